This is an optimization exercise on Yosys and OpenROAD, whose aim is small area and a short achievable clock period, not a production implementation.
In this exercise RTL edits were held to simulation tests only and were not proved equivalent to the original.
Order is by start time. A run may have started before the one above it ended, and the first run may already hold edits.
Not every run is shown, and edits may drop behaviour that the tests do not exercise.
Power is estimated from default activity; no workload was simulated.

### run.sh
#!/bin/bash
# synth_recipe.tcl (not shown) runs the flow's synth.tcl, then flattens the netlist and writes it again
# the make line also repeats each setting of config.mk as NAME=value (left out here)
make -C /OpenROAD-flow-scripts/flow DESIGN_CONFIG=/design/flow/config.mk WORK_HOME=/design/flow/orfs CLKGATE_MAP_FILE= SYNTH_SCRIPT=/design/flow/synth_recipe.tcl finish
### config.mk
export PLATFORM = sky130hd
export DESIGN_NAME = alu_top
export DESIGN_NICKNAME = alu_top
export VERILOG_FILES = /design/flow/design.v
export SDC_FILE = /design/flow/constraint.sdc
export NUM_CORES = 4
export LEC_CHECK = 0
export CAP_MARGIN = 20
export CORE_MARGIN = 2
export CORE_UTILIZATION = 40
export SLEW_MARGIN = 20
### constraint.sdc
create_clock -name core_clock -period 10.5 [get_ports {clk}]
set_input_delay 2.1000 -clock core_clock [delete_from_list [all_inputs] [get_ports {clk}]]
set_output_delay 2.1000 -clock core_clock [all_outputs]
set_load 0.01 [all_outputs]
### design.v
`timescale 1ns / 1ps
module ALU(a,b,s,out);
input [7:0] a,b;
input [3:0] s;
output [7:0] out;
reg [7:0] out;
always@(*)
begin
	case(s)
	3'b000:
		out=a+b;
	3'b001:
		out=a-b;	
	3'b010:
		out=a*b;
	3'b011:
		out=(b==8'd0) ? 8'hff : a/b;
	3'b100:
		out=a&b;
	3'b101:
		out=a|b;
	3'b110:
		out=a^b;
	3'b111:
		out=~(a^b);
	default:
		out=8'd0;
	endcase 
end
endmodule
`timescale 1ns / 1ps
module alu_top(clk,a,b,s,out);
input clk;
input [7:0] a,b;
input [3:0] s;
output [7:0] out;
reg [7:0] a_q,b_q;
reg [3:0] s_q;
reg [7:0] out_q;
wire [7:0] alu_out;
ALU u_alu(.a(a_q),.b(b_q),.s(s_q),.out(alu_out));
always@(posedge clk)begin
	a_q<=a;
	b_q<=b;
	s_q<=s;
	out_q<=alu_out;
end
assign out=out_q;
endmodule
==> results of run 1 <==
## state kept, by name (all words and copies together), names as in the netlist
name / flops
a_q: 8
out_q: 8
s_q: 4
b_q: 8
## kinds of logic (layout without fill, tap and decap cells)
group / after synthesis / after routing / share of synthesized area (%)
simple gates: 138 / 138 / 15.6
compound gates: 116 / 116 / 18.3
fa+ha+maj: 92 / 92 / 30.5
buf+inv: 64 / 105 / 6.32
xor+xnor: 45 / 45 / 9.62
flops: 28 / 28 / 13.7
mux: 22 / 22 / 5.98
## metrics by stage
stage          std cells  instance area [um^2]  power, W  hold slack (ns)  utilization, %
6_report             679                  4800  0.000510            0.678            48.7
5_1_grt              679                  4800  0.000546            0.730            48.7
4_1_cts              673                  4710  0.000500            0.690            47.7
3_5_place_dp         669                  4630  0.000407            0.645            46.9
3_3_place_gp         669                  4620  0.000403            0.627            46.8
2_1_floorplan        505                  4100  0.000329            0.575               -
## final timing paths
kind	cells after the start	slack [ns]	to
max	45	0.59	out_q[0]
min	1	0.68	out_q[7]
max reg2reg	45	0.59	out_q[0]
min reg2reg	1	0.68	out_q[7]
## worst max-delay path, delay by kind of cell (launching register included)
kind                       cells  cell delay (ns)
AOI/OAI and AO/OA             26             4.76
adders and majority gates      7             2.23
muxes                          4             1.39
and+or+nand+nor                7             1.03
DFF                            1             0.35
buffers and inverters          1             0.06
## layout make-up
cell class / count / area, um^2 / area share (%)
Multi-Input combinational cell: 413 / 3340 / 69.6
Clock buffer: 3 / 41.3 / 0.860
Timing Repair Buffer: 56 / 490 / 10.2
Tap cell: 133 / 166 / 3.46
Inverter: 45 / 169 / 3.52
Clock inverter: 1 / 30.0 / 0.625
Sequential cell: 28 / 562 / 11.7
## power by group through the flow
stage	Combinational [W]	Sequential [W]	Clock, W
final	0.000299	0.000123	0.0000886
after global routing	0.000330	0.000124	0.0000930
after detailed placement	0.000283	0.000125	0
after CTS	0.000287	0.000122	0.0000901
after floorplan	0.000204	0.000125	0
after global placement	0.000279	0.000125	0
## cells in the final DEF (no fill, tap or decap), drive strengths merged, types with 2 or more instances in the layout
cell type / count
a211oi: 3
a21boi: 3
a21o: 3
a21oi: 26
a221oi: 3
a31oi: 4
and3: 3
buf: 28
clkbuf: 3
clkdlybuf4s50: 28
dfxtp: 28
fa: 13
ha: 79
inv: 44
mux2: 10
mux2i: 12
nand2: 36
nand2b: 4
nand4: 4
nor2: 57
nor2b: 6
nor3: 13
nor4: 3
o211ai: 8
o21a: 12
o21ai: 36
o221ai: 5
o31ai: 2
or2: 3
or3: 4
xnor2: 33
xor2: 12
## what timing repair did
action                                  in CTS  in global routing
gates resized for setup                      2                 18
buffers inserted                             0                  6
pin swaps                                    1                  6
endpoints found under the setup margin       1                  2
## per-layer routing
metal,vias to the layer above,routed length [um],GRT usage (%)
met3,11,528,2.47
met1,1754,5650,29.1
met2,107,5630,35.7
met4,0,151,4.76
li1,1849,-,-
met5,-,0,0
==> results.yml, run 1 <==
clocking:
  clock_sinks: 28
  cts_made_buffers: 3
  cts_hold_buf: 0
  root_buffer: "clkbuf_8"
  cts_max_path_buffers: 2
  clk_latency_ns: 0.28
  clk_pin_slew_ns: 0.11
  cts_tree: "built"
  htree_levels: 1
power:
  clkPwrFrac_pct: 17.4
  p_sw_w: 0.000205
  swShare_pct: 40.2
  comb_power_share_pct: 58.6
  p_leak_nw: 2.17
  vdd_ir_drop_max_v: 0.0000661
  p_int_w: 0.000305
  pwr-share-seq_pct: 24.1
  power_density_nw_per_um2: 106
timing:
  clock.fmax_mhz: 101
  hold_viol_final: 0
  final.setup_skew_ns: 0.00398
  setup_tns_ns: 0
  min_period_over_period_pct: 94.4
  period_needed_ns: 9.91
  slew_violations: 0
  worstMarginPinSlew_ns: 0.748
  rsz0062_at_grt: "no"
  setup_viol: 0
  worst_slack_ns: 0.587
  relSlewSlack_pct: 49.4
hold_path:
  min_from: "s_q[3]"
  hold_class: "flop to flop"
global_route:
  grt_pass1_vias: 3679
  grt_pass1_wl_mm: 18.6
  grt_max_degree: 27
  grtUsageTotal_pct: 21.2
  overflow: 0
  antenna_found_initial: 0
logic_synthesis:
  ys_seq_area_share_pct: 13.7
  yosys_warnings: 2
  synth.area.top_cells: "ha_1 24%, dfxtp_1 14%, xnor2_1 7.1%"
  synth_fp_nets: 618
  avgSynthCellArea_um2: 8.12
  synth_edf_count: 0
  async_flop_share_pct: 0
  synth_cell_types: 54
  yosys.area.top_type: "ha_1"
  yosysMostFrequentCell: "ha_1"
  synthCells: 505
  ys_top_cells_by_count: "79 x ha_1, 57 x nor2_1, 44 x inv_1"
  synth_area_um2: 4100
  synth_top_area_share_pct: 24.1
  synth_flop_cell: "dfxtp_1"
  synth_seq_cells: 28
detailed_routing:
  drt_iter0_drc: 222
  ant_nets: 0
  routed_wl_mm: 12.0
  vias: 3721
  viasPerCell: 5.48
  drc_errors: 0
  firstDrtPassIters: 5
  wl_per_cell_um: 17.6
floorplan:
  start_util_pct: 41.6
  fp.dieArea_um2: 11100
  fp.dieW_um: 105
  coreArea_um2: 9860
  ios: 29
  rows: 36
  die_h_um: 105
setup_path:
  cp_data_required_time_ns: 10.68
  arrival_ns: 10.09
  r2r_start: "b_q[6]"
  endpoint_kind: "flop"
  slowest_stage: "ha_2"
  crit_top_cell: "ha_1"
  crit_type: "flop to flop"
  crit_start: "b_q[6]"
  cp_slowest_stage_delay_ns: 0.39
  cp-start-kind: "flop"
  critPathMaxFanout: 9
placement:
  io_buffers: 28
  gp_congestion: 0.882
  place_ws_ns: -0.247
  hpwl_mm: 9.15
job:
  cap_violations: 0
layout:
  syn_to_final_growth_pct: 17.2
  antenna_cells: 0
  drive_above_1_share_pct: 11.7
  nets: 660
  fillers: 980
run_status:
  status: "timing/DRC/antenna clean"
==> run 2: changes to the inputs <==
==> design.v (replaced) <==
`timescale 1ns / 1ps
module ALU_DIVSTEP #(parameter J = 0) (r, b, q, ro);
input  [7:0] r, b;
output       q;
output [7:0] ro;
localparam W = 8 - J;
wire [W-1:0] x = r[7:J];
wire [W-1:0] y = b[W-1:0];
wire bz;
generate
	if (J == 0) begin : nz
		assign bz = 1'b1;
	end else begin : hz
		assign bz = ~|b[7:W];
	end
endgenerate
wire [W-1:0] G [0:3];
wire [W-1:0] L [0:3];
assign G[0] = x & ~y;
assign L[0] = ~x & y;
genvar k, i;
generate
	for (k = 0; k < 3; k = k + 1) begin : lvl
		for (i = 0; i < W; i = i + 1) begin : bt
			if (((i >> k) & 1) == 1) begin : cmb
				localparam integer P = ((i >> k) << k) - 1;
				assign G[k+1][i] = G[k][i] | (~L[k][i] & G[k][P]);
				assign L[k+1][i] = L[k][i] | (~G[k][i] & L[k][P]);
			end else begin : pas
				assign G[k+1][i] = G[k][i];
				assign L[k+1][i] = L[k][i];
			end
		end
	end
endgenerate
assign q = bz & ~L[3][W-1];
generate
	if (W == 1) begin : w1
		assign ro[7:J] = x ^ (q & y);
	end else begin : wn
		assign ro[7:J] = x ^ ({W{q}} & (y ^ {L[3][W-2:0], 1'b0}));
	end
	if (J > 0) begin : lo
		assign ro[J-1:0] = r[J-1:0];
	end
endgenerate
endmodule
module ALU(a,b,s,out);
input [7:0] a,b;
input [3:0] s;
output [7:0] out;
reg [7:0] out;
always@(*)
begin
	case(s)
	4'd0: out=a+b;
	4'd1: out=a-b;
	4'd2: out=a*b;
	4'd4: out=a&b;
	4'd5: out=a|b;
	4'd6: out=a^b;
	4'd7: out=~(a^b);
	default: out=8'd0;
	endcase
end
endmodule
`timescale 1ns / 1ps
module alu_top(clk,a,b,s,out);
input clk;
input [7:0] a,b;
input [3:0] s;
output [7:0] out;
wire [7:0] r7;
wire q7;
ALU_DIVSTEP #(7) d7(.r(a), .b(b), .q(q7), .ro(r7));
wire [7:0] r6;
wire q6;
ALU_DIVSTEP #(6) d6(.r(r7), .b(b), .q(q6), .ro(r6));
wire [7:0] r5;
wire q5;
ALU_DIVSTEP #(5) d5(.r(r6), .b(b), .q(q5), .ro(r5));
reg [7:0] a_q, b_q;
reg [3:0] s_q;
reg [7:5] rh_q;
reg [2:0] qh_q;
always@(posedge clk)begin
	a_q<=a;
	b_q<=b;
	s_q<=s;
	rh_q<=r5[7:5];
	qh_q<={q7,q6,q5};
end
wire [7:0] r1_in = {rh_q, a_q[4:0]};
wire [7:0] r4;
wire q4;
ALU_DIVSTEP #(4) d4(.r(r1_in), .b(b_q), .q(q4), .ro(r4));
wire [7:0] r3;
wire q3;
ALU_DIVSTEP #(3) d3(.r(r4), .b(b_q), .q(q3), .ro(r3));
wire [7:0] r2;
wire q2;
ALU_DIVSTEP #(2) d2(.r(r3), .b(b_q), .q(q2), .ro(r2));
wire [7:0] r1;
wire q1;
ALU_DIVSTEP #(1) d1(.r(r2), .b(b_q), .q(q1), .ro(r1));
wire [7:0] other;
ALU u_alu(.a(a_q),.b(b_q),.s(s_q),.out(other));
wire isdiv = (s_q == 4'd3);
wire [7:0] qsofar = {qh_q,q4,q3,q2,q1,1'b0};
reg [7:0] res_q;
reg [7:0] rem_q, bl_q;
reg dv_q;
always@(posedge clk)begin
	res_q<=isdiv ? qsofar : other;
	rem_q<=r1;
	bl_q<=b_q;
	dv_q<=isdiv;
end
wire [7:0] x0;
wire lq0;
ALU_DIVSTEP #(0) e0(.r(rem_q), .b(bl_q), .q(lq0), .ro(x0));
assign out = {res_q[7:1], res_q[0:0] | ({1{dv_q}} & {lq0})};
endmodule
==> flow/run.sh (new file) <==
#!/bin/bash
# The standard layout (standard.sh), with one change to synthesis: ABC maps
# with a delay-driven script (flow/abc_speed.script) in place of ORFS's, and
# full adders are not extracted before ABC, so ABC can restructure them.
# The scripts folder is a copy of ORFS's with only abc_speed.script replaced.
set -euo pipefail
W=$(pwd)
S=$W/scripts_own
rm -rf "$S"
cp -r "$FLOW_HOME/scripts" "$S"
cp "$W/flow/abc_speed.script" "$S/abc_speed.script"
bash "$W/standard.sh" "SCRIPTS_DIR=$S" "ADDER_MAP_FILE=" finish > "$W/flow_make.log" 2>&1
==> flow/abc_speed.script (new file) <==
strash
dch
map -D 2500
topo
buffer -p
upsize -D 2500
dnsize -D 2500
==> standard.sh (new file) <==
#!/bin/bash
# synth_recipe.tcl (not shown) runs the flow's synth.tcl, then flattens the netlist and writes it again
# the make line also repeats each setting of config.mk as NAME=value (left out here)
make -C /OpenROAD-flow-scripts/flow DESIGN_CONFIG=/design/flow/config.mk WORK_HOME=/design/flow/orfs CLKGATE_MAP_FILE= SYNTH_SCRIPT=/design/flow/synth_recipe.tcl "${@:-finish}"
--- a/config.mk
+++ b/config.mk
@@ -6,6 +6,7 @@
 export NUM_CORES = 4
 export LEC_CHECK = 0
-export CAP_MARGIN = 20
+export CAP_MARGIN = 80
 export CORE_MARGIN = 2
 export CORE_UTILIZATION = 40
-export SLEW_MARGIN = 20
+export SETUP_SLACK_MARGIN = 5
+export SLEW_MARGIN = 80
removed: run.sh
==> results.yml, run 2 <==
hold_path:
  hold-path-endpoint: "bl_q[7]"
  min_from: "b_q[7]"
  worstHoldPathCells: 0
  hold_class: "flop to flop"
global_route:
  antenna_found_initial: 0
  grt_max_degree: 20
  overflow: 0
  grt_pass1_wl_mm: 21.2
  grt_pass1_vias: 4271
  grtUsageTotal_pct: 23.3
setup_path:
  cp-start-kind: "flop"
  cp_data_required_time_ns: 10.76
  endpoint_kind: "flop"
  reg2reg_depth: 29
  rr_endpoint: "rem_q[2]"
  ff2ff_setup_slack_ns: 5.65
  arrival_ns: 5.11
  crit_top_cell: "nand2_1"
  r2r_start: "b_q[4]"
  critPathMaxFanout: 13
  cp_slowest_stage_delay_ns: 0.31
  slowest_stage: "dfxtp_1"
  crit_type: "flop to flop"
power:
  vdd_ir_drop_max_v: 0.0000626
  p_leak_nw: 2.23
  power_density_nw_per_um2: 114
placement:
  io_buffers: 28
  gp_congestion: 0.916
  hpwl_mm: 10.1
  place_area_um2: 4760
timing:
  period_needed_ns: 4.85
  final.setup_skew_ns: 0.0113
  holdWs_ns: 0.455
  relSlewSlack_pct: 80.0
  worstMarginPinSlew_ns: 0.298
  slew_violations: 0
  setup_tns_ns: 0
  clock.fmax_mhz: 206
  rsz0062_at_grt: "no"
  hold_viol_final: 0
  min_period_over_period_pct: 46.2
  setup_viol: 0
floorplan:
  coreArea_um2: 10300
  ios: 29
  rows: 37
  fp.dieW_um: 107
  fp.dieArea_um2: 11500
  start_util_pct: 41.4
  die_h_um: 107
logic_synthesis:
  synth_edf_count: 0
  async_flop_share_pct: 0
  synth_flop_cell: "dfxtp_1"
  ys_seq_area_share_pct: 23.9
  yosys_warnings: 10
  yosysMostFrequentCell: "nand2_1"
  synth_area_um2: 4270
  ys_top_cells_by_count: "178 x nand2_1, 97 x nor2_1, 77 x inv_1"
  synth_fp_nets: 713
  synth_cell_types: 55
  synthCells: 692
  synth_top_area_share_pct: 23.9
  synth_seq_cells: 51
  avgSynthCellArea_um2: 6.17
  yosys.area.top_type: "dfxtp_1"
  synth.area.top_cells: "dfxtp_1 24%, nand2_1 16%, nor2_1 8.5%"
clocking:
  clk_pin_slew_ns: 0.10
  root_buffer: "clkbuf_8"
  cts_max_path_buffers: 2
  post_cts_resized: 0
  cts_hold_buf: 0
  clock_sinks: 51
  cts_tree: "built"
  htree_levels: 2
  cts_made_buffers: 5
  post_cts_buffers: 0
  clk_latency_ns: 0.31
layout:
  fillers: 1064
  layout_commonest_cell: "nand2_1"
  nets: 740
  syn_to_final_growth_pct: 16.9
  multiInputGateArea_um2: 2990
  final_cell_mix: "177 x nand2_1, 93 x nor2_1, 71 x inv_1"
  drive_above_1_share_pct: 12.4
  antenna_cells: 0
  design_area_um2: 4990
  utilization_pct: 48.3
  regArea_um2: 1040
job:
  cap_violations: 0
detailed_routing:
  drt_iter0_drc: 430
  wl_per_cell_um: 15.2
  vias: 4659
  firstDrtPassIters: 7
  drc_errors: 0
  routed_wl_mm: 13.0
  ant_nets: 0
  viasPerCell: 5.44
run_status:
  status: "timing/DRC/antenna clean"
-- run 2: cells by family after synthesis --
family	count (synthesis)	synth area share (%)
AO/OA/AOI/OAI	117	20.2
XOR/XNOR	35	7.18
AND/OR/NAND/NOR	384	38.7
buffers and inverters	105	9.99
flip-flops	51	23.9
-- run 2: where the power goes --
part	switching, W	internal, W	leakage, nW
registers	0.0000155	0.000208	0.430
clock network	0.0000666	0.0000614	0.0563
logic	0.000133	0.0000814	1.74
-- run 2: layout make-up --
type / instances / share of cell area (%)
Tap cell: 136 / 3.41
Inverter: 84 / 6.52
Sequential cell: 51 / 20.9
Clock buffer: 6 / 1.88
Timing Repair Buffer: 41 / 6.97
Multi-Input combinational cell: 536 / 60.0
Clock inverter: 2 / 0.276
-- run 2: metrics by stage --
step,setup WS [ns],power [W],std cells
2_1_floorplan,6.51,0.000376,692
3_3_place_gp,5.56,0.000425,837
3_5_place_dp,5.41,0.000431,845
4_1_cts,5.72,0.000560,853
5_1_grt,5.29,0.000607,856
6_report,5.65,0.000566,856
-- run 2: worst max-delay path by stage --
stage,start,to,slack [ns],depth (start not counted)
6_report,b_q[4],rem_q[2],5.65,29
5_1_grt,b_q[4],rem_q[5],5.29,29
4_1_cts,b[3],rh_q[6],5.72,18
3_5_place_dp,b[3],rh_q[6],5.41,18
3_3_place_gp,b[3],rh_q[6],5.56,18
2_1_floorplan,b[4],rh_q[6],6.51,17
-- run 2: layer usage --
metal  vias to the layer above  global-route usage (%)  part of all wire, %
li1                       2353                       -                    -
met1                      2087                    32.7                   46
met2                       180                    36.9                   44
met3                        39                    3.33                  6.8
met4                         0                    7.05                  3.0
met5                         -                       0                    0
-- run 2: critical path: cells and delay by family (launching register included) --
family,cells,cell delay [ns]
simple gates,14,1.72
buf+inv,7,1.17
compound gates,8,1.57
flops,1,0.31
==> run 3: changes to the inputs <==
==> design.v (replaced) <==
`timescale 1ns / 1ps
module ALU_DIVSTEP #(parameter J = 0) (r, b, q, ro);
input  [7:0] r, b;
output       q;
output [7:0] ro;
localparam W = 8 - J;
wire [W-1:0] x = r[7:J];
wire [W-1:0] y = b[W-1:0];
wire bz;
generate
	if (J == 0) begin : nz
		assign bz = 1'b1;
	end else begin : hz
		assign bz = ~|b[7:W];
	end
endgenerate
wire [W-1:0] G [0:3];
wire [W-1:0] L [0:3];
assign G[0] = x & ~y;
assign L[0] = ~x & y;
genvar k, i;
generate
	for (k = 0; k < 3; k = k + 1) begin : lvl
		for (i = 0; i < W; i = i + 1) begin : bt
			if (((i >> k) & 1) == 1) begin : cmb
				localparam integer P = ((i >> k) << k) - 1;
				assign G[k+1][i] = G[k][i] | (~L[k][i] & G[k][P]);
				assign L[k+1][i] = L[k][i] | (~G[k][i] & L[k][P]);
			end else begin : pas
				assign G[k+1][i] = G[k][i];
				assign L[k+1][i] = L[k][i];
			end
		end
	end
endgenerate
assign q = bz & ~L[3][W-1];
generate
	if (W == 1) begin : w1
		assign ro[7:J] = x ^ (q & y);
	end else begin : wn
		assign ro[7:J] = x ^ ({W{q}} & (y ^ {L[3][W-2:0], 1'b0}));
	end
	if (J > 0) begin : lo
		assign ro[J-1:0] = r[J-1:0];
	end
endgenerate
endmodule
module ALU_S0(a, b, rh, qh);
input [7:0] a, b;
output [7:4] rh;
output [3:0] qh;
wire [7:0] rs7;
wire qs7;
ALU_DIVSTEP #(7) ds7(.r(a), .b(b), .q(qs7), .ro(rs7));
wire [7:0] rs6;
wire qs6;
ALU_DIVSTEP #(6) ds6(.r(rs7), .b(b), .q(qs6), .ro(rs6));
wire [7:0] rs5;
wire qs5;
ALU_DIVSTEP #(5) ds5(.r(rs6), .b(b), .q(qs5), .ro(rs5));
wire [7:0] rs4;
wire qs4;
ALU_DIVSTEP #(4) ds4(.r(rs5), .b(b), .q(qs4), .ro(rs4));
assign rh = rs4[7:4];
assign qh = {qs7,qs6,qs5,qs4};
endmodule
module ALU_S1(a, b, s, rh, qh, other, res, rem, dv);
input [7:0] a, b, other;
input [3:0] s;
input [7:4] rh;
input [3:0] qh;
output [7:0] res;
output [7:0] rem;
output dv;
wire [7:0] r1_in = {rh, a[3:0]};
wire [7:0] rm3;
wire qm3;
ALU_DIVSTEP #(3) dm3(.r(r1_in), .b(b), .q(qm3), .ro(rm3));
wire [7:0] rm2;
wire qm2;
ALU_DIVSTEP #(2) dm2(.r(rm3), .b(b), .q(qm2), .ro(rm2));
wire [7:0] rm1;
wire qm1;
ALU_DIVSTEP #(1) dm1(.r(rm2), .b(b), .q(qm1), .ro(rm1));
wire isdiv = (s == 4'd3);
assign res = isdiv ? {qh,qm3,qm2,qm1,1'b0} : other;
assign rem = rm1;
assign dv = isdiv;
endmodule
module ALU(a,b,s,out);
input [7:0] a,b;
input [3:0] s;
output [7:0] out;
reg [7:0] out;
wire [7:0] bx = b ^ {8{s[0]}};
wire [7:0] sum = a + bx + {7'd0, s[0]};
wire [7:0] prod = a * b;
always@(*)
begin
	case(s)
	4'd0, 4'd1: out=sum;
	4'd2: out=prod;
	4'd4: out=a&b;
	4'd5: out=a|b;
	4'd6: out=a^b;
	4'd7: out=~(a^b);
	default: out=8'd0;
	endcase
end
endmodule
module ALU_S2(res, rem, b, dv, out);
input [7:0] res, rem, b;
input dv;
output [7:0] out;
wire [7:0] re0;
wire qe0;
ALU_DIVSTEP #(0) de0(.r(rem), .b(b), .q(qe0), .ro(re0));
assign out = {res[7:1], res[0:0] | ({1{dv}} & {qe0})};
endmodule
`timescale 1ns / 1ps
module alu_top(clk,a,b,s,out);
input clk;
input [7:0] a,b;
input [3:0] s;
output [7:0] out;
wire [7:4] rh;
wire [3:0] qh;
ALU_S0 u_s0(.a(a), .b(b), .rh(rh), .qh(qh));
reg [7:0] a_q, b_q;
reg [3:0] s_q;
reg [7:4] rh_q;
reg [3:0] qh_q;
always@(posedge clk)begin
	a_q<=a;
	b_q<=b;
	s_q<=s;
	rh_q<=rh;
	qh_q<=qh;
end
wire [7:0] other, res;
ALU u_alu(.a(a_q),.b(b_q),.s(s_q),.out(other));
wire [7:0] rem;
wire dv;
ALU_S1 u_s1(.a(a_q), .b(b_q), .s(s_q), .rh(rh_q), .qh(qh_q), .other(other), .res(res), .rem(rem), .dv(dv));
reg [7:0] res_q;
reg [7:0] rem_q, bl_q;
reg dv_q;
always@(posedge clk)begin
	res_q<=res;
	rem_q<=rem;
	bl_q<=b_q;
	dv_q<=dv;
end
ALU_S2 u_s2(.res(res_q), .rem(rem_q), .b(bl_q), .dv(dv_q), .out(out));
endmodule
==> flow/run.sh (replaced) <==
#!/bin/bash
# Own flow: the standard layout (standard.sh) with two changes.
# 1. Synthesis: the datapath modules ALU_S0, ALU_S1, ALU and ALU_S2 are kept
#    apart until after technology mapping (SYNTH_KEEP_MODULES), and ABC maps
#    each with its own script and delay target (flow/own_abc.tcl) in place of
#    ORFS's single ABC run; full adders are not extracted before ABC. The
#    design is then flattened as usual (synth_recipe.tcl), so the registers and
#    their names are those of the standard synthesis.
# 2. Placement: the port buffers that buffer_ports inserts are buf_4 cells.
# Everything else is the standard flow, run from a copy of ORFS's scripts
# that differs only in the ABC line of synth.tcl.
set -euo pipefail
W=$(pwd)
S=$W/scripts_own
rm -rf "$S"
cp -r "$FLOW_HOME/scripts" "$S"
python3 - "$S/synth.tcl" <<'PY'
import sys
p = sys.argv[1]
t = open(p).read()
old = "  log_cmd abc {*}$abc_args\n"
assert t.count(old) == 1
open(p, "w").write(t.replace(old, "  source $::env(OWN_ABC_TCL)\n"))
PY
export OWN_ABC_TCL=$W/flow/own_abc.tcl
bash "$W/standard.sh" "SCRIPTS_DIR=$S" "ADDER_MAP_FILE=" \
  "SYNTH_KEEP_MODULES=ALU_S0 ALU_S1 ALU ALU_S2" \
  "BUFFER_PORTS_ARGS=-buffer_cell sky130_fd_sc_hd__buf_4" \
  finish > "$W/flow_make.log" 2>&1
==> flow/abc_map.tmpl (new file) <==
strash
dch
map {D}
topo
buffer -p
upsize {D}
dnsize {D}
==> flow/abc_restructure.tmpl (new file) <==
&get -n
&st
&dch
&nf
&st
&syn2
&if -g -K 6
&synch2
&nf
&st
&syn2
&if -g -K 6
&synch2
&nf
&st
&syn2
&if -g -K 6
&synch2
&nf
&put
strash
dch
map {D}
topo
buffer -p
upsize {D}
dnsize {D}
==> flow/own_abc.tcl (new file) <==
# Sourced by synth.tcl in place of its ABC call. Each datapath module is
# mapped on its own, with one of two ABC scripts and its own delay target (ps):
#   restructure: ORFS's delay-oriented restructuring, then delay-driven mapping
#   map:         delay-driven mapping of the structure as it is
# The stage-0 and stage-2 logic shares the clock period with the fixed input
# and output delays, so it gets tight targets.
set own_targets {
  ALU_S0  restructure 1500
  ALU_S1  map         3000
  ALU     map         2500
  ALU_S2  restructure 800
  alu_top map         3000
}
set own_dir [file dirname $::env(OWN_ABC_TCL)]
foreach {mod kind d} $own_targets {
  set fh [open $own_dir/abc_$kind.tmpl r]
  set body [string map [list "{D}" "-D $d"] [read $fh]]
  close $fh
  set f $::env(OBJECTS_DIR)/abc_own_$mod.script
  set fh [open $f w]
  puts -nonewline $fh $body
  close $fh
  log_cmd abc {*}[lreplace $abc_args 1 1 $f] $mod
}
--- a/config.mk
+++ b/config.mk
@@ -6,7 +6,6 @@
 export NUM_CORES = 4
 export LEC_CHECK = 0
-export CAP_MARGIN = 80
+export CAP_MARGIN = 20
 export CORE_MARGIN = 2
 export CORE_UTILIZATION = 40
-export SETUP_SLACK_MARGIN = 5
-export SLEW_MARGIN = 80
+export SLEW_MARGIN = 20
removed: flow/abc_speed.script
==> results.yml, run 3 <==
run_status:
  status: "timing/DRC/antenna clean"
logic_synthesis:
  async_flop_share_pct: 0
  ys_seq_area_share_pct: 26.1
  synthCells: 627
  synth_flop_cell: "dfxtp_1"
  synth_cell_types: 61
  synth_edf_count: 0
  yosys.area.top_type: "dfxtp_1"
  synth_top_area_share_pct: 26.1
  avgSynthCellArea_um2: 6.50
  yosys_warnings: 10
  synth.area.top_cells: "dfxtp_1 26%, nand2_1 12%, nor2_1 10%"
  synth_fp_nets: 648
  synth_seq_cells: 53
  synth_area_um2: 4070
  yosysMostFrequentCell: "nand2_1"
  ys_top_cells_by_count: "128 x nand2_1, 113 x nor2_1, 64 x inv_1"
power:
  power_density_nw_per_um2: 122
  p_leak_nw: 1.97
  power_w: 0.000539
  vdd_ir_drop_max_v: 0.0000513
layout:
  syn_to_final_growth_pct: 8.48
  nets: 665
  fillers: 1072
  layout_commonest_cell: "nand2_1"
  final_cell_mix: "128 x nand2_1, 113 x nor2_1, 64 x inv_1"
  antenna_cells: 0
  design_area_um2: 4420
  drive_above_1_share_pct: 10.9
hold_path:
  hold_class: "flop to flop"
job:
  cap_violations: 0
timing:
  worstMarginPinSlew_ns: 1.09
  min_period_over_period_pct: 40.8
  hold_viol_final: 0
  holdWs_ns: 0.439
  setup_viol: 0
  final.setup_skew_ns: 0.00640
  worst_slack_ns: 6.22
  rsz0062_at_grt: "no"
  setup_tns_ns: 0
  period_needed_ns: 4.28
  clock.fmax_mhz: 234
  slew_violations: 0
  relSlewSlack_pct: 26.9
floorplan:
  start_util_pct: 41.5
  rows: 36
  die_h_um: 105
  fp.dieArea_um2: 11000
  ios: 29
  fp.dieW_um: 105
  coreArea_um2: 9820
detailed_routing:
  drt_iter0_drc: 221
  top_layer: "met4"
  vias: 3989
  routed_wl_mm: 10.6
  viasPerCell: 5.13
  drc_errors: 0
  wl_met2_mm: 4.90
  route.met3.wl_um: 569
  firstDrtPassIters: 6
  ant_nets: 0
  wl_met1_mm: 5.01
  wl_per_cell_um: 13.6
setup_path:
  crit_top_cell: "nor2_1"
  ff2ff_setup_slack_ns: 6.22
  cp.depth: 22
  slowest_stage: "dfxtp_1"
  arrival_ns: 4.47
  cp_slowest_stage_delay_ns: 0.64
  cp-start-kind: "flop"
  critPathTopFamily: "compound AO/OA/AOI/OAI gates"
  reg2reg_depth: 22
  cp_cell_sequence: "inv_2 > nor2_1 > o31ai_1 > o21ai_1 > xor2_1 > a21oi_1 > inv_1 > nor2_1 > nor2_1 > a2111oi_0 > a21boi_2 > nand2_1 > xor2_1 > nor2_1 > o31ai_4 > nor3_2 > a211oi_2 > o21bai_1 > nand2_2 > inv_2 > nand3_1 > xor2_1"
  endpoint_kind: "flop"
  path_buf_inv: 3
  critPathMaxFanout: 10
  r2r_start: "b_q[3]"
  rr_endpoint: "rem_q[2]"
  cp_data_required_time_ns: 10.69
  crit_path_end: "rem_q[2]"
  crit_start: "b_q[3]"
  crit_type: "flop to flop"
global_route:
  grtUsageTotal_pct: 19.7
  grt_pass1_vias: 3689
  grt_pass1_wl_mm: 17.7
  overflow: 0
  grt_max_degree: 18
  antenna_found_initial: 0
clocking:
  post_cts_buffers: 0
  cts_tree: "built"
  root_buffer: "clkbuf_8"
  cts_max_path_buffers: 2
  cts_made_buffers: 5
  htree_levels: 2
  clk_latency_ns: 0.30
  post_cts_resized: 0
  cts_hold_buf: 0
  clk_pin_slew_ns: 0.09
  clock_sinks: 53
placement:
  hpwl_mm: 8.47
  gp_congestion: 0.886
  io_buffers: 28
  place_area_um2: 4330
  place_ws_ns: 6.11
run 3: metal layers:
| metal | vias to the layer above | GRT usage, % |
|---|---|---|
| met2 | 97 | 33.0 |
| met5 | - | 0 |
| met4 | 0 | 4.10 |
| li1 | 2070 | - |
| met3 | 7 | 3.24 |
| met1 | 1815 | 26.8 |
run 3: through the flow:
step           std cells  utilization, %
6_report             778            45.0
5_1_grt              778            45.0
4_1_cts              778            45.0
3_5_place_dp         770            44.1
3_3_place_gp         770            44.1
2_1_floorplan        627               -
run 3: tightest hold or removal path, stage by stage, from the launching register on:
cell and delay, ns:
dfxtp_1 0.32, nand2_1 0.05, nand2_1 0.05
run 3: worst min-delay path by stage:
| stage | start | to | slack, ns | cells past startpoint |
|---|---|---|---|---|
| 3_5_place_dp | qh_q[2] | res_q[6] | 0.42 | 2 |
| 5_1_grt | a_q[0] | rem_q[0] | 0.47 | 0 |
| 3_3_place_gp | qh_q[2] | res_q[6] | 0.42 | 2 |
| 4_1_cts | qh_q[2] | res_q[6] | 0.45 | 2 |
| 2_1_floorplan | b_q[2] | bl_q[2] | 0.38 | 0 |
| 6_report | qh_q[2] | res_q[6] | 0.44 | 2 |
run 3: cell families (layout without fill, tap and decap cells):
kind of cell    after synthesis  count (layout)  synth area share, %
simple gates                311             311                 33.0
xor+xnor                     53              53                 11.4
buf+inv                      92             110                 9.83
compound gates              117             117                 19.5
flops                        53              53                 26.1
fa+ha+maj                     1               1                0.246
run 3: report_power, final:
group | switching [W] | internal [W] | total [W]
Clock | 0.0000638 | 0.0000468 | 0.000111
Sequential | 0.0000157 | 0.000217 | 0.000233
Combinational | 0.000118 | 0.0000767 | 0.000195
Total | 0.000198 | 0.000341 | 0.000539
run 3: per-module statistics from Yosys (local to each module, per instance):
| module | cells | times used | cell area (um^2) | flops+latches |
|---|---|---|---|---|
| alu_top | 53 | 1 | 1060 | 53 |
| ALU_S1 | 146 | 1 | 802 | 0 |
| ALU_S2 | 37 | 1 | 203 | 0 |
| ALU_S0 | 98 | 1 | 572 | 0 |
| ALU | 293 | 1 | 1440 | 0 |
run 3: final cells by class:
class / count / area [um^2] / area share, %
multi-input combinational: 482 / 2610 / 59.1
clock buffer: 5 / 68.8 / 1.56
timing repair buffer: 28 / 210 / 4.76
sequential: 53 / 1060 / 24.0
inverter: 74 / 278 / 6.29
clock inverter: 3 / 22.5 / 0.510
tap: 133 / 166 / 3.77
==> run 4: changes to the inputs <==
--- a/design.v
+++ b/design.v
@@ -46,8 +46,10 @@
 endgenerate
 endmodule
-module ALU_S0(a, b, rh, qh);
+module ALU_S0(a, b, s, ah, sf, dv);
 input [7:0] a, b;
-output [7:4] rh;
-output [3:0] qh;
+input [3:0] s;
+output [7:4] ah;
+output [3:0] sf;
+output dv;
 wire [7:0] rs7;
 wire qs7;
@@ -62,19 +64,18 @@
 wire qs4;
 ALU_DIVSTEP #(4) ds4(.r(rs5), .b(b), .q(qs4), .ro(rs4));
-assign rh = rs4[7:4];
-assign qh = {qs7,qs6,qs5,qs4};
+assign dv = (s == 4'd3);
+assign ah = dv ? rs4[7:4] : a[7:4];
+assign sf = dv ? {qs7,qs6,qs5,qs4} : s;
 endmodule
-module ALU_S1(a, b, s, rh, qh, other, res, rem, dv);
+module ALU_S1(a, b, sf, dv, other, sa, res, rem);
 input [7:0] a, b, other;
-input [3:0] s;
-input [7:4] rh;
-input [3:0] qh;
-output [7:0] res;
-output [7:0] rem;
-output dv;
-wire [7:0] r1_in = {rh, a[3:0]};
+input [3:0] sf;
+input dv;
+output [3:0] sa;
+output [7:0] res, rem;
+assign sa = {sf[3] | dv, sf[2:0]};
 wire [7:0] rm3;
 wire qm3;
-ALU_DIVSTEP #(3) dm3(.r(r1_in), .b(b), .q(qm3), .ro(rm3));
+ALU_DIVSTEP #(3) dm3(.r(a), .b(b), .q(qm3), .ro(rm3));
 wire [7:0] rm2;
 wire qm2;
@@ -83,8 +84,6 @@
 wire qm1;
 ALU_DIVSTEP #(1) dm1(.r(rm2), .b(b), .q(qm1), .ro(rm1));
-wire isdiv = (s == 4'd3);
-assign res = isdiv ? {qh,qm3,qm2,qm1,1'b0} : other;
+assign res = other | ({8{dv}} & {sf[3:0], qm3, qm2, qm1, 1'b0});
 assign rem = rm1;
-assign dv = isdiv;
 endmodule
 module ALU(a,b,s,out);
@@ -116,5 +115,5 @@
 wire qe0;
 ALU_DIVSTEP #(0) de0(.r(rem), .b(b), .q(qe0), .ro(re0));
-assign out = {res[7:1], res[0:0] | ({1{dv}} & {qe0})};
+assign out = {res[7:1], res[0] | (dv & qe0)};
 endmodule
 `timescale 1ns / 1ps
@@ -124,25 +123,22 @@
 input [3:0] s;
 output [7:0] out;
-wire [7:4] rh;
-wire [3:0] qh;
-ALU_S0 u_s0(.a(a), .b(b), .rh(rh), .qh(qh));
+wire [7:4] ah;
+wire [3:0] sf;
+wire dv0;
+ALU_S0 u_s0(.a(a), .b(b), .s(s), .ah(ah), .sf(sf), .dv(dv0));
 reg [7:0] a_q, b_q;
 reg [3:0] s_q;
-reg [7:4] rh_q;
-reg [3:0] qh_q;
+reg d_q;
 always@(posedge clk)begin
-	a_q<=a;
+	a_q<={ah, a[3:0]};
 	b_q<=b;
-	s_q<=s;
-	rh_q<=rh;
-	qh_q<=qh;
+	s_q<=sf;
+	d_q<=dv0;
 end
-wire [7:0] other, res;
-ALU u_alu(.a(a_q),.b(b_q),.s(s_q),.out(other));
-wire [7:0] rem;
-wire dv;
-ALU_S1 u_s1(.a(a_q), .b(b_q), .s(s_q), .rh(rh_q), .qh(qh_q), .other(other), .res(res), .rem(rem), .dv(dv));
-reg [7:0] res_q;
-reg [7:0] rem_q, bl_q;
+wire [7:0] other, res, rem;
+wire [3:0] sa;
+ALU_S1 u_s1(.a(a_q), .b(b_q), .sf(s_q), .dv(d_q), .other(other), .sa(sa), .res(res), .rem(rem));
+ALU u_alu(.a(a_q),.b(b_q),.s(sa),.out(other));
+reg [7:0] res_q, rem_q, bl_q;
 reg dv_q;
 always@(posedge clk)begin
@@ -150,5 +146,5 @@
 	rem_q<=rem;
 	bl_q<=b_q;
-	dv_q<=dv;
+	dv_q<=d_q;
 end
 ALU_S2 u_s2(.res(res_q), .rem(rem_q), .b(bl_q), .dv(dv_q), .out(out));
--- a/flow/run.sh
+++ b/flow/run.sh
@@ -7,5 +7,7 @@
 #    design is then flattened as usual (synth_recipe.tcl), so the registers and
 #    their names are those of the standard synthesis.
-# 2. Placement: the port buffers that buffer_ports inserts are buf_4 cells.
+# 2. The registers that feed most of the stage-1 logic are mapped to stronger
+#    flip-flops of the same type (drive 4 or 2), in flow/own_abc.tcl.
+# 3. Placement: the port buffers that buffer_ports inserts are buf_1 cells.
 # Everything else is the standard flow, run from a copy of ORFS's scripts
 # that differs only in the ABC line of synth.tcl.
@@ -26,4 +28,4 @@
 bash "$W/standard.sh" "SCRIPTS_DIR=$S" "ADDER_MAP_FILE=" \
   "SYNTH_KEEP_MODULES=ALU_S0 ALU_S1 ALU ALU_S2" \
-  "BUFFER_PORTS_ARGS=-buffer_cell sky130_fd_sc_hd__buf_4" \
+  "BUFFER_PORTS_ARGS=-buffer_cell sky130_fd_sc_hd__buf_1" \
   finish > "$W/flow_make.log" 2>&1
==> flow/abc_collapse.tmpl (new file) <==
strash
collapse
strash
&get -n
&st
&syn2
&if -g -K 6
&synch2
&nf
&st
&syn2
&if -g -K 6
&synch2
&nf
&put
strash
dch
map {D}
topo
buffer -p
upsize {D}
dnsize {D}
--- a/flow/own_abc.tcl
+++ b/flow/own_abc.tcl
@@ -1,11 +1,12 @@
 # Sourced by synth.tcl in place of its ABC call. Each datapath module is
-# mapped on its own, with one of two ABC scripts and its own delay target (ps):
+# mapped on its own, with one of three ABC scripts and its own delay target (ps):
 #   restructure: ORFS's delay-oriented restructuring, then delay-driven mapping
 #   map:         delay-driven mapping of the structure as it is
+#   collapse:    the logic collapsed to two levels first, then restructure
 # The stage-0 and stage-2 logic shares the clock period with the fixed input
 # and output delays, so it gets tight targets.
 set own_targets {
-  ALU_S0  restructure 1500
-  ALU_S1  map         3000
+  ALU_S0  collapse    800
+  ALU_S1  map         2600
   ALU     map         2500
   ALU_S2  restructure 800
@@ -23,2 +24,6 @@
   log_cmd abc {*}[lreplace $abc_args 1 1 $f] $mod
 }
+# The registers that feed most of the stage-1 logic get a stronger drive
+# (the same flip-flop, drive strength 4 or 2).
+chtype -map sky130_fd_sc_hd__dfxtp_1 sky130_fd_sc_hd__dfxtp_4 alu_top/c:a_q* alu_top/c:b_q*
+chtype -map sky130_fd_sc_hd__dfxtp_1 sky130_fd_sc_hd__dfxtp_2 alu_top/c:s_q* alu_top/c:rem_q* alu_top/c:bl_q*
==> results.yml, run 4 <==
timing:
  rsz0062_at_grt: "no"
  clock.fmax_mhz: 266
  worstMarginPinSlew_ns: 0.970
  worst_slack_ns: 6.75
  relSlewSlack_pct: 34.8
  final.setup_skew_ns: 0.00849
  min_period_over_period_pct: 35.8
  slew_violations: 0
  period_needed_ns: 3.75
  setup_tns_ns: 0
  hold_viol_final: 0
  setup_viol: 0
logic_synthesis:
  synth_edf_count: 0
  avgSynthCellArea_um2: 6.38
  yosysMostFrequentCell: "nand2_1"
  synth_cell_types: 64
  synth_fp_nets: 709
  ys_seq_area_share_pct: 22.9
  ys_top_cells_by_count: "121 x nand2_1, 120 x nor2_1, 84 x inv_1"
  synthCells: 688
  yosys.area.top_type: "nand2_1"
  synth_flop_cell: "dfxtp_2"
  yosys_warnings: 10
  synth_area_um2: 4390
  synth_seq_cells: 46
  async_flop_share_pct: 0
  synth_top_area_share_pct: 10.3
  synth.area.top_cells: "nand2_1 10%, nor2_1 10%, dfxtp_2 9.7%"
layout:
  layout_commonest_cell: "nand2_1"
  drive_above_1_share_pct: 11.4
  antenna_cells: 0
  nets: 722
  utilization_pct: 43.0
  final_cell_mix: "121 x nand2_1, 120 x nor2_1, 84 x inv_1"
  fillers: 1135
  syn_to_final_growth_pct: 5.56
floorplan:
  die_h_um: 109
  start_util_pct: 40.7
  rows: 38
  ios: 29
  coreArea_um2: 10800
  fp.dieArea_um2: 11800
  fp.dieW_um: 109
global_route:
  grtUsageTotal_pct: 21.4
  antenna_found_initial: 0
  grt_max_degree: 15
  overflow: 0
  grt_pass1_vias: 4133
  grt_pass1_wl_mm: 20.1
placement:
  place_ws_ns: 6.50
  io_buffers: 28
  hpwl_mm: 9.48
  gp_congestion: 0.915
setup_path:
  arrival_ns: 3.93
  crit_type: "input pin to flop"
  ff2ff_setup_slack_ns: 6.75
  endpoint_kind: "flop"
  slowest_stage: "buf_1"
  cp_data_required_time_ns: 10.67
  cp-start-kind: "input pin"
  cp_cell_sequence: "buf_1 > clkinv_1 > nand2_1 > o221ai_1 > a221oi_2 > o211ai_1"
  cp_slowest_stage_delay_ns: 0.50
  critPathMaxFanout: 13
detailed_routing:
  route.met3.wl_um: 707
  top_layer: "met4"
  drt_iter0_drc: 299
  drc_errors: 0
  wl_per_cell_um: 14.5
  wl_met1_mm: 5.80
  ant_nets: 0
  wl_met2_mm: 5.50
  viasPerCell: 5.39
  firstDrtPassIters: 5
  vias: 4536
  routed_wl_mm: 12.2
clocking:
  post_cts_resized: 0
  clk_pin_slew_ns: 0.08
  root_buffer: "clkbuf_8"
  cts_max_path_buffers: 2
  cts_made_buffers: 5
  clock_sinks: 46
  clk_latency_ns: 0.30
  htree_levels: 2
  cts_hold_buf: 0
  post_cts_buffers: 0
  cts_tree: "built"
power:
  vdd_ir_drop_max_v: 0.0000587
  p_leak_nw: 1.99
  power_density_nw_per_um2: 121
job:
  cap_violations: 0
hold_path:
  hold_class: "flop to flop"
run_status:
  status: "timing/DRC/antenna clean"
[run 4: changes by cell type after synthesis, sizes merged, moves of 3 or more]
cell	previous run	this run
inv	72	87
a21oi	24	28
xnor2	19	15
o21a	3	6
nand2	130	124
a21o	0	3
nand3	20	30
o21bai	2	6
dfxtp	53	46
nor2	115	124
o21ai	42	59
buf	15	19
[run 4: cell type report]
type	instances	area [um^2]	share of cell area [%]
Tap cell	140	175	3.78
Clock buffer	6	72.6	1.57
Clock inverter	2	36.3	0.783
Multi-Input combinational cell	531	2910	62.7
Timing Repair Buffer	28	105	2.27
Sequential cell	46	1010	21.7
Inverter	89	335	7.23
[run 4: report_power, final]
part	switching (W)	total (W)	leakage [nW]	internal, W
combinational	0.000142	0.000222	1.54	0.0000801
clock	0.0000583	0.000129	0.0557	0.0000712
sequential	0.0000174	0.000208	0.392	0.000190
total	0.000217	0.000559	1.99	0.000342
[run 4: logic make-up (layout without fill, tap and decap cells)]
kind of cell	count (synthesis)	count (layout)	synth area share [%]
simple gates	327	327	33.1
compound gates	156	156	23.1
buf+inv	111	125	10.9
xor+xnor	47	47	9.72
flops	46	46	22.9
fa+ha+maj	1	1	0.228
[run 4: stage by stage]
stage	hold WS (ns)	power, W	instances	instance area [um^2]
6_report	0.416	0.000559	842	4640
5_1_grt	0.423	0.000600	842	4640
3_3_place_gp	0.404	0.000427	834	4530
3_5_place_dp	0.404	0.000429	834	4530
2_1_floorplan	0.377	0.000383	688	4390
4_1_cts	0.417	0.000561	842	4640
[run 4: routing by layer]
metal	GRT usage [%]	up-vias
met2	34.9	138
met5	0	-
li1	-	2307
met3	2.87	17
met4	6.04	0
met1	29.4	2074
[run 4: worst paths after layout]
| kind | from | to | depth (start not counted) |
|---|---|---|---|
| max | b[3] | a_q[5] | 6 |
| min | a_q[0] | rem_q[0] | 0 |
| max reg2reg | b_q[0] | rem_q[6] | 23 |
| min reg2reg | a_q[0] | rem_q[0] | 0 |
[run 4: worst max-delay path: cells and delay by family]
family / cells / cell delay, ns
simple gates: 1 / 0.27
compound gates: 3 / 0.59
buf+inv: 2 / 0.96
[run 4: Yosys stat by module, one instance, submodules excluded]
module / copies in the design / cells
ALU: 1 / 293
alu_top: 1 / 46
ALU_S1: 1 / 166
ALU_S0: 1 / 146
ALU_S2: 1 / 37
==> run 5: changes to the inputs <==
--- a/flow/run.sh
+++ b/flow/run.sh
@@ -9,5 +9,5 @@
 # 2. The registers that feed most of the stage-1 logic are mapped to stronger
 #    flip-flops of the same type (drive 4 or 2), in flow/own_abc.tcl.
-# 3. Placement: the port buffers that buffer_ports inserts are buf_1 cells.
+# 3. Placement: the port buffers that buffer_ports inserts are buf_2 cells.
 # Everything else is the standard flow, run from a copy of ORFS's scripts
 # that differs only in the ABC line of synth.tcl.
@@ -28,4 +28,4 @@
 bash "$W/standard.sh" "SCRIPTS_DIR=$S" "ADDER_MAP_FILE=" \
   "SYNTH_KEEP_MODULES=ALU_S0 ALU_S1 ALU ALU_S2" \
-  "BUFFER_PORTS_ARGS=-buffer_cell sky130_fd_sc_hd__buf_1" \
+  "BUFFER_PORTS_ARGS=-buffer_cell sky130_fd_sc_hd__buf_2" \
   finish > "$W/flow_make.log" 2>&1
==> flow/abc_syn4.tmpl (new file) <==
strash
&get -n
&st
&syn4
&put
dch -f
map {D}
topo
buffer -p
upsize {D}
dnsize {D}
--- a/flow/own_abc.tcl
+++ b/flow/own_abc.tcl
@@ -1,14 +1,16 @@
 # Sourced by synth.tcl in place of its ABC call. Each datapath module is
-# mapped on its own, with one of three ABC scripts and its own delay target (ps):
+# mapped on its own, with its own ABC script (flow/abc_KIND.tmpl) and delay
+# target (ps):
 #   restructure: ORFS's delay-oriented restructuring, then delay-driven mapping
 #   map:         delay-driven mapping of the structure as it is
 #   collapse:    the logic collapsed to two levels first, then restructure
+#   syn4:        AIG rewriting (&syn4), then delay-driven mapping
 # The stage-0 and stage-2 logic shares the clock period with the fixed input
 # and output delays, so it gets tight targets.
 set own_targets {
   ALU_S0  collapse    800
-  ALU_S1  map         2600
+  ALU_S1  syn4        2000
   ALU     map         2500
-  ALU_S2  restructure 800
+  ALU_S2  restructure 500
   alu_top map         3000
 }
==> results.yml, run 5 <==
run_status:
  status: "timing/DRC/antenna clean"
timing:
  worstMarginPinSlew_ns: 0.998
  setup_tns_ns: 0
  slew_violations: 0
  min_period_over_period_pct: 32.8
  period_needed_ns: 3.44
  rsz0062_at_grt: "no"
  final.setup_skew_ns: 0.0122
  clock.fmax_mhz: 290
  setup_viol: 0
  hold_viol_final: 0
  worst_slack_ns: 7.06
  relSlewSlack_pct: 33.0
clocking:
  clk_latency_ns: 0.31
  cts_hold_buf: 0
  cts_tree: "built"
  htree_levels: 2
  post_cts_buffers: 0
  post_cts_resized: 0
  cts_max_path_buffers: 2
  root_buffer: "clkbuf_8"
  clock_sinks: 46
  cts_made_buffers: 5
  clk_pin_slew_ns: 0.09
setup_path:
  ff2ff_setup_slack_ns: 7.06
  reg2reg_depth: 17
  rr_endpoint: "res_q[7]"
  critPathTopFamily: "simple AND/OR/NAND/NOR gates"
  critPathMaxFanout: 12
  crit_top_cell: "xor2_1"
  r2r_start: "b_q[4]"
  path_buf_inv: 1
  slowest_stage: "dfxtp_4"
  endpoint_kind: "flop"
  crit_type: "flop to flop"
  cp_slowest_stage_delay_ns: 0.47
  cp_cell_sequence: "inv_1 > o22ai_1 > nand4_1 > nand2_1 > xor2_1 > xnor2_1 > or2_1 > nand2_1 > xor2_1 > xor2_1 > or2_2 > nand2_1 > o21ai_0 > a21oi_1 > xor2_1 > o221ai_1 > o21bai_1"
  cp_data_required_time_ns: 10.70
  cp-start-kind: "flop"
  arrival_ns: 3.64
logic_synthesis:
  async_flop_share_pct: 0
  ys_seq_area_share_pct: 22.6
  synth.area.top_cells: "nand2_1 11%, dfxtp_2 9.5%, nor2_1 9.0%"
  synth_cell_types: 62
  synthCells: 702
  synth_fp_nets: 723
  yosys.area.top_type: "nand2_1"
  avgSynthCellArea_um2: 6.35
  synth_seq_cells: 46
  synth_edf_count: 0
  synth_flop_cell: "dfxtp_2"
  yosys_warnings: 10
  synth_top_area_share_pct: 11.2
  synth_area_um2: 4460
  ys_top_cells_by_count: "133 x nand2_1, 107 x nor2_1, 88 x inv_1"
  yosysMostFrequentCell: "nand2_1"
hold_path:
  worstHoldPathCells: 0
  min_from: "a_q[0]"
  hold_class: "flop to flop"
  hold-path-endpoint: "rem_q[0]"
detailed_routing:
  drt_iter0_drc: 327
  routed_wl_mm: 12.7
  vias: 4706
  ant_nets: 0
  wl_per_cell_um: 14.9
  wl_met1_mm: 5.88
  top_layer: "met4"
  viasPerCell: 5.50
  route.met3.wl_um: 876
  drc_errors: 0
  firstDrtPassIters: 5
  wl_met2_mm: 5.68
placement:
  place_area_um2: 4630
  gp_congestion: 0.925
  hpwl_mm: 9.91
  place_ws_ns: 6.84
  io_buffers: 28
power:
  power_w: 0.000555
  p_leak_nw: 2.17
  power_density_nw_per_um2: 117
  vdd_ir_drop_max_v: 0.0000743
floorplan:
  ios: 29
  start_util_pct: 41.1
  die_h_um: 110
  rows: 38
  fp.dieArea_um2: 12000
  fp.dieW_um: 110
  coreArea_um2: 10800
layout:
  layout_commonest_cell: "nand2_1"
  multiInputGateArea_um2: 2960
  design_area_um2: 4730
  antenna_cells: 0
  fillers: 1158
  drive_above_1_share_pct: 14.8
  regArea_um2: 1010
  nets: 736
  syn_to_final_growth_pct: 6.18
  final_cell_mix: "133 x nand2_1, 107 x nor2_1, 88 x inv_1"
global_route:
  grt_max_degree: 19
  antenna_found_initial: 0
  grt_pass1_vias: 4266
  grtUsageTotal_pct: 21.9
  grt_pass1_wl_mm: 20.5
  overflow: 0
job:
  cap_violations: 0
## run 5: cell types whose count changed in the layout (fill, tap and decap cells not counted), moves of 4 or more
cell	previous run	this run
buf_2	0	28
o21a_1	4	0
o21ai_2	5	1
xor2_1	30	25
inv_1	84	88
o21bai_1	6	10
buf_1	28	0
nand3_1	27	48
nor2_1	120	107
nand2_1	121	133
nand3_2	2	8
## run 5: worst max path at each step
| stage | start | to | slack, ns | cells after the start |
|---|---|---|---|---|
| 2_1_floorplan | b[4] | a_q[5] | 7.36 | 5 |
| 3_3_place_gp | b[4] | a_q[5] | 6.83 | 6 |
| 3_5_place_dp | b[4] | a_q[5] | 6.84 | 6 |
| 4_1_cts | b_q[2] | rem_q[6] | 7.08 | 21 |
| 5_1_grt | b_q[2] | rem_q[2] | 6.78 | 22 |
| 6_report | b_q[4] | res_q[7] | 7.06 | 17 |
## run 5: worst reg2reg max path: stages, from the launching register on
cell and delay [ns]:
dfxtp_4 0.47, inv_1 0.13, o22ai_1 0.25, nand4_1 0.15, nand2_1 0.14, xor2_1 0.23
xnor2_1 0.10, or2_1 0.25, nand2_1 0.09, xor2_1 0.22, xor2_1 0.17, or2_2 0.30
nand2_1 0.09, o21ai_0 0.08, a21oi_1 0.14, xor2_1 0.22, o221ai_1 0.13, o21bai_1 0.18
## run 5: cell type report
class	count	area share, %
Timing Repair Buffer	28	2.96
Clock inverter	1	0.159
Tap cell	140	3.70
Sequential cell	46	21.3
Clock buffer	7	2.06
Multi-Input combinational cell	543	62.6
Inverter	91	7.22
## run 5: cell families after synthesis
kind of cell    synth area share, %
compound gates                 22.8
buf+inv                        10.9
fa+ha+maj                     0.225
simple gates                   36.2
flops                          22.6
xor+xnor                       7.27
## run 5: power by group
| group | switching [W] | internal (W) | total (W) |
|---|---|---|---|
| clock | 0.0000587 | 0.0000614 | 0.000120 |
| sequential | 0.0000175 | 0.000191 | 0.000208 |
| combinational | 0.000144 | 0.0000821 | 0.000227 |
| total | 0.000221 | 0.000334 | 0.000555 |
## run 5: layer usage
layer  vias up  GRT usage [%]
met5         -              0
met4         0           7.05
met3        27           3.62
met2       174           35.6
met1      2117           29.4
li1       2388              -
## run 5: Yosys stat by module (local to each module, per instance)
module | flops+latches | cells
ALU_S1 | 0 | 175
alu_top | 46 | 46
ALU | 0 | 293
ALU_S2 | 0 | 42
ALU_S0 | 0 | 146
## run 5: metrics by stage
step / utilization (%) / hold slack [ns] / cells
after floorplan: - / 0.375 / 702
after global placement: 42.7 / 0.406 / 848
after detailed placement: 42.7 / 0.405 / 848
after CTS: 43.6 / 0.419 / 856
after global routing: 43.6 / 0.430 / 856
final: 43.6 / 0.420 / 856
==> run 6: changes to the inputs <==
--- a/design.v
+++ b/design.v
@@ -68,10 +68,10 @@
 assign sf = dv ? {qs7,qs6,qs5,qs4} : s;
 endmodule
-module ALU_S1(a, b, sf, dv, other, sa, res, rem);
+module ALU_S1(a, b, sf, dv, other, sa, res);
 input [7:0] a, b, other;
 input [3:0] sf;
 input dv;
 output [3:0] sa;
-output [7:0] res, rem;
+output [7:0] res;
 assign sa = {sf[3] | dv, sf[2:0]};
 wire [7:0] rm3;
@@ -81,9 +81,11 @@
 wire qm2;
 ALU_DIVSTEP #(2) dm2(.r(rm3), .b(b), .q(qm2), .ro(rm2));
-wire [7:0] rm1;
-wire qm1;
-ALU_DIVSTEP #(1) dm1(.r(rm2), .b(b), .q(qm1), .ro(rm1));
-assign res = other | ({8{dv}} & {sf[3:0], qm3, qm2, qm1, 1'b0});
-assign rem = rm1;
+wire [9:0] b3 = {2'b0, b} + {1'b0, b, 1'b0};
+wire c1 = rm2 >= b;
+wire c2 = {1'b0, rm2} >= {b, 1'b0};
+wire c3 = {2'b0, rm2} >= b3;
+wire q1 = c2;
+wire q0 = c2 ? c3 : c1;
+assign res = other | ({8{dv}} & {sf, qm3, qm2, q1, q0});
 endmodule
 module ALU(a,b,s,out);
@@ -108,13 +110,4 @@
 end
 endmodule
-module ALU_S2(res, rem, b, dv, out);
-input [7:0] res, rem, b;
-input dv;
-output [7:0] out;
-wire [7:0] re0;
-wire qe0;
-ALU_DIVSTEP #(0) de0(.r(rem), .b(b), .q(qe0), .ro(re0));
-assign out = {res[7:1], res[0] | (dv & qe0)};
-endmodule
 `timescale 1ns / 1ps
 module alu_top(clk,a,b,s,out);
@@ -136,16 +129,12 @@
 	d_q<=dv0;
 end
-wire [7:0] other, res, rem;
+wire [7:0] other, res;
 wire [3:0] sa;
-ALU_S1 u_s1(.a(a_q), .b(b_q), .sf(s_q), .dv(d_q), .other(other), .sa(sa), .res(res), .rem(rem));
+ALU_S1 u_s1(.a(a_q), .b(b_q), .sf(s_q), .dv(d_q), .other(other), .sa(sa), .res(res));
 ALU u_alu(.a(a_q),.b(b_q),.s(sa),.out(other));
-reg [7:0] res_q, rem_q, bl_q;
-reg dv_q;
+reg [7:0] res_q;
 always@(posedge clk)begin
 	res_q<=res;
-	rem_q<=rem;
-	bl_q<=b_q;
-	dv_q<=d_q;
 end
-ALU_S2 u_s2(.res(res_q), .rem(rem_q), .b(bl_q), .dv(dv_q), .out(out));
+assign out=res_q;
 endmodule
--- a/flow/run.sh
+++ b/flow/run.sh
@@ -1,5 +1,5 @@
 #!/bin/bash
 # Own flow: the standard layout (standard.sh) with two changes.
-# 1. Synthesis: the datapath modules ALU_S0, ALU_S1, ALU and ALU_S2 are kept
+# 1. Synthesis: the datapath modules ALU_S0, ALU_S1 and ALU are kept
 #    apart until after technology mapping (SYNTH_KEEP_MODULES), and ABC maps
 #    each with its own script and delay target (flow/own_abc.tcl) in place of
@@ -27,5 +27,5 @@
 export OWN_ABC_TCL=$W/flow/own_abc.tcl
 bash "$W/standard.sh" "SCRIPTS_DIR=$S" "ADDER_MAP_FILE=" \
-  "SYNTH_KEEP_MODULES=ALU_S0 ALU_S1 ALU ALU_S2" \
+  "SYNTH_KEEP_MODULES=ALU_S0 ALU_S1 ALU" \
   "BUFFER_PORTS_ARGS=-buffer_cell sky130_fd_sc_hd__buf_2" \
   finish > "$W/flow_make.log" 2>&1
--- a/flow/own_abc.tcl
+++ b/flow/own_abc.tcl
@@ -6,11 +6,10 @@
 #   collapse:    the logic collapsed to two levels first, then restructure
 #   syn4:        AIG rewriting (&syn4), then delay-driven mapping
-# The stage-0 and stage-2 logic shares the clock period with the fixed input
-# and output delays, so it gets tight targets.
+# The stage-0 logic shares the clock period with the fixed input delay, so
+# it gets a tight target.
 set own_targets {
   ALU_S0  collapse    800
   ALU_S1  syn4        2000
   ALU     map         2500
-  ALU_S2  restructure 500
   alu_top map         3000
 }
@@ -29,3 +28,3 @@
 # (the same flip-flop, drive strength 4 or 2).
 chtype -map sky130_fd_sc_hd__dfxtp_1 sky130_fd_sc_hd__dfxtp_4 alu_top/c:a_q* alu_top/c:b_q*
-chtype -map sky130_fd_sc_hd__dfxtp_1 sky130_fd_sc_hd__dfxtp_2 alu_top/c:s_q* alu_top/c:rem_q* alu_top/c:bl_q*
+chtype -map sky130_fd_sc_hd__dfxtp_1 sky130_fd_sc_hd__dfxtp_2 alu_top/c:s_q*
==> results.yml, run 6 <==
logic_synthesis:
  synthCells: 696
  synth_seq_cells: 29
  ys_top_cells_by_count: "123 x nor2_1, 122 x nand2_1, 84 x inv_1"
  synth_edf_count: 0
  avgSynthCellArea_um2: 5.87
  synth_area_um2: 4080
  async_flop_share_pct: 0
  yosysMostFrequentCell: "nor2_1"
  yosys_warnings: 8
  synth_fp_nets: 717
  synth.area.top_cells: "nor2_1 11%, nand2_1 11%, dfxtp_4 9.3%"
  synth_top_area_share_pct: 11.3
  synth_cell_types: 58
  yosys.area.top_type: "nor2_1"
  ys_seq_area_share_pct: 15.8
  synth_flop_cell: "dfxtp_4"
hold_path:
  hold-path-endpoint: "res_q[7]"
  worstHoldPathCells: 2
  hold_class: "flop to flop"
  min_from: "s_q[3]"
layout:
  syn_to_final_growth_pct: 8.24
  reg_top3: "a_q (8), b_q (8), res_q (8)"
  nets: 735
  drive_above_1_share_pct: 12.4
  fillers: 1092
  utilization_pct: 45.0
  antenna_cells: 0
  layout_commonest_cell: "nor2_1"
  final_cell_mix: "123 x nor2_1, 122 x nand2_1, 84 x inv_1"
placement:
  io_buffers: 28
  hpwl_mm: 10.3
  gp_congestion: 0.947
setup_path:
  ff2ff_setup_slack_ns: 6.96
  cp_slowest_stage_delay_ns: 0.40
  endpoint_kind: "flop"
  crit_type: "flop to flop"
  slowest_stage: "xor2_1"
  rr_endpoint: "res_q[0]"
  reg2reg_depth: 19
  cp_cell_sequence: "inv_1 > nand2_1 > nand3_2 > a41oi_2 > o21ai_1 > nand3_1 > nand3_2 > nand2_1 > nand3_1 > nand3_2 > a31oi_4 > nor2_2 > xor2_1 > o21ai_1 > nor2_1 > nand4_1 > o22ai_1 > o21ai_1 > nand2_1"
  cp_data_required_time_ns: 10.73
  arrival_ns: 3.77
  critPathMaxFanout: 12
  cp-start-kind: "flop"
  r2r_start: "b_q[2]"
timing:
  rsz0062_at_grt: "no"
  setup_viol: 0
  setup_tns_ns: 0
  worstMarginPinSlew_ns: 0.973
  hold_viol_final: 0
  min_period_over_period_pct: 33.7
  slew_violations: 0
  relSlewSlack_pct: 34.7
  period_needed_ns: 3.54
  clock.fmax_mhz: 282
  final.setup_skew_ns: 0.0135
detailed_routing:
  viasPerCell: 5.62
  vias: 4767
  wl_met1_mm: 5.96
  firstDrtPassIters: 6
  ant_nets: 0
  wl_per_cell_um: 15.3
  top_layer: "met4"
  route.met3.wl_um: 742
  drc_errors: 0
  drt_iter0_drc: 260
  routed_wl_mm: 13.0
  wl_met2_mm: 5.98
clocking:
  htree_levels: 2
  post_cts_resized: 0
  clk_pin_slew_ns: 0.07
  cts_hold_buf: 0
  clk_latency_ns: 0.28
  clock_sinks: 29
  cts_made_buffers: 5
  cts_tree: "built"
  post_cts_buffers: 0
  root_buffer: "clkbuf_8"
  cts_max_path_buffers: 2
floorplan:
  die_h_um: 105
  rows: 36
  fp.dieW_um: 105
  coreArea_um2: 9820
  ios: 29
  start_util_pct: 41.6
  fp.dieArea_um2: 11000
job:
  cap_violations: 0
power:
  vdd_ir_drop_max_v: 0.0000536
  p_leak_nw: 2.00
  power_density_nw_per_um2: 109
global_route:
  antenna_found_initial: 0
  overflow: 0
  grt_pass1_wl_mm: 21.5
  grtUsageTotal_pct: 23.7
  grt_max_degree: 21
  grt_pass1_vias: 4428
run_status:
  status: "timing/DRC/antenna clean"
[run 6: critical path: cells and delay by family (launching register included)]
kind                      cells  cell delay, ns
xor gates and xnor gates      1            0.40
DFF                           1            0.39
and+or+nand+nor              11            1.19
AOI/OAI and AO/OA             6            1.19
buffers and inverters         1            0.33
[run 6: through the flow]
| stage | setup WS [ns] | power [W] | cells | hold WS (ns) | instance area, um^2 |
|---|---|---|---|---|---|
| 3_5_place_dp | 6.85 | 0.000358 | 840 | 0.465 | 4300 |
| 3_3_place_gp | 6.86 | 0.000356 | 840 | 0.458 | 4300 |
| 2_1_floorplan | 7.36 | 0.000302 | 696 | 0.419 | 4080 |
| 6_report | 6.96 | 0.000482 | 848 | 0.475 | 4420 |
| 5_1_grt | 6.56 | 0.000520 | 848 | 0.510 | 4420 |
| 4_1_cts | 6.99 | 0.000482 | 848 | 0.481 | 4420 |
[run 6: worst max path at each step]
stage / start / end / slack, ns
4_1_cts: b_q[2] / res_q[0] / 6.99
3_5_place_dp: b[3] / a_q[5] / 6.85
3_3_place_gp: b[3] / a_q[6] / 6.86
2_1_floorplan: b[4] / a_q[5] / 7.36
5_1_grt: b_q[0] / res_q[0] / 6.56
6_report: b_q[2] / res_q[0] / 6.96
[run 6: cells by family after synthesis]
group / share of synthesized area (%)
buf+inv: 10.1
simple gates: 40.1
fa+ha+maj: 0.245
compound gates: 25.2
flops: 15.8
xor+xnor: 8.58
[run 6: final cells by class]
class | instances | area, um^2 | area share [%]
multi-input combinational | 564 | 3030 | 68.5
sequential | 29 | 646 | 14.6
inverter | 86 | 323 | 7.30
tap | 133 | 166 | 3.77
timing repair buffer | 28 | 140 | 3.17
clock buffer | 6 | 82.6 | 1.87
clock inverter | 2 | 36.3 | 0.821
[run 6: report_power, final]
part	leakage, nW	total, W	internal [W]	switching [W]
sequential	0.249	0.000133	0.000118	0.0000152
clock	0.0617	0.000124	0.0000773	0.0000464
combinational	1.69	0.000225	0.0000810	0.000144
total	2.00	0.000482	0.000276	0.000205
[run 6: modules after synthesis (local to each module, per instance)]
module	times used	cells inside	flops+latches	area, um^2
alu_top	1	29	29	646
ALU_S1	1	228	0	1240
ALU	1	293	0	1440
ALU_S0	1	146	0	763
[run 6: layer usage]
layer	vias to the layer above	GRT usage (%)
li1	2393	-
met3	26	2.68
met5	-	0
met4	0	7.14
met2	153	39.7
met1	2195	31.8
==> run 7: changes to the inputs <==
--- a/design.v
+++ b/design.v
@@ -68,5 +68,5 @@
 assign sf = dv ? {qs7,qs6,qs5,qs4} : s;
 endmodule
-module ALU_S1(a, b, sf, dv, other, sa, res);
+module ALU_S1(a, b, sf, dv, other, sa, res, c1, c2, c3);
 input [7:0] a, b, other;
 input [3:0] sf;
@@ -74,4 +74,5 @@
 output [3:0] sa;
 output [7:0] res;
+output c1, c2, c3;
 assign sa = {sf[3] | dv, sf[2:0]};
 wire [7:0] rm3;
@@ -82,10 +83,8 @@
 ALU_DIVSTEP #(2) dm2(.r(rm3), .b(b), .q(qm2), .ro(rm2));
 wire [9:0] b3 = {2'b0, b} + {1'b0, b, 1'b0};
-wire c1 = rm2 >= b;
-wire c2 = {1'b0, rm2} >= {b, 1'b0};
-wire c3 = {2'b0, rm2} >= b3;
-wire q1 = c2;
-wire q0 = c2 ? c3 : c1;
-assign res = other | ({8{dv}} & {sf, qm3, qm2, q1, q0});
+assign c1 = dv & (rm2 >= b);
+assign c2 = dv & ({1'b0, rm2} >= {b, 1'b0});
+assign c3 = {2'b0, rm2} >= b3;
+assign res = other | ({8{dv}} & {sf, qm3, qm2, 2'b0});
 endmodule
 module ALU(a,b,s,out);
@@ -110,4 +109,10 @@
 end
 endmodule
+module ALU_S2(res, c1, c2, c3, out);
+input [7:0] res;
+input c1, c2, c3;
+output [7:0] out;
+assign out = {res[7:2], res[1] | c2, res[0] | (c2 ? c3 : c1)};
+endmodule
 `timescale 1ns / 1ps
 module alu_top(clk,a,b,s,out);
@@ -131,10 +136,15 @@
 wire [7:0] other, res;
 wire [3:0] sa;
-ALU_S1 u_s1(.a(a_q), .b(b_q), .sf(s_q), .dv(d_q), .other(other), .sa(sa), .res(res));
+wire c1, c2, c3;
+ALU_S1 u_s1(.a(a_q), .b(b_q), .sf(s_q), .dv(d_q), .other(other), .sa(sa), .res(res), .c1(c1), .c2(c2), .c3(c3));
 ALU u_alu(.a(a_q),.b(b_q),.s(sa),.out(other));
 reg [7:0] res_q;
+reg c1_q, c2_q, c3_q;
 always@(posedge clk)begin
 	res_q<=res;
+	c1_q<=c1;
+	c2_q<=c2;
+	c3_q<=c3;
 end
-assign out=res_q;
+ALU_S2 u_s2(.res(res_q), .c1(c1_q), .c2(c2_q), .c3(c3_q), .out(out));
 endmodule
--- a/flow/run.sh
+++ b/flow/run.sh
@@ -1,5 +1,5 @@
 #!/bin/bash
 # Own flow: the standard layout (standard.sh) with two changes.
-# 1. Synthesis: the datapath modules ALU_S0, ALU_S1 and ALU are kept
+# 1. Synthesis: the datapath modules ALU_S0, ALU_S1, ALU and ALU_S2 are kept
 #    apart until after technology mapping (SYNTH_KEEP_MODULES), and ABC maps
 #    each with its own script and delay target (flow/own_abc.tcl) in place of
@@ -27,5 +27,5 @@
 export OWN_ABC_TCL=$W/flow/own_abc.tcl
 bash "$W/standard.sh" "SCRIPTS_DIR=$S" "ADDER_MAP_FILE=" \
-  "SYNTH_KEEP_MODULES=ALU_S0 ALU_S1 ALU" \
+  "SYNTH_KEEP_MODULES=ALU_S0 ALU_S1 ALU ALU_S2" \
   "BUFFER_PORTS_ARGS=-buffer_cell sky130_fd_sc_hd__buf_2" \
   finish > "$W/flow_make.log" 2>&1
--- a/flow/own_abc.tcl
+++ b/flow/own_abc.tcl
@@ -6,10 +6,11 @@
 #   collapse:    the logic collapsed to two levels first, then restructure
 #   syn4:        AIG rewriting (&syn4), then delay-driven mapping
-# The stage-0 logic shares the clock period with the fixed input delay, so
-# it gets a tight target.
+# The stage-0 and stage-2 logic shares the clock period with the fixed input
+# and output delays, so it gets tight targets.
 set own_targets {
   ALU_S0  collapse    800
   ALU_S1  syn4        2000
   ALU     map         2500
+  ALU_S2  restructure 500
   alu_top map         3000
 }
==> results.yml, run 7 <==
floorplan:
  rows: 37
  die_h_um: 106
  start_util_pct: 40.8
  coreArea_um2: 10200
  fp.dieW_um: 106
  ios: 29
  fp.dieArea_um2: 11300
layout:
  syn_to_final_growth_pct: 6.38
  nets: 734
  layout_commonest_cell: "nand2_1"
  reg_top3: "a_q (8), b_q (8), res_q (8)"
  final_cell_mix: "123 x nand2_1, 114 x nor2_1, 90 x inv_1"
  drive_above_1_share_pct: 11.8
  fillers: 1110
  antenna_cells: 0
setup_path:
  critPathTopFamily: "simple AND/OR/NAND/NOR gates"
  slowest_stage: "dfxtp_4"
  cp_cell_sequence: "inv_1 > o22ai_1 > nand4_1 > nand2_1 > xor2_1 > xnor2_1 > or2_1 > nand2_1 > xor2_1 > xor2_1 > or2_2 > nand2_1 > o21ai_0 > a21oi_1 > xor2_1 > o221ai_1 > o21bai_1"
  cp-start-kind: "flop"
  crit_top_cell: "xor2_1"
  critPathMaxFanout: 14
  path_buf_inv: 1
  endpoint_kind: "flop"
  crit_type: "flop to flop"
  cp_slowest_stage_delay_ns: 0.46
  cp_data_required_time_ns: 10.63
  arrival_ns: 3.63
  ff2ff_setup_slack_ns: 7.00
logic_synthesis:
  ys_top_cells_by_count: "123 x nand2_1, 114 x nor2_1, 90 x inv_1"
  synth_fp_nets: 725
  synth_compound_area_share_pct: 24.9
  synthMuxAreaShare_pct: 0
  synth_area_um2: 4170
  synth_top_area_share_pct: 11.1
  synth_flop_cell: "dfxtp_4"
  yosys_warnings: 8
  synth.area.top_cells: "nand2_1 11%, nor2_1 10%, dfxtp_4 9.1%"
  yosysMostFrequentCell: "nand2_1"
  synth_seq_cells: 32
  ys_seq_area_share_pct: 16.9
  avgSynthCellArea_um2: 5.93
  synthAdderAreaFrac_pct: 0.240
  async_flop_share_pct: 0
  synthCells: 704
  synth_top_family_by_area: "simple AND/OR/NAND/NOR gates"
  yosys.area.top_type: "nand2_1"
  synth_cell_types: 58
  yosys.area_share.simple_pct: 38.0
  synth_edf_count: 0
  synth-xor-area-share_pct: 7.97
clocking:
  cts_made_buffers: 5
  htree_levels: 2
  post_cts_buffers: 0
  clk_latency_ns: 0.28
  cts_max_path_buffers: 2
  clock_sinks: 32
  cts_tree: "built"
  root_buffer: "clkbuf_8"
  post_cts_resized: 0
  clk_pin_slew_ns: 0.08
  cts_hold_buf: 0
power:
  power_density_nw_per_um2: 109
  vdd_ir_drop_max_v: 0.0000699
  p_leak_nw: 2.03
timing:
  period_needed_ns: 3.50
  holdWs_ns: 0.496
  relSlewSlack_pct: 33.3
  min_period_over_period_pct: 33.3
  clock.fmax_mhz: 286
  hold_viol_final: 0
  setup_tns_ns: 0
  slew_violations: 0
  final.setup_skew_ns: 0.00763
  rsz0062_at_grt: "no"
  setup_viol: 0
  worstMarginPinSlew_ns: 0.992
run_status:
  status: "timing/DRC/antenna clean"
detailed_routing:
  drt_iter0_drc: 319
  viasPerCell: 5.63
  wl_per_cell_um: 14.9
  routed_wl_mm: 12.7
  drc_errors: 0
  ant_nets: 0
  vias: 4783
  firstDrtPassIters: 6
placement:
  hpwl_mm: 9.88
  gp_congestion: 0.936
  io_buffers: 28
hold_path:
  hold_class: "flop to flop"
global_route:
  overflow: 0
  antenna_found_initial: 0
  grt_pass1_vias: 4398
  grt_max_degree: 19
  grtUsageTotal_pct: 22.9
  grt_pass1_wl_mm: 21.3
job:
  cap_violations: 0
## run 7: final cells by class
cell class	count	area [um^2]	share of cell area, %
Inverter	92	345	7.78
Tap cell	136	170	3.83
Multi-Input combinational cell	554	2970	66.9
Clock buffer	5	68.8	1.55
Sequential cell	32	706	15.9
Timing Repair Buffer	28	140	3.16
Clock inverter	3	41.3	0.930
## run 7: report_power, final
part	switching, W	leakage [nW]	internal (W)
Clock	0.0000480	0.0585	0.0000704
Sequential	0.0000155	0.273	0.000130
Combinational	0.000140	1.70	0.0000801
Total	0.000203	2.03	0.000281
## run 7: final timing paths
| check | startpoint | end | depth (start not counted) |
|---|---|---|---|
| worst min-delay path | s_q[2] | res_q[6] | 1 |
| worst max-delay path | a_q[2] | res_q[7] | 17 |
| worst min register to register | s_q[2] | res_q[6] | 1 |
| worst max register to register | a_q[2] | res_q[7] | 17 |
## run 7: per-module statistics from Yosys, one instance, submodules excluded
| module | times used | area (um^2) |
|---|---|---|
| ALU | 1 | 1440 |
| ALU_S0 | 1 | 763 |
| ALU_S1 | 1 | 1200 |
| ALU_S2 | 1 | 65.1 |
| alu_top | 1 | 706 |
## run 7: cells by family (layout without fill, tap and decap cells)
group	count (synthesis)	count (layout)
AND/OR/NAND/NOR	352	352
AO/OA/AOI/OAI	163	163
XOR/XNOR	38	38
buffers and inverters	118	128
flip-flops	32	32
adder cells (fa/ha/maj)	1	1
## run 7: routing by layer
metal / GRT usage, % / share of wire, % / up-vias / wire length [um]
met1: 31.3 / 45 / 2151 / 5740
met2: 37.6 / 44 / 195 / 5590
met3: 3.86 / 8.2 / 30 / 1030
met5: 0 / 0 / - / 0
met4: 5.36 / 2.5 / 0 / 311
li1: - / - / 2407 / -
## run 7: stage by stage
| stage | util [%] | std cells | cell area [um^2] | total power (W) | setup slack (ns) |
|---|---|---|---|---|---|
| 3_5_place_dp | 42.3 | 842 | 4330 | 0.000364 | 6.93 |
| 6_report | 43.4 | 850 | 4440 | 0.000484 | 7.00 |
| 3_3_place_gp | 42.3 | 842 | 4330 | 0.000363 | 6.91 |
| 5_1_grt | 43.4 | 850 | 4440 | 0.000525 | 6.65 |
| 4_1_cts | 43.4 | 850 | 4440 | 0.000484 | 7.02 |
| 2_1_floorplan | - | 704 | 4170 | 0.000317 | 7.36 |

[separate check: timing with driven ports]
No port has a modelled driver above. Below, the same layouts with a new extraction and two added sets of constraints. Step 1 (the two cells are an assumption about what drives the block):
set clk [get_ports {clk}]
set_driving_cell -lib_cell sky130_fd_sc_hd__clkbuf_16 $clk
set_driving_cell -lib_cell sky130_fd_sc_hd__buf_2 [delete_from_list [all_inputs] $clk]
Step 2, shift: input delay + t, output delay - t, t = (earliest + latest rising clock arrival at the registers) / 2. This alone moves slack from input paths to output paths. Three values: ideal ports, drivers, drivers and shift; two values: the first two.
run | shift t [ns] | setup slack, ns | cell pins on the clock port's net
run 1 | 0.305 | 0.587 / 0.587 / 0.587 | 1
run 2 | 0.342 | 5.652 / 5.652 / 5.369 | 1
run 3 | 0.331 | 6.219 / 6.219 / 6.086 | 1
run 4 | 0.323 | 6.745 / 6.751 / 6.429 | 1
run 5 | 0.335 | 7.058 / 7.058 / 6.830 | 1
run 6 | 0.312 | 6.959 / 6.959 / 6.832 | 1
run 7 | 0.308 | 7.001 / 7.001 / 6.837 | 1
After both steps setup and hold are still met in every run listed. The setup slack of run 4, which loses most, moves by +0.006 ns with the drivers and by -0.316 ns with both steps.
